What follows belongs to an exercise in optimizing a design on an open flow for small area and a short achievable clock period; a production flow would make more cautious choices.
RTL that was checked went through simulation tests only; none was proved equivalent to the original.
The runs stand in the order in which they began. Some may have run side by side, so a run need not build on the results above it, and the first need not be the original design.
The series may have gaps, and a smaller design here may also do less where the tests do not look.
For run 1, only the layout was checked, not whether the RTL still works.
Power is estimated from default activity; no workload was simulated.

==> flow/design.v <==
`timescale 1ns / 1ps
  module priority_encoder#
	(
		N = 8  
	)
	(
		in,
		idx,
		vld
	);
input wire [N - 1 : 0] in;
output wire [$clog2(N) - 1 : 0] idx;
output wire vld;
localparam N_K = N / 2;  
generate
    if (N == 2) begin   
		assign vld = in[0] | in[1];
		assign idx = in[0] ? (1'b0) : (in[1] ? (1'b1) : (1'bX));
	end else begin  
		wire [$clog2(N_K) - 1 : 0] idx0, idx1;
		wire vld0, vld1;
		priority_encoder#
		(
			.N(N_K)
		)
		priority_encoder_0
		(
			.in(in[N_K - 1 : 0]),
			.vld(vld0),
			.idx(idx0)
		);
		priority_encoder#
		(
			.N(N_K)
		)
		priority_encoder_1
		(
			.in(in[N - 1 : N_K]),
			.vld(vld1),
			.idx(idx1)
		);
		assign vld = vld0 | vld1;
		assign idx = vld ? (vld0 ? {1'b0, idx0} : {1'b1, idx1}) : (1'bX); 
	end
endgenerate
endmodule
`timescale 1ns / 1ps
 module mem_arr#
	(
		WORD_WIDTH = 8,
		WORD_NUM = 8
	)
	(
		clk,
		rst_n,
		word,
		mask,
		addr,
		opcode,  
		req,
		clr,
		line
	);
input wire clk;
input wire rst_n;
input wire [WORD_WIDTH - 1 : 0] word;
input wire [WORD_WIDTH - 1 : 0] mask;
input wire [$clog2(WORD_NUM) - 1 : 0] addr;
input wire opcode;
input wire req;
input wire clr;
output wire [WORD_NUM - 1 : 0] line;
 reg [2 * WORD_WIDTH - 1 : 0] mem_entries[WORD_NUM - 1 : 0];
reg [WORD_NUM - 1 : 0] entry_valid;
reg [WORD_NUM - 1 : 0] line_reg;
assign line = line_reg;
integer i, j;
always @(posedge clk) begin
	if (rst_n == 1'b0) begin
		entry_valid <= {WORD_NUM{1'b0}};
		for (j = 0; j < WORD_NUM; j = j + 1) begin
			mem_entries[j] <= {2 * WORD_WIDTH{1'b0}};
		end
	end else begin
		if (req == 1'b1 && opcode == 1'b0) begin
			entry_valid[addr] <= ~clr;
			mem_entries[addr][2 * WORD_WIDTH - 1 : WORD_WIDTH] <= word;
			mem_entries[addr][WORD_WIDTH - 1 : 0] <= mask;
		end
	end
end
always @(posedge clk) begin
	if (rst_n == 1'b0) begin
        line_reg <= {WORD_WIDTH{1'b0}};
	end else begin
		if (req == 1'b1 && opcode == 1'b1) begin
			for (i = 0; i < WORD_NUM; i = i + 1) begin
				line_reg[i] <= entry_valid[i] &
				                ((word & mem_entries[i][WORD_WIDTH - 1 : 0]) ==
						mem_entries[i][2 * WORD_WIDTH - 1 : WORD_WIDTH]);
			end
		end
	end
end
endmodule
`timescale 1ns / 1ps
module ram#
	(
		DATA_WIDTH = 8, 
		ADDR_WIDTH = 8
	)
	(
		clk,
		rst_n,
		wr_addr,
		wr_en,
		wr_data,
		rd_addr,
		rd_data
	);
input wire clk;
input wire rst_n;
input wire [ADDR_WIDTH - 1 : 0] wr_addr;
input wire wr_en;
input wire [DATA_WIDTH - 1 : 0] wr_data;
input wire [ADDR_WIDTH - 1 : 0] rd_addr;
output wire [DATA_WIDTH - 1 : 0] rd_data;
(* ram_style="block" *)reg [DATA_WIDTH - 1 : 0] mem[2 ** ADDR_WIDTH - 1 : 0];
reg [DATA_WIDTH - 1 : 0] rd_data_reg;
assign rd_data = rd_data_reg;
integer i;
always @(posedge clk) begin
	if (rst_n == 1'b0) begin
		for (i = 0; i < 2 ** ADDR_WIDTH; i = i + 1) begin
			mem[i] <= {DATA_WIDTH{1'b0}};
		end
	end else begin
		if (wr_en == 1'b1) begin
			mem[wr_addr] <= wr_data; 
		end
		rd_data_reg <= mem[rd_addr];
	end
end
endmodule
`timescale 1ns / 1ps
module tcam#
	(
		WORD_WIDTH = 32,
		ADDR_WIDTH = 4,
		DATA_WIDTH = 32,
		DATA_SIZE_PER_ENTRY = 4
	)
	(
		clk,
		rst_n,
		ack,
		opcode,  
		req,
		clr,
		word,
		mask_in,
		addr_in,
		data_in,
		valid,
		data_out
	);
input wire clk;
input wire rst_n;
input wire ack;
input wire opcode;
input wire req;
input wire clr;
input wire [WORD_WIDTH - 1 : 0] word;
input wire [WORD_WIDTH - 1 : 0] mask_in;
input wire [ADDR_WIDTH - 1 : 0] addr_in;
input wire [DATA_WIDTH - 1 : 0] data_in;
output wire valid;
output wire [DATA_WIDTH - 1 : 0] data_out;
reg valid_reg;
wire valid_wire;
wire vld;
assign valid = ack ? 1'b0 : valid_reg;
wire [2 ** ADDR_WIDTH - 1 : 0] line;
wire [ADDR_WIDTH - 1 : 0] encoded_addr;
assign valid_wire = vld; 
always @(posedge clk) begin
    if (rst_n == 1'b0) begin
        valid_reg <= 1'b0;
    end else begin
        valid_reg <= valid_wire;
    end
end
mem_arr#
	(
		.WORD_WIDTH(WORD_WIDTH),
		.WORD_NUM(2 **ADDR_WIDTH)
	)
mem_arr_0	
	(
		.clk(clk),
		.rst_n(rst_n),
		.opcode(opcode),
		.req(req),
		.clr(clr),
		.word(word),
		.mask(mask_in),
		.addr(addr_in),
		.line(line)
	);
priority_encoder#
	(
		.N(2 ** ADDR_WIDTH)
	)
priority_encoder_0
	(
		.in(line),
		.vld(vld),
		.idx(encoded_addr)
	);
ram#
	(
		.DATA_WIDTH(DATA_WIDTH),
		.ADDR_WIDTH(ADDR_WIDTH)
	)
ram_0
	(
		.clk(clk),
		.rst_n(rst_n),
		.wr_addr(addr_in),
		.wr_en(req & ~opcode),
		.wr_data(data_in),
		.rd_addr(encoded_addr),
		.rd_data(data_out)
	);
endmodule
==> flow/run.sh <==
#!/bin/bash
# synth_recipe.tcl (not shown) runs the flow's synth.tcl, then flattens the netlist and writes it again
# the make line also repeats each setting of config.mk as NAME=value (left out here)
make -C /OpenROAD-flow-scripts/flow DESIGN_CONFIG=/design/flow/config.mk WORK_HOME=/design/flow/orfs CLKGATE_MAP_FILE= SYNTH_SCRIPT=/design/flow/synth_recipe.tcl finish
==> flow/config.mk <==
export PLATFORM = sky130hd
export DESIGN_NAME = tcam
export DESIGN_NICKNAME = tcam
export VERILOG_FILES = /design/flow/design.v
export SDC_FILE = /design/flow/constraint.sdc
export NUM_CORES = 4
export LEC_CHECK = 0
export CAP_MARGIN = 20
export CORE_MARGIN = 2
export CORE_UTILIZATION = 45
export PLACE_DENSITY = 0.6
export SLEW_MARGIN = 20
==> flow/constraint.sdc <==
create_clock -name core_clock -period 5.0 [get_ports {clk}]
set_input_delay 1.0000 -clock core_clock [delete_from_list [all_inputs] [get_ports {clk}]]
set_output_delay 1.0000 -clock core_clock [all_outputs]
set_load 0.01 [all_outputs]
==> results of run 1 <==
cell type report:
cell class / count / area [um2]
multi-input cells: 3379 / 22200
clock buffers: 241 / 4640
well taps: 2058 / 2570
flip-flops and latches: 1601 / 47700
diodes: 10 / 25.0
clock inverters: 69 / 484
fillers: 13300 / 75400
inverters: 6 / 22.5
repair buffers: 352 / 3470
synth_stat cells, drive strengths merged (30+ instances only):
cell,number,area share (%)
and2,1541,14
nand2,557,2.9
xor2,91,1.1
nor4,97,0.87
dfxtp,33,0.93
clkbuf,347,1.8
o22ai,98,0.86
xnor2,400,4.9
edfxtp,1568,66
o21ai,30,0.21
nor3,36,0.25
buf,40,0.33
nor2,60,0.32
mux2i,238,3.3
nand4,54,0.47
per-layer routing:
metal	wire length, um	global-route usage (%)	share of wire, %	vias up
met5	27	0	0.013	-
met4	6390	8.02	3.1	4
met3	12800	3.44	6.1	328
met2	103000	44.0	50	1444
met1	85400	33.9	41	21200
li1	-	-	-	18900
report_power, final:
part | internal [mW] | switching, mW
registers | 15.4 | 0.225
logic | 0.631 | 1.28
clock network | 6.70 | 5.21
total | 22.8 | 6.71
worst max path at each step:
stage,from,to,slack (ns)
final,mem_arr_0.line_reg[8]$_SDFFE_PN0P_,ram_0.rd_data_reg[17]$_DFFE_PP_,0.92
after global routing,mem_arr_0.line_reg[8]$_SDFFE_PN0P_,ram_0.rd_data_reg[22]$_DFFE_PP_,0.78
after CTS,mem_arr_0.line_reg[8]$_SDFFE_PN0P_,ram_0.rd_data_reg[30]$_DFFE_PP_,0.92
after detailed placement,req,ram_0.mem[14][7]$_SDFFCE_PN0P_,0.79
after global placement,word[30],mem_arr_0.line_reg[4]$_SDFFE_PN0P_,0.75
after floorplan,addr_in[0],mem_arr_0.mem_entries[12][0]$_SDFFCE_PN0P_,-1.51
per-stage QoR:
stage / total power [mW] / instance area, um2
detailed placement: 17.9 / 75900
CTS: 29.6 / 81100
global route: 30.3 / 81100
finish: 29.5 / 81100
floorplan: 16.9 / 71200
global placement: 17.8 / 75900
logic make-up after synthesis:
kind of cell / Yosys count / share of synthesized area [%]
and+or+nand+nor: 2419 / 19.1
AOI/OAI and AO/OA: 222 / 2.05
muxes: 241 / 3.44
buffers and inverters: 393 / 2.19
DFF: 1601 / 67.1
adders and majority gates: 6 / 0.105
xor gates and xnor gates: 491 / 6.04
critical path, cell delays in order, from the launching register on:
cell	delay, ns
dfxtp_1	0.38
nor4_2	0.67
a2111oi_4	0.20
nor2_4	0.91
buf_12	0.50
mux2i_1	0.29
o22ai_1	0.11
or4_1	0.61
==> flow_metrics.py, run 1 <==
metrics = {
    "run_status": {
        "status": "timing/DRC/antenna clean",
    },
    "timing": {
        "worst_pin_slew_ns": 1.16,
        "fin_ws_ns": 0.918,
        "relSlewSlack_pct": 22.2,
        "rsz0062_at_grt": "false",
        "fin_crit_ns": 4.08,
        "slew_viol_final": 0,
        "tns_ns": 0,
        "whs_ns": 0.490,
        "hold_violations": 0,
        "finClkSkew_ns": 0.0250,
        "setup-violations-final": 0,
        "fin_crit_sh_pct": 81.6,
        "max_freq_mhz": 245,
    },
    "placement": {
        "dp_cells": 7395,
        "place_hpwl_mm": 122,
        "dpl_worst_slack_ns": 0.787,
        "place_congestion": 0.842,
        "port_buffers": 138,
    },
    "clock_network": {
        "cts.sinks": 1601,
        "clkTransAtPathRegs_ns": 0.06,
        "cts.repair.resized": 0,
        "cts_made_buffers": 169,
        "cts_tree": "done",
        "htree_levels": 4,
        "post_cts_buffers": 0,
        "clk_path_buf_depth": 3,
        "root_buffer": "clkbuf_16",
        "postCtsHoldBufs": 0,
        "insertion_delay_ns": 0.79,
    },
    "pwr": {
        "ir_drop_uv": 350,
        "leakagePower_nw": 29.8,
        "powerDensity_mw_per_mm2": 363,
    },
    "route": {
        "first_pass_iters": 5,
        "initialDrtViolationCount": 4204,
        "via_count": 41900,
        "via_per_inst": 5.44,
        "drt-total-wl_mm": 208,
        "wire_per_inst_um": 26.9,
        "ant_nets": 0,
        "drc": 0,
    },
    "setup_path": {
        "reg2regPathDepth": 7,
        "worst-r2r-setup-slack_ns": 0.92,
        "required_ns": 5.50,
        "rr_startpoint": "mem_arr_0.line_reg[8]$_SDFFE_PN0P_",
        "r2r-end": "ram_0.rd_data_reg[17]$_DFFE_PP_",
        "endpoint_kind": "flip-flop",
        "startpoint_type": "flip-flop",
        "crit_arrival_ns": 4.59,
        "path_max_fanout": 76,
        "critPathKind": "reg -> reg",
    },
    "worst_hold_path": {
        "min_from": "mem_arr_0.entry_valid[12]$_SDFFE_PN0P_",
        "holdPathEnd": "mem_arr_0.entry_valid[12]$_SDFFE_PN0P_",
        "hp-class": "reg -> reg",
        "hold_depth": 2,
    },
    "yosys": {
        "synth_edf_count": 1568,
        "syn_area_per_cell_um2": 13.2,
        "seq_area_frac_synth_pct": 67.1,
        "synth-async-reset-ratio_pct": 0,
        "synthesis.area_mm2": 0.0712,
        "yosysWarnings": 3,
        "syn_nets": 5485,
        "synth-main-ff-cell": "edfxtp_1",
        "synth_seq_cells": 1601,
        "ys_types": 51,
        "synth_cells": 5373,
    },
    "cells_and_area": {
        "fin_nets": 5621,
        "drive_above_1_share_pct": 8.99,
        "finalCoreUtilization_pct": 51.8,
        "instances_no_fill": 7716,
        "final_common_cell": "edfxtp_1",
        "largest_reg_flops": 1024,
        "layout_common_cells": "edfxtp_1, and2_1, nand2_1",
        "areaGrowthSynthToFinish_pct": 14.0,
    },
    "floorplan": {
        "die_w_um": 402,
        "dieArea_mm2": 0.161,
        "rows": 145,
        "start_util_pct": 45.5,
        "die_y_um": 402,
        "core_mm2": 0.157,
        "io_pins": 139,
    },
    "global_route": {
        "grt_start_max_net_pins": 97,
        "antenna_found_initial": 34,
        "grt_pass1_vias": 40900,
        "overflow": 0,
        "grtUsageTotal_pct": 25.7,
        "grt_pass1_wl_mm": 297,
    },
    "flow_run": {
        "cap_violations": 0,
    },
}
==> run 2: changes to the inputs <==
==> flow/design.v (replaced) <==
module tcam #
	(
		parameter WORD_WIDTH = 32,
		parameter ADDR_WIDTH = 4,
		parameter DATA_WIDTH = 32,
		parameter DATA_SIZE_PER_ENTRY = 4
	)
	(
		clk,
		rst_n,
		ack,
		opcode,  
		req,
		clr,
		word,
		mask_in,
		addr_in,
		data_in,
		valid,
		data_out
	);
localparam N = 2 ** ADDR_WIDTH;
input wire clk;
input wire rst_n;
input wire ack;
input wire opcode;
input wire req;
input wire clr;
input wire [WORD_WIDTH - 1 : 0] word;
input wire [WORD_WIDTH - 1 : 0] mask_in;
input wire [ADDR_WIDTH - 1 : 0] addr_in;
input wire [DATA_WIDTH - 1 : 0] data_in;
output wire valid;
output wire [DATA_WIDTH - 1 : 0] data_out;
reg [WORD_WIDTH - 1 : 0] mz [0 : N - 1];
reg [WORD_WIDTH - 1 : 0] mo [0 : N - 1];
reg [DATA_WIDTH - 1 : 0] dat [0 : N - 1];
reg [N - 1 : 0] entry_valid;
reg [N - 1 : 0] line_reg;
reg valid_reg;
reg [DATA_WIDTH - 1 : 0] data_reg;
wire wr = req & ~opcode;
wire srch = req & opcode;
wire [WORD_WIDTH - 1 : 0] mo_in = word ^ mask_in;
assign valid = ~ack & valid_reg;
assign data_out = data_reg;
integer e;
always @(posedge clk) begin
	for (e = 0; e < N; e = e + 1) begin
		if (wr && addr_in == e) begin
			mz[e] <= word;
			mo[e] <= mo_in;
			dat[e] <= data_in;
		end
	end
end
always @(posedge clk) begin
	if (!rst_n)
		entry_valid <= {N{1'b0}};
	else if (wr)
		entry_valid[addr_in] <= ~clr;
end
reg [N - 1 : 0] match;
always @(*) begin
	for (e = 0; e < N; e = e + 1)
		match[e] = entry_valid[e] & ~|((word & mo[e]) | (~word & mz[e]));
end
always @(posedge clk) begin
	if (!rst_n)
		line_reg <= {N{1'b0}};
	else if (srch)
		line_reg <= match;
end
reg [N - 1 : 0] first;
reg [N - 1 : 0] below;
reg [DATA_WIDTH - 1 : 0] sel_data;
always @(*) begin
	below[0] = 1'b0;
	for (e = 1; e < N; e = e + 1)
		below[e] = below[e - 1] | line_reg[e - 1];
	first = line_reg & ~below;
	sel_data = {DATA_WIDTH{1'b0}};
	for (e = 0; e < N; e = e + 1)
		sel_data = sel_data | ({DATA_WIDTH{first[e]}} & dat[e]);
end
always @(posedge clk) begin
	valid_reg <= rst_n & |line_reg;
	data_reg <= sel_data;
end
endmodule
==> run 2 against run 1 <==
The layout now fails its checks (antenna rules); flip-flop and latch count did not move; total power down 5.3%; global-route usage down 1.1 points; wire length fell by 21%; utilization is 0.82 points higher; sequential power shrank 4%; final area fell by 16%; register-to-register slack better by 0.83 ns; critical path type is now in -> reg; cell count is 32% lower; highest routed layer unchanged.
==> flow_metrics.py, run 2 <==
metrics = {
    "yosys": {
        "synth_cells": 3107,
        "seq_area_frac_synth_pct": 80.9,
        "synth_top_area_share_pct": 78.6,
        "synth_seq_cells": 1601,
        "synth-main-ff-cell": "edfxtp_1",
        "yosysWarnings": 4,
        "syn_area_per_cell_um2": 18.9,
        "yosysTopAreaCell": "edfxtp_1",
        "synth_commonest_cells": "edfxtp_1, mux2i_1, a22oi_1",
        "synth_area_leaders": "edfxtp_1, mux2i_1, a22oi_1, dfxtp_1, nand4_1",
        "synth_edf_count": 1536,
        "ys_types": 41,
        "synth-async-reset-ratio_pct": 0,
        "yosysMostFrequentCell": "edfxtp_1",
        "synthesis.area_mm2": 0.0587,
        "syn_nets": 3218,
    },
    "setup_path": {
        "critical-path-max-stage-delay_ns": 0.69,
        "path_max_fanout": 64,
        "endpoint_kind": "flip-flop",
        "cp.depth": 5,
        "crit_arrival_ns": 3.65,
        "required_ns": 5.39,
        "startpoint_type": "input pin",
        "worst-r2r-setup-slack_ns": 1.75,
        "reg2regPathDepth": 6,
        "crit_chain": "clkdlybuf4s50_1 -> nor2b_1 -> nand2_1 -> nor2_4 -> buf_4",
        "critPathTopFamily": "simple AND/OR/NAND/NOR gates",
        "critPathKind": "in -> reg",
        "rr_startpoint": "line_reg[2]$_SDFFE_PN0P_",
        "r2r-end": "data_reg[18]$_DFF_P_",
        "slowest_stage": "buf_4",
        "crit_buf_inv": 2,
    },
    "timing": {
        "setup-violations-final": 0,
        "slew_viol_final": 0,
        "finClkSkew_ns": 0.0284,
        "fin_crit_sh_pct": 65.1,
        "fin_ws_ns": 1.75,
        "relSlewSlack_pct": 28.3,
        "max_freq_mhz": 307,
        "fin_crit_ns": 3.25,
        "rsz0062_at_grt": "false",
        "worst_pin_slew_ns": 1.07,
        "hold_violations": 0,
    },
    "worst_hold_path": {
        "hold_depth": 2,
        "min_from": "dat[4][13]$_DFFE_PP_",
        "holdPathEnd": "data_reg[13]$_DFF_P_",
        "hp-class": "reg -> reg",
    },
    "flow_run": {
        "cap_violations": 0,
    },
    "clock_network": {
        "cts.sinks": 1601,
        "cts_tree": "done",
        "insertion_delay_ns": 0.79,
        "htree_levels": 4,
        "postCtsHoldBufs": 0,
        "cts.repair.resized": 0,
        "post_cts_buffers": 0,
        "clk_path_buf_depth": 3,
        "root_buffer": "clkbuf_16",
        "cts_made_buffers": 160,
        "clkTransAtPathRegs_ns": 0.06,
    },
    "pwr": {
        "leakagePower_nw": 22.5,
        "ir_drop_uv": 384,
        "pwr-share-clk_pct": 42.1,
        "switchingPower_mw": 5.79,
        "seqPwrFrac_pct": 53.7,
        "p_int_mw": 22.1,
        "switching_share_pct": 20.8,
        "powerDensity_mw_per_mm2": 409,
        "pwr-share-comb_pct": 4.2,
    },
    "floorplan": {
        "die_w_um": 365,
        "start_util_pct": 45.3,
        "dieArea_mm2": 0.133,
        "io_pins": 139,
        "core_mm2": 0.129,
        "rows": 132,
        "die_y_um": 365,
    },
    "placement": {
        "dpl_worst_slack_ns": 1.05,
        "place_hpwl_mm": 99.2,
        "port_buffers": 138,
        "place_congestion": 0.838,
        "dp_cells": 4972,
    },
    "cells_and_area": {
        "areaGrowthSynthToFinish_pct": 16.2,
        "drive_above_1_share_pct": 12.4,
        "instances_no_fill": 5273,
        "n_fill_cell": 10200,
        "layout_common_cells": "edfxtp_1, mux2i_1, a22oi_1",
        "final_common_cell": "edfxtp_1",
        "fin_nets": 3503,
    },
    "global_route": {
        "grt_pass1_vias": 30000,
        "grt_start_max_net_pins": 97,
        "overflow": 0,
        "grt_pass1_wl_mm": 227,
        "antenna_found_initial": 18,
        "grtUsageTotal_pct": 24.6,
    },
    "route": {
        "drc": 0,
        "via_per_inst": 5.89,
        "drt-total-wl_mm": 164,
        "initialDrtViolationCount": 3599,
        "wire_per_inst_um": 31.1,
        "first_pass_iters": 8,
        "via_count": 31100,
        "ant_nets": 1,
    },
    "run_status": {
        "so_faults": "antenna rules",
        "status": "failed layout checks",
    },
}
## run 2: cell types whose count changed after synthesis, moves of 41 or more
cell / change
a22o_1: +48
a22oi_1: +168
and2_1: -1541
clkbuf_1: -198
mux2i_1: +276
nand2_1: -463
nand4_1: +75
nor4_1: -93
o21ai_0: +41
o22ai_1: -98
xnor2_1: -400
xor2_1: -59
## run 2: metrics by stage
step           util [%]  power [mW]  hold WS (ns)  TNS (ns)  area [um2]
6_report           52.6        27.9         0.492         0       68200
5_1_grt            52.6        28.6         0.518         0       68100
4_1_cts            52.6        28.1         0.492         0       68100
3_5_place_dp       48.6        16.4         0.480         0       63000
3_3_place_gp       48.6        16.4         0.471         0       63000
2_1_floorplan         -        15.6         0.439  -1665.86       58700
## run 2: cell families after synthesis
family,count (synthesis),synth area share [%]
flip-flops,1601,80.9
multiplexers,514,8.77
AO/OA/AOI/OAI,399,5.06
AND/OR/NAND/NOR,393,3.62
buffers and inverters,163,1.10
XOR/XNOR,32,0.478
adder cells (fa/ha/maj),5,0.107
## run 2: power by group through the flow
stage	sequential, mW	combinational, mW	clock (mW)
2_1_floorplan	15.2	0.399	0
3_3_place_gp	15.2	1.16	0
3_5_place_dp	15.2	1.18	0
4_1_cts	15.0	1.18	11.9
5_1_grt	15.0	1.21	12.4
6_report	15.0	1.17	11.8
## run 2: layer usage
layer	global-route usage (%)	vias up	routed length [um]
met1	32.4	16100	64600
li1	-	13200	-
met3	3.91	269	11700
met2	41.4	1413	81800
met4	9.05	6	5860
met5	0	-	36
## run 2: worst max-delay path by stage
| stage | to | startpoint | slack, ns |
|---|---|---|---|
| after floorplan | dat[13][0]$_DFFE_PP_ | req | -1.20 |
| after global placement | dat[9][16]$_DFFE_PP_ | req | 1.17 |
| after detailed placement | mo[15][15]$_DFFE_PP_ | req | 1.05 |
| after CTS | data_reg[25]$_DFF_P_ | line_reg[2]$_SDFFE_PN0P_ | 1.75 |
| after global routing | mz[15][31]$_DFFE_PP_ | req | 1.72 |
| final | mz[15][3]$_DFFE_PP_ | req | 1.75 |
## run 2: worst min-delay path, cell delays in order (launching register included)
cell	delay, ns
edfxtp_1	0.32
a221oi_1	0.07
nand3_1	0.08
## run 2: cell type report
class	count	area, um2	share of cell area, %
Antenna cell	10	25.0	0.0367
Inverter	6	22.5	0.0330
Timing Repair Buffer	280	2520	3.70
Multi-Input combinational cell	1343	10800	15.9
Clock inverter	74	706	1.04
Clock buffer	217	4440	6.51
Sequential cell	1601	47400	69.6
Tap cell	1742	2180	3.20
==> run 3: changes to the inputs <==
--- a/flow/config.mk
+++ b/flow/config.mk
@@ -10,3 +10,4 @@
 export CORE_UTILIZATION = 45
 export PLACE_DENSITY = 0.6
+export SETUP_SLACK_MARGIN = 2.6
 export SLEW_MARGIN = 20
==> run 3 against run 2 <==
The run now finishes clean; count of clock-buffer cells in the layout grew 1; non-clock buffer count grew 37; via count grew 1.4%; combinational power is essentially flat; register-to-register slack gained 0.76 ns; worst hold slack gained 0.012 ns; utilization grew 0.74 points; critical path depth grew 4; flip-flop and latch count is the same; wire length is essentially flat; maximum frequency grew 30%; first-iteration DRC count grew 3.1%; critical endpoint is now data_reg[30]$_DFF_P_.
==> flow_metrics.py, run 3 <==
metrics = {
    "timing": {
        "tns_ns": 0,
        "fin_ws_ns": 2.51,
        "slew_viol_final": 0,
        "fin_crit_ns": 2.49,
        "relSlewSlack_pct": 27.9,
        "whs_ns": 0.504,
        "setup-violations-final": 0,
        "hold_violations": 0,
        "max_freq_mhz": 401,
        "worst_pin_slew_ns": 1.08,
        "fin_crit_sh_pct": 49.9,
        "rsz0062_at_grt": "true",
        "finClkSkew_ns": 0.0311,
    },
    "route": {
        "via_count": 31500,
        "wire_per_inst_um": 30.8,
        "ant_nets": 0,
        "first_pass_iters": 6,
        "drt-total-wl_mm": 164,
        "via_per_inst": 5.92,
        "drc": 0,
        "initialDrtViolationCount": 3710,
    },
    "pwr": {
        "leakagePower_nw": 23.0,
        "ir_drop_uv": 311,
        "powerDensity_mw_per_mm2": 400,
    },
    "yosys": {
        "synth_seq_cells": 1601,
        "synth-main-ff-cell": "edfxtp_1",
        "synth_commonest_cells": "edfxtp_1, mux2i_1, a22oi_1",
        "yosysMostFrequentCell": "edfxtp_1",
        "ys_types": 41,
        "synth-async-reset-ratio_pct": 0,
        "synth_area_leaders": "edfxtp_1, mux2i_1, a22oi_1, dfxtp_1, nand4_1",
        "syn_area_per_cell_um2": 18.9,
        "syn_nets": 3218,
        "yosysTopAreaCell": "edfxtp_1",
        "synth_edf_count": 1536,
        "yosysWarnings": 4,
        "synthesis.area_mm2": 0.0587,
        "synth_top_area_share_pct": 78.6,
        "seq_area_frac_synth_pct": 80.9,
        "synth_cells": 3107,
    },
    "worst_hold_path": {
        "min_from": "word[3]",
        "hold_depth": 1,
        "holdPathEnd": "mz[11][3]$_DFFE_PP_",
        "hp-class": "in -> reg",
    },
    "setup_path": {
        "worst-r2r-setup-slack_ns": 2.51,
        "rr_startpoint": "line_reg[1]$_SDFFE_PN0P_",
        "critPathKind": "reg -> reg",
        "crit_arrival_ns": 3.20,
        "endpoint_kind": "flip-flop",
        "crit_start": "line_reg[1]$_SDFFE_PN0P_",
        "required_ns": 5.70,
        "reg2regPathDepth": 9,
        "startpoint_type": "flip-flop",
        "path_max_fanout": 8,
        "r2r-end": "data_reg[30]$_DFF_P_",
    },
    "floorplan": {
        "core_mm2": 0.129,
        "rows": 132,
        "die_w_um": 365,
        "io_pins": 139,
        "die_y_um": 365,
        "start_util_pct": 45.3,
        "dieArea_mm2": 0.133,
    },
    "cells_and_area": {
        "n_fill_cell": 10100,
        "drive_above_1_share_pct": 15.3,
        "fin_area_mm2": 0.0691,
        "final_common_cell": "edfxtp_1",
        "layout_common_cells": "edfxtp_1, mux2i_1, clkbuf_16",
        "fin_nets": 3547,
        "areaGrowthSynthToFinish_pct": 17.8,
        "instances_no_fill": 5317,
    },
    "clock_network": {
        "insertion_delay_ns": 0.79,
        "cts.sinks": 1601,
        "cts_made_buffers": 161,
        "clk_path_buf_depth": 3,
        "cts_tree": "done",
        "root_buffer": "clkbuf_16",
        "htree_levels": 4,
        "clkTransAtPathRegs_ns": 0.06,
    },
    "placement": {
        "dpl_worst_slack_ns": 1.19,
        "place_hpwl_mm": 92.7,
        "port_buffers": 138,
        "dpl_cell_area_mm2": 0.0628,
        "dp_cells": 4966,
        "place_congestion": 0.848,
    },
    "global_route": {
        "grt_pass1_wl_mm": 229,
        "overflow": 0,
        "grt_pass1_vias": 30600,
        "antenna_found_initial": 20,
        "grtUsageTotal_pct": 24.5,
        "grt_start_max_net_pins": 67,
    },
    "run_status": {
        "status": "timing/DRC/antenna clean",
    },
    "flow_run": {
        "cap_violations": 0,
    },
}
run 3: worst max-delay path by stage:
stage                     depth (start not counted)  slack (ns)                        to
after floorplan                                   4        0.73       dat[1][0]$_DFFE_PP_
after global placement                            7        1.28  line_reg[8]$_SDFFE_PN0P_
after detailed placement                          4        1.19      mo[14][15]$_DFFE_PP_
after CTS                                        10        2.39       data_reg[2]$_DFF_P_
after global routing                              9        2.48      data_reg[25]$_DFF_P_
final                                             9        2.51      data_reg[30]$_DFF_P_
run 3: cell families after synthesis:
kind of cell	synth area share, %
mux	8.77
xor+xnor	0.478
fa+ha+maj	0.107
simple gates	3.62
buf+inv	1.10
compound gates	5.06
flops	80.9
run 3: power breakdown:
part	total (mW)	internal, mW	switching [mW]	leakage (nW)
combinational	1.15	0.303	0.849	6.11
sequential	15.0	14.9	0.0379	14.4
clock	11.5	6.46	5.04	2.48
run 3: worst max-delay path: stages, from the launching register on:
cell	delay, ns
dfxtp_2	0.35
or4_4	0.52
or4b_4	0.59
nor4_4	0.17
buf_6	0.18
buf_6	0.12
buf_12	0.10
buf_16	0.15
a22oi_2	0.07
nand3_1	0.15
run 3: timing repair:
| action | CTS | global route |
|---|---|---|
| setup endpoints to repair | 1613 | 1231 |
| cloned | 15 | 1 |
| pin swaps | 69 | 11 |
| setup buffers | 25 | 6 |
| hold buffers | 0 | 0 |
| resized for setup | 174 | 51 |
run 3: metrics by stage:
stage               utilization (%)  total power, mW
floorplan                         -             15.7
global placement               48.5             16.4
detailed placement             48.5             16.4
CTS                            53.2             27.8
global route                   53.4             28.4
finish                         53.4             27.6
run 3: layout make-up:
type	instances	area [um2]	share of cell area, %
diodes	3	7.51	0.0109
clock buffers	218	4380	6.34
clock inverters	81	698	1.01
inverters	6	26.3	0.0380
multi-input cells	1349	11200	16.2
flip-flops and latches	1601	47400	68.7
well taps	1742	2180	3.15
repair buffers	317	3180	4.61
run 3: metal layers:
metal  GRT usage [%]  part of all wire [%]  up-vias
li1                -                     -    13300
met4            7.63                   2.9        2
met2            39.7                    48     1498
met1            33.8                    41    16400
met3            4.67                   8.4      265
met5               0                0.0067        -
==> run 4: changes to the inputs <==
--- a/flow/config.mk
+++ b/flow/config.mk
@@ -9,4 +9,7 @@
 export CORE_MARGIN = 2
 export CORE_UTILIZATION = 45
+export CTS_BUF_LIST = sky130_fd_sc_hd__clkbuf_16
+export CTS_CLUSTER_DIAMETER = 100
+export CTS_CLUSTER_SIZE = 30
 export PLACE_DENSITY = 0.6
 export SETUP_SLACK_MARGIN = 2.6
==> run 4 against run 3 <==
Still clean on timing, DRC and antenna; setup slack better by 0.088 ns; cell count is 3.6% lower; non-clock buffer count shrank 5; clock skew rose by 0.0014 ns; critical path depth decreased by 1; synthesized cell count unchanged; combinational power hardly changed; global-route usage is 0.55 points lower; final area is 4.9% lower; sequential share of layout area is 3.5 points higher; largest cell class unchanged.
==> flow_metrics.py, run 4 <==
metrics = {
    "worst_hold_path": {
        "hp-class": "reg -> reg",
    },
    "setup_path": {
        "startpoint_type": "flip-flop",
        "path_max_fanout": 8,
        "crit_arrival_ns": 3.07,
        "critPathKind": "reg -> reg",
        "endpoint_kind": "flip-flop",
        "required_ns": 5.66,
    },
    "timing": {
        "setup-violations-final": 0,
        "max_freq_mhz": 416,
        "fin_crit_ns": 2.41,
        "relSlewSlack_pct": 22.0,
        "slew_viol_final": 0,
        "worst_pin_slew_ns": 1.17,
        "whs_ns": 0.524,
        "fin_crit_sh_pct": 48.1,
        "hold_violations": 0,
        "rsz0062_at_grt": "true",
        "tns_ns": 0,
        "finClkSkew_ns": 0.0325,
    },
    "clock_network": {
        "cts_tree": "done",
        "cts.sinks": 1601,
        "root_buffer": "clkbuf_16",
        "insertion_delay_ns": 0.73,
        "clkTransAtPathRegs_ns": 0.11,
        "htree_levels": 2,
        "clk_path_buf_depth": 3,
        "cts_made_buffers": 59,
    },
    "floorplan": {
        "die_y_um": 365,
        "rows": 132,
        "die_w_um": 365,
        "io_pins": 139,
        "dieArea_mm2": 0.133,
        "start_util_pct": 45.3,
        "core_mm2": 0.129,
    },
    "yosys": {
        "synth-async-reset-ratio_pct": 0,
        "synthesis.area_mm2": 0.0587,
        "synth_edf_count": 1536,
        "synth_cells": 3107,
        "yosysTopAreaCell": "edfxtp_1",
        "syn_area_per_cell_um2": 18.9,
        "seq_area_frac_synth_pct": 80.9,
        "yosysWarnings": 4,
        "synth-main-ff-cell": "edfxtp_1",
        "ys_types": 41,
        "synth_top_area_share_pct": 78.6,
        "synth_commonest_cells": "edfxtp_1, mux2i_1, a22oi_1",
        "synth_area_leaders": "edfxtp_1, mux2i_1, a22oi_1, dfxtp_1, nand4_1",
        "syn_nets": 3218,
        "synth_seq_cells": 1601,
        "yosysMostFrequentCell": "edfxtp_1",
    },
    "route": {
        "via_per_inst": 5.99,
        "drc": 0,
        "via_count": 30700,
        "ant_nets": 0,
        "drt-total-wl_mm": 162,
        "first_pass_iters": 5,
        "wire_per_inst_um": 31.5,
        "initialDrtViolationCount": 3883,
    },
    "pwr": {
        "leakagePower_nw": 21.6,
        "powerDensity_mw_per_mm2": 337,
        "ir_drop_uv": 255,
    },
    "global_route": {
        "grt_pass1_wl_mm": 225,
        "grt_start_max_net_pins": 67,
        "grtUsageTotal_pct": 24.0,
        "overflow": 0,
        "grt_pass1_vias": 29400,
        "antenna_found_initial": 18,
    },
    "cells_and_area": {
        "finalCoreUtilization_pct": 50.8,
        "layout_common_cells": "edfxtp_1, mux2i_1, a22oi_1",
        "drive_above_1_share_pct": 11.3,
        "fin_nets": 3440,
        "final_common_cell": "edfxtp_1",
        "areaGrowthSynthToFinish_pct": 12.1,
    },
    "placement": {
        "port_buffers": 138,
        "place_congestion": 0.848,
        "place_hpwl_mm": 92.7,
    },
    "flow_run": {
        "cap_violations": 0,
    },
    "run_status": {
        "status": "timing/DRC/antenna clean",
    },
}
-- run 4: layer usage --
| metal | part of all wire, % | GRT usage, % | vias up |
|---|---|---|---|
| met5 | 0.0056 | 0 | - |
| met4 | 2.4 | 5.70 | 2 |
| met3 | 7.5 | 3.37 | 171 |
| met2 | 49 | 40.0 | 1281 |
| met1 | 41 | 33.5 | 16300 |
| li1 | - | - | 13000 |
-- run 4: layout make-up --
class	instances	area, um2
Inverter	6	26.3
Sequential cell	1601	47400
Tap cell	1742	2180
Fill cell	10400	63800
Timing Repair Buffer	312	3130
Multi-Input combinational cell	1349	11200
Clock buffer	60	1500
Antenna cell	4	10.0
Clock inverter	50	225
-- run 4: through the flow --
stage	power [mW]	std cells	cell area, um2	setup WS (ns)
after floorplan	15.7	3107	58900	0.727
after global placement	16.4	4966	62800	1.28
after detailed placement	16.4	4966	62800	1.19
after CTS	22.3	5113	65500	2.49
after global routing	22.7	5121	65700	2.53
final	22.2	5124	65700	2.59
-- run 4: logic make-up after synthesis --
logic type               Yosys count  synth area share [%]
buffers and inverters            163                  1.10
flip-flops                      1601                  80.9
XOR/XNOR                          32                 0.478
AO/OA/AOI/OAI                    399                  5.06
adder cells (fa/ha/maj)            5                 0.107
AND/OR/NAND/NOR                  393                  3.62
multiplexers                     514                  8.77
-- run 4: final timing paths --
| path | cells after the start | to | slack (ns) | startpoint |
|---|---|---|---|---|
| worst max-delay path | 8 | data_reg[20]$_DFF_P_ | 2.59 | line_reg[0]$_SDFFE_PN0P_ |
| worst min-delay path | 2 | data_reg[8]$_DFF_P_ | 0.52 | dat[4][8]$_DFFE_PP_ |
| worst max register to register | 8 | data_reg[20]$_DFF_P_ | 2.59 | line_reg[0]$_SDFFE_PN0P_ |
| worst min register to register | 2 | data_reg[8]$_DFF_P_ | 0.52 | dat[4][8]$_DFFE_PP_ |
-- run 4: report_power, final --
| part | switching [mW] | internal [mW] | total (mW) |
|---|---|---|---|
| clock network | 3.86 | 2.23 | 6.08 |
| registers | 0.0375 | 14.9 | 14.9 |
| logic | 0.848 | 0.304 | 1.15 |
| total | 4.74 | 17.4 | 22.2 |
-- run 4: what timing repair did --
action,CTS,global route
pin swaps,71,8
endpoints found under the setup margin,1624,1337
gates cloned,14,2
gates resized for setup,163,46
setup buffers,23,4
hold buffers,0,0
-- run 4: worst max-delay path, cell delays in order, from the launching register on --
cell and delay (ns):
dfxtp_2 0.36, or4_4 0.54, or4b_4 0.59, nor4_4 0.17
buf_6 0.16, buf_12 0.13, buf_16 0.16, a22oi_2 0.08
nand3_1 0.15
==> run 5: changes to the inputs <==
--- a/flow/design.v
+++ b/flow/design.v
@@ -38,10 +38,10 @@
 reg [N - 1 : 0] entry_valid;
 reg [N - 1 : 0] line_reg;
-reg valid_reg;
+reg valid_n_reg;  
 reg [DATA_WIDTH - 1 : 0] data_reg;
 wire wr = req & ~opcode;
 wire srch = req & opcode;
 wire [WORD_WIDTH - 1 : 0] mo_in = word ^ mask_in;
-assign valid = ~ack & valid_reg;
+assign valid = ~(ack | valid_n_reg);
 assign data_out = data_reg;
 integer e;
@@ -73,10 +73,20 @@
 end
 reg [N - 1 : 0] first;
+reg [N / 4 - 1 : 0] gany;
+reg [N / 4 - 1 : 0] gbelow;
 reg [N - 1 : 0] below;
 reg [DATA_WIDTH - 1 : 0] sel_data;
+integer g;
 always @(*) begin
-	below[0] = 1'b0;
-	for (e = 1; e < N; e = e + 1)
-		below[e] = below[e - 1] | line_reg[e - 1];
+	for (g = 0; g < N / 4; g = g + 1)
+		gany[g] = |line_reg[4 * g +: 4];
+	gbelow[0] = 1'b0;
+	for (g = 1; g < N / 4; g = g + 1)
+		gbelow[g] = gbelow[g - 1] | gany[g - 1];
+	for (e = 0; e < N; e = e + 1) begin
+		below[e] = gbelow[e / 4];
+		for (g = 4 * (e / 4); g < e; g = g + 1)
+			below[e] = below[e] | line_reg[g];
+	end
 	first = line_reg & ~below;
 	sel_data = {DATA_WIDTH{1'b0}};
@@ -85,5 +95,5 @@
 end
 always @(posedge clk) begin
-	valid_reg <= rst_n & |line_reg;
+	valid_n_reg <= ~(rst_n & |gany);
 	data_reg <= sel_data;
 end
--- a/flow/config.mk
+++ b/flow/config.mk
@@ -13,4 +13,4 @@
 export CTS_CLUSTER_SIZE = 30
 export PLACE_DENSITY = 0.6
-export SETUP_SLACK_MARGIN = 2.6
+export SETUP_SLACK_MARGIN = 2.8
 export SLEW_MARGIN = 20
==> run 5 against run 4 <==
Critical path type is now in -> out; clock power grew 0.8%; via count shrank 0.67%; largest cell class unchanged; register-to-register slack improved by 0.20 ns.
==> flow_metrics.py, run 5 <==
metrics = {
    "yosys": {
        "synth_edf_count": 1536,
        "yosysWarnings": 4,
        "synth-main-ff-cell": "edfxtp_1",
        "synthesis.area_mm2": 0.0588,
        "synth_commonest_cells": "edfxtp_1, mux2i_1, nand4_1",
        "synthMuxAreaShare_pct": 8.75,
        "synth_compound_area_share_pct": 5.23,
        "synth_top_family_by_area": "multiplexers",
        "syn_nets": 3229,
        "synth_area_leaders": "edfxtp_1, mux2i_1, dfxtp_1, a22o_1, nand4_1",
        "synth_seq_cells": 1601,
        "synth-async-reset-ratio_pct": 0,
        "syn_area_per_cell_um2": 18.9,
        "yosysMostFrequentCell": "edfxtp_1",
        "ys_types": 48,
        "yosys.area_share.simple_pct": 3.61,
        "synth_cells": 3118,
        "seq_area_frac_synth_pct": 80.7,
        "yosysTopAreaCell": "edfxtp_1",
        "synth_top_area_share_pct": 78.5,
        "synth_adder_area_share_pct": 0.106,
        "synthXorXnorAreaFrac_pct": 0.477,
    },
    "pwr": {
        "ir_drop_uv": 255,
        "powerDensity_mw_per_mm2": 333,
        "leakagePower_nw": 22.1,
        "power_mw": 22.1,
    },
    "route": {
        "ant_nets": 0,
        "wire_per_inst_um": 30.0,
        "drc": 0,
        "via_per_inst": 5.91,
        "first_pass_iters": 6,
        "drt-total-wl_mm": 155,
        "initialDrtViolationCount": 3347,
        "via_count": 30500,
    },
    "setup_path": {
        "worst-r2r-setup-slack_ns": 2.79,
        "path_max_fanout": 1,
        "required_ns": 4.00,
        "rr_startpoint": "line_reg[1]$_SDFFE_PN0P_",
        "r2r-end": "data_reg[6]$_DFF_P_",
        "endpoint_kind": "primary output",
        "crit_start": "ack",
        "crit_arrival_ns": 1.29,
        "reg2regPathDepth": 6,
        "startpoint_type": "input pin",
        "critPathKind": "in -> out",
    },
    "global_route": {
        "grtUsageTotal_pct": 22.8,
        "grt_start_max_net_pins": 67,
        "antenna_found_initial": 8,
        "grt_pass1_vias": 29600,
        "grt_pass1_wl_mm": 217,
        "overflow": 0,
    },
    "cells_and_area": {
        "drive_above_1_share_pct": 13.4,
        "n_fill_cell": 10200,
        "areaGrowthSynthToFinish_pct": 13.2,
        "fin_nets": 3481,
        "multi_input_area_mm2": 0.0114,
        "seq_area_mm2": 0.0475,
        "layout_common_cells": "edfxtp_1, mux2i_1, nand4_1",
        "final_common_cell": "edfxtp_1",
    },
    "clock_network": {
        "clkTransAtPathRegs_ns": 0.11,
        "cts.sinks": 1601,
        "cts_tree": "done",
        "cts_made_buffers": 60,
        "clk_path_buf_depth": 3,
        "insertion_delay_ns": 0.72,
        "root_buffer": "clkbuf_16",
        "htree_levels": 2,
    },
    "timing": {
        "relSlewSlack_pct": 28.1,
        "setup-violations-final": 0,
        "fin_crit_ns": 2.29,
        "hold_violations": 0,
        "max_freq_mhz": 437,
        "rsz0062_at_grt": "true",
        "fin_crit_sh_pct": 45.8,
        "worst_pin_slew_ns": 1.07,
        "tns_ns": 0,
        "slew_viol_final": 0,
        "finClkSkew_ns": 0.0267,
    },
    "floorplan": {
        "die_y_um": 365,
        "die_w_um": 365,
        "rows": 132,
        "io_pins": 139,
        "dieArea_mm2": 0.134,
        "start_util_pct": 45.3,
        "core_mm2": 0.130,
    },
    "worst_hold_path": {
        "hp-class": "reg -> reg",
        "holdPathEnd": "entry_valid[4]$_SDFFE_PN0P_",
        "min_from": "entry_valid[4]$_SDFFE_PN0P_",
        "hold_depth": 2,
    },
    "placement": {
        "port_buffers": 138,
        "place_hpwl_mm": 87.9,
        "place_congestion": 0.824,
    },
    "run_status": {
        "status": "timing/DRC/antenna clean",
    },
    "flow_run": {
        "cap_violations": 0,
    },
}
==> run 5: changes by cell type after synthesis, moves of 22 or more <==
| cell | previous run | this run |
|---|---|---|
| nand3_1 | 40 | 8 |
| or3_1 | 2 | 24 |
| buf_2 | 4 | 51 |
| clkbuf_1 | 149 | 89 |
| nand2b_1 | 36 | 4 |
| a22oi_1 | 190 | 107 |
| o221ai_1 | 32 | 1 |
| a22o_1 | 48 | 99 |
==> run 5: cell families (layout without fill, tap and decap cells) <==
group	after synthesis	after routing
DFF	1601	1601
muxes	514	514
AOI/OAI and AO/OA	410	410
and+or+nand+nor	398	411
buffers and inverters	158	449
xor gates and xnor gates	32	32
adders and majority gates	5	5
other	0	1
==> run 5: through the flow <==
stage | utilization (%) | cell area [um2] | hold WS [ns] | instances | setup WS (ns)
after floorplan | - | 59000 | 0.437 | 3118 | 0.727
after global placement | 48.6 | 63000 | 0.462 | 4986 | 1.30
after detailed placement | 48.6 | 63000 | 0.453 | 4986 | 1.18
after CTS | 51.0 | 66100 | 0.476 | 5153 | 2.70
after global routing | 51.3 | 66500 | 0.509 | 5164 | 2.67
final | 51.3 | 66500 | 0.482 | 5165 | 2.71
==> run 5: worst max path at each step <==
stage | endpoint
after floorplan | dat[1][0]$_DFFE_PP_
after global placement | mz[15][27]$_DFFE_PP_
after detailed placement | mz[15][28]$_DFFE_PP_
after CTS | valid
after global routing | valid
final | valid
==> run 5: critical path, stage by stage <==
cell	delay [ns]
buf_6	0.09
nor2_2	0.07
buf_2	0.13
==> run 5: report_power, final <==
group	internal, mW	switching [mW]	total, mW
logic	0.321	0.763	1.08
registers	14.9	0.0375	14.9
clock network	2.27	3.86	6.13
total	17.5	4.66	22.1
==> run 5: area by class of cell <==
| class | count | area share, % |
|---|---|---|
| diodes | 1 | 0.00376 |
| clock buffers | 61 | 2.29 |
| clock inverters | 53 | 0.363 |
| inverters | 8 | 0.0508 |
| multi-input cells | 1372 | 17.2 |
| flip-flops and latches | 1601 | 71.3 |
| well taps | 1742 | 3.28 |
| repair buffers | 327 | 5.51 |
==> run 5: what timing repair did <==
item / CTS / global route
buffers inserted: 30 / 7
gates resized for setup: 327 / 70
hold buffers: 0 / 0
pin swaps: 17 / 5
endpoints found under the setup margin: 1634 / 125
cloned: 23 / 4
==> run 5: metal layers <==
layer	part of all wire [%]	wire, um	GRT usage (%)
met5	0.022	34	0
met4	2.5	3860	5.56
met3	7.0	10900	2.69
met2	49	75500	38.2
met1	42	64600	32.0
==> run 6: changes to the inputs <==
--- a/flow/design.v
+++ b/flow/design.v
@@ -33,8 +33,9 @@
 output wire valid;
 output wire [DATA_WIDTH - 1 : 0] data_out;
-reg [WORD_WIDTH - 1 : 0] mz [0 : N - 1];
-reg [WORD_WIDTH - 1 : 0] mo [0 : N - 1];
+reg [WORD_WIDTH - 1 : 1] mz [0 : N - 1];
+reg [WORD_WIDTH - 1 : 1] mo [0 : N - 1];
+reg [N - 1 : 0] mz0;
+reg [N - 1 : 0] mo0;
 reg [DATA_WIDTH - 1 : 0] dat [0 : N - 1];
-reg [N - 1 : 0] entry_valid;
 reg [N - 1 : 0] line_reg;
 reg valid_n_reg;  
@@ -49,6 +50,6 @@
 	for (e = 0; e < N; e = e + 1) begin
 		if (wr && addr_in == e) begin
-			mz[e] <= word;
-			mo[e] <= mo_in;
+			mz[e] <= word[WORD_WIDTH - 1 : 1];
+			mo[e] <= mo_in[WORD_WIDTH - 1 : 1];
 			dat[e] <= data_in;
 		end
@@ -56,13 +57,18 @@
 end
 always @(posedge clk) begin
-	if (!rst_n)
-		entry_valid <= {N{1'b0}};
-	else if (wr)
-		entry_valid[addr_in] <= ~clr;
+	for (e = 0; e < N; e = e + 1) begin
+		if (!rst_n) begin
+			mz0[e] <= 1'b1;
+			mo0[e] <= 1'b1;
+		end else if (wr && addr_in == e) begin
+			mz0[e] <= clr | word[0];
+			mo0[e] <= clr | mo_in[0];
+		end
+	end
 end
 reg [N - 1 : 0] match;
 always @(*) begin
 	for (e = 0; e < N; e = e + 1)
-		match[e] = entry_valid[e] & ~|((word & mo[e]) | (~word & mz[e]));
+		match[e] = ~|((word & {mo[e], mo0[e]}) | (~word & {mz[e], mz0[e]}));
 end
 always @(posedge clk) begin
==> flow/flow/run.sh (new file) <==
#!/bin/bash
# The standard layout, with plain buffers (instead of the default delay
# buffers) on the input and output ports.
set -euo pipefail
export BUFFER_PORTS_ARGS="-buffer_cell sky130_fd_sc_hd__buf_2"
bash standard.sh > standard.log 2>&1
==> flow/standard.sh (new file) <==
#!/bin/bash
# synth_recipe.tcl (not shown) runs the flow's synth.tcl, then flattens the netlist and writes it again
# the make line also repeats each setting of config.mk as NAME=value (left out here)
make -C /OpenROAD-flow-scripts/flow DESIGN_CONFIG=/design/flow/config.mk WORK_HOME=/design/flow/orfs CLKGATE_MAP_FILE= SYNTH_SCRIPT=/design/flow/synth_recipe.tcl "${@:-finish}"
removed: flow/run.sh
==> run 6 against run 5 <==
Still clean on timing, DRC and antenna; non-clock buffer count fell by 22; critical path depth rose by 4; cell count fell by 0.56%; maximum frequency fell by 3.8%; critical path type is now in -> reg.
==> flow_metrics.py, run 6 <==
metrics = {
    "clock_network": {
        "clkTransAtPathRegs_ns": 0.12,
        "clk_path_buf_depth": 3,
        "cts.sinks": 1585,
        "htree_levels": 2,
        "cts_made_buffers": 60,
        "cts_tree": "done",
        "postCtsHoldBufs": 0,
        "root_buffer": "clkbuf_16",
        "insertion_delay_ns": 0.76,
    },
    "floorplan": {
        "die_y_um": 363,
        "io_pins": 139,
        "dieArea_mm2": 0.132,
        "core_mm2": 0.128,
        "rows": 131,
        "die_w_um": 363,
        "start_util_pct": 45.4,
    },
    "worst_hold_path": {
        "min_from": "dat[15][15]$_DFFE_PP_",
        "hp-class": "reg -> reg",
        "hold_depth": 2,
    },
    "cells_and_area": {
        "layout_common_cells": "edfxtp_1, mux2i_1, a22oi_1",
        "drive_above_1_share_pct": 15.7,
        "final_common_cell": "edfxtp_1",
        "n_fill_cell": 10300,
        "fin_area_mm2": 0.0656,
        "instances_no_fill": 5136,
        "fin_nets": 3529,
        "areaGrowthSynthToFinish_pct": 13.2,
        "largest_register": "dat",
        "largest_reg_flops": 512,
        "n_antenna_cell": 0,
        "finalCoreUtilization_pct": 51.4,
    },
    "setup_path": {
        "required_ns": 5.71,
        "rr_startpoint": "line_reg[9]$_SDFFE_PN0P_",
        "cp.depth": 7,
        "startpoint_type": "input pin",
        "crit_arrival_ns": 3.09,
        "critical-path-max-stage-delay_ns": 0.54,
        "path_max_fanout": 15,
        "slowest_stage": "a2111oi_2",
        "reg2regPathDepth": 7,
        "critPathTopFamily": "simple AND/OR/NAND/NOR gates",
        "crit_buf_inv": 2,
        "crit_start": "word[4]",
        "endpoint_kind": "flip-flop",
        "critPathKind": "in -> reg",
        "crit_chain": "buf_4 -> buf_6 -> nor2b_1 -> a2111oi_2 -> nand4_1 -> nor4_4 -> a22o_1",
    },
    "global_route": {
        "grt_start_max_net_pins": 97,
        "grt_pass1_wl_mm": 241,
        "overflow": 0,
        "grtUsageTotal_pct": 26.2,
        "grt_pass1_vias": 29800,
        "antenna_found_initial": 8,
    },
    "yosys": {
        "synth_edf_count": 1504,
        "syn_area_per_cell_um2": 18.1,
        "synth_seq_cells": 1585,
        "ys_types": 47,
        "synth_commonest_cells": "edfxtp_1, mux2i_1, a22oi_1",
        "synth_cells": 3208,
        "yosysMostFrequentCell": "edfxtp_1",
        "seq_area_frac_synth_pct": 80.8,
        "synth-async-reset-ratio_pct": 0,
        "synth_area_leaders": "edfxtp_1, mux2i_1, dfxtp_1, a22oi_1, a22o_1",
        "synth_top_area_share_pct": 78.0,
        "syn_nets": 3314,
        "synthesis.area_mm2": 0.0579,
        "synth-main-ff-cell": "edfxtp_1",
        "yosysWarnings": 4,
        "yosysTopAreaCell": "edfxtp_1",
    },
    "route": {
        "via_count": 31800,
        "initialDrtViolationCount": 4156,
        "drt-total-wl_mm": 175,
        "wire_per_inst_um": 34.1,
        "ant_nets": 0,
        "via_per_inst": 6.19,
        "first_pass_iters": 6,
        "drc": 0,
    },
    "timing": {
        "fin_crit_ns": 2.38,
        "relSlewSlack_pct": 20.0,
        "worst_pin_slew_ns": 1.20,
        "tns_ns": 0,
        "slew_viol_final": 0,
        "fin_crit_sh_pct": 47.6,
        "rsz0062_at_grt": "true",
        "max_freq_mhz": 420,
        "hold_violations": 0,
        "finClkSkew_ns": 0.0703,
        "setup-violations-final": 0,
    },
    "pwr": {
        "ir_drop_uv": 302,
        "switching_share_pct": 22.1,
        "pwr-share-clk_pct": 28.0,
        "p_int_mw": 17.3,
        "pwr-share-comb_pct": 5.5,
        "switchingPower_mw": 4.92,
        "leakagePower_nw": 21.4,
        "powerDensity_mw_per_mm2": 339,
        "seqPwrFrac_pct": 66.5,
    },
    "placement": {
        "dp_cells": 4978,
        "dpl_cell_area_mm2": 0.0620,
        "place_hpwl_mm": 101,
        "port_buffers": 138,
        "place_congestion": 0.892,
    },
    "flow_run": {
        "cap_violations": 0,
    },
    "run_status": {
        "status": "timing/DRC/antenna clean",
    },
}
## run 6: cell types whose count changed after synthesis, sizes merged, moves of 31 or more
cell | previous run | this run
inv | 8 | 42
edfxtp | 1536 | 1504
o21ai | 83 | 50
a22oi | 107 | 196
nor2b | 17 | 58
mux2i | 514 | 311
o221ai | 1 | 32
nand2 | 115 | 191
## run 6: power by group through the flow
stage	combinational, mW	clock (mW)	sequential (mW)
after floorplan	0.399	0	15.1
after global placement	1.11	0	15.1
after detailed placement	1.12	0	15.1
after CTS	1.18	6.30	14.8
after global routing	1.25	6.66	14.8
final	1.22	6.23	14.8
## run 6: cell type report
cell class                      instances  area [um2]  share of cell area (%)
Tap cell                             1662        2080                    3.17
Clock buffer                           60        1500                    2.29
Inverter                               42         264                   0.403
Sequential cell                      1585       46800                    71.4
Timing Repair Buffer                  305        3140                    4.79
Timing Repair inverter                  1        8.76                  0.0134
Multi-Input combinational cell       1428       11500                    17.5
Clock inverter                         53         279                   0.426
## run 6: timing repair
item / CTS / global route
resized for setup: 217 / 95
pin swaps: 21 / 15
gates cloned: 11 / 2
setup endpoints to repair: 873 / 194
setup buffers: 22 / 10
## run 6: worst register-to-register path: cells and delay by family (launching register included)
family	cells	cell delay (ns)
flip-flops	1	0.64
AND/OR/NAND/NOR	4	0.67
buffers and inverters	2	0.47
AO/OA/AOI/OAI	1	0.20
## run 6: worst paths after layout
check	end	slack, ns
worst min register to register	data_reg[15]$_DFF_P_	0.45
worst max register to register	data_reg[19]$_DFF_P_	2.79
worst min-delay path	data_reg[15]$_DFF_P_	0.45
worst max-delay path	line_reg[9]$_SDFFE_PN0P_	2.62
## run 6: logic make-up (layout without fill, tap and decap cells)
family,after synthesis,in the layout,share of synthesized area (%)
multiplexers,332,332,5.78
AO/OA/AOI/OAI,524,524,6.89
XOR/XNOR,32,32,0.484
flip-flops,1585,1585,80.8
AND/OR/NAND/NOR,535,540,4.73
buffers and inverters,200,461,1.36
## run 6: per-stage QoR
stage | setup WS (ns) | hold slack (ns) | power (mW)
global placement | 0.823 | 0.445 | 16.2
detailed placement | 0.917 | 0.444 | 16.2
finish | 2.62 | 0.454 | 22.2
CTS | 2.39 | 0.461 | 22.2
global route | 2.60 | 0.489 | 22.7
floorplan | 0.531 | 0.428 | 15.5
## run 6: metal layers
layer / up-vias / wire, um / track usage [%]
li1: 13300 / - / -
met1: 16700 / 69800 / 36.3
met2: 1587 / 84900 / 43.2
met3: 270 / 13900 / 3.25
met4: 0 / 6540 / 8.67
met5: - / 0 / 0
==> run 7: changes to the inputs <==
--- a/flow/config.mk
+++ b/flow/config.mk
@@ -8,9 +8,9 @@
 export CAP_MARGIN = 20
 export CORE_MARGIN = 2
-export CORE_UTILIZATION = 45
+export CORE_UTILIZATION = 60
 export CTS_BUF_LIST = sky130_fd_sc_hd__clkbuf_16
 export CTS_CLUSTER_DIAMETER = 100
 export CTS_CLUSTER_SIZE = 30
-export PLACE_DENSITY = 0.6
+export PLACE_DENSITY = 0.75
 export SETUP_SLACK_MARGIN = 2.8
 export SLEW_MARGIN = 20
==> run 7 against run 6 <==
Sequential power about the same; flip-flop and latch count did not move; still clean on timing, DRC and antenna; total power shrank 1.5%.
==> flow_metrics.py, run 7 <==
metrics = {
    "route": {
        "via_count": 32700,
        "via_per_inst": 6.90,
        "drc": 0,
        "wire_per_inst_um": 34.8,
        "ant_nets": 0,
        "first_pass_iters": 6,
        "initialDrtViolationCount": 5257,
        "drt-total-wl_mm": 165,
    },
    "placement": {
        "place_congestion": 0.949,
        "port_buffers": 138,
        "place_hpwl_mm": 94.3,
    },
    "setup_path": {
        "worst-r2r-setup-slack_ns": 2.66,
        "reg2regPathDepth": 5,
        "rr_startpoint": "mz[14][9]$_DFFE_PP_",
        "path_max_fanout": 3,
        "crit_start": "word[9]",
        "startpoint_type": "input pin",
        "required_ns": 5.65,
        "crit_chain": "buf_16 -> mux2i_4 -> nand4_1 -> or3_1 -> or4_1 -> o21ai_1",
        "critPathKind": "in -> reg",
        "critical-path-max-stage-delay_ns": 0.51,
        "crit_buf_inv": 1,
        "endpoint": "line_reg[14]$_SDFFE_PN0P_",
        "r2r-end": "line_reg[14]$_SDFFE_PN0P_",
        "cp.depth": 6,
        "critPathTopFamily": "simple AND/OR/NAND/NOR gates",
        "slowest_stage": "or4_1",
        "crit_arrival_ns": 3.00,
        "endpoint_kind": "flip-flop",
    },
    "clock_network": {
        "root_buffer": "clkbuf_16",
        "cts_made_buffers": 58,
        "postCtsHoldBufs": 0,
        "insertion_delay_ns": 0.71,
        "clk_path_buf_depth": 3,
        "htree_levels": 2,
        "clkTransAtPathRegs_ns": 0.11,
        "cts_tree": "done",
        "cts.sinks": 1585,
    },
    "timing": {
        "tns_ns": 0,
        "fin_crit_ns": 2.36,
        "max_freq_mhz": 424,
        "rsz0062_at_grt": "true",
        "fin_crit_sh_pct": 47.1,
        "relSlewSlack_pct": 23.2,
        "setup-violations-final": 0,
        "worst_pin_slew_ns": 1.15,
        "finClkSkew_ns": 0.0420,
        "hold_violations": 0,
        "slew_viol_final": 0,
    },
    "yosys": {
        "syn_nets": 3314,
        "ys_types": 47,
        "synthesis.area_mm2": 0.0579,
        "synth_seq_cells": 1585,
        "synth_edf_count": 1504,
        "yosysWarnings": 4,
        "synth_commonest_cells": "edfxtp_1, mux2i_1, a22oi_1",
        "synth_cells": 3208,
        "synth-main-ff-cell": "edfxtp_1",
        "yosysMostFrequentCell": "edfxtp_1",
        "synth-async-reset-ratio_pct": 0,
        "synth_area_leaders": "edfxtp_1, mux2i_1, dfxtp_1, a22oi_1, a22o_1",
        "seq_area_frac_synth_pct": 80.8,
        "syn_area_per_cell_um2": 18.1,
        "yosysTopAreaCell": "edfxtp_1",
        "synth_top_area_share_pct": 78.0,
    },
    "pwr": {
        "powerDensity_mw_per_mm2": 337,
        "leakagePower_nw": 21.5,
        "ir_drop_uv": 353,
    },
    "cells_and_area": {
        "layout_common_cells": "edfxtp_1, mux2i_1, a22oi_1",
        "largest_register": "dat",
        "drive_above_1_share_pct": 15.6,
        "final_common_cell": "edfxtp_1",
        "fin_nets": 3524,
        "n_fill_cell": 5979,
        "areaGrowthSynthToFinish_pct": 12.1,
        "finalCoreUtilization_pct": 68.1,
        "largest_reg_flops": 512,
    },
    "global_route": {
        "antenna_found_initial": 14,
        "grt_pass1_vias": 31200,
        "grtUsageMet1_pct": 44.8,
        "grtUsageTotal_pct": 32.6,
        "grt_use_met3_pct": 5.16,
        "grt_pass1_wl_mm": 227,
        "met2_usage_pct": 52.2,
        "busiest_layer": "met2",
        "grt_start_max_net_pins": 97,
        "overflow": 0,
    },
    "flow_run": {
        "cap_violations": 0,
    },
    "floorplan": {
        "dieArea_mm2": 0.0991,
        "core_mm2": 0.0953,
        "rows": 113,
        "die_w_um": 315,
        "start_util_pct": 60.8,
        "die_y_um": 315,
        "io_pins": 139,
    },
    "worst_hold_path": {
        "hp-class": "reg -> reg",
    },
    "run_status": {
        "status": "timing/DRC/antenna clean",
    },
}
run 7: cell types whose count changed in the layout (fill, tap and decap cells not counted), moves of 10 or more:
cell,before,now
nand2_2,2,17
nand2_1,185,159
buf_2,90,102
dfxtp_1,56,67
buf_6,44,34
nand2_4,4,15
run 7: worst min-delay path, stage by stage (launching register included):
cell and delay (ns):
dfxtp_1 0.33, nand2_1 0.05, nand3_1 0.06
run 7: worst min-delay path by stage:
stage,startpoint,end,slack (ns),cells past startpoint
after global routing,dat[10][21]$_DFFE_PP_,data_reg[21]$_DFF_P_,0.51,2
final,mz0[5]$_SDFFE_PN1P_,mz0[5]$_SDFFE_PN1P_,0.49,2
after CTS,dat[15][7]$_DFFE_PP_,data_reg[7]$_DFF_P_,0.48,2
after global placement,dat[15][20]$_DFFE_PP_,data_reg[20]$_DFF_P_,0.44,2
after detailed placement,dat[15][7]$_DFFE_PP_,data_reg[7]$_DFF_P_,0.46,2
after floorplan,line_reg[7]$_SDFFE_PN0P_,line_reg[7]$_SDFFE_PN0P_,0.43,2
run 7: timing repair:
action | 4_1_cts | 5_1_grt
endpoints found under the setup margin | 839 | 244
pin swaps | 24 | 64
setup buffers | 29 | 12
resized for setup | 185 | 154
cloned | 7 | 10
run 7: power by group:
group / switching (mW) / total (mW) / leakage (nW) / internal, mW
clock network: 3.73 / 5.90 / 0.981 / 2.18
registers: 0.0420 / 14.8 / 14.2 / 14.7
logic: 0.881 / 1.21 / 6.27 / 0.325
run 7: metal layers:
| layer | wire [um] | part of all wire (%) |
|---|---|---|
| met1 | 58500 | 35 |
| met2 | 78300 | 47 |
| met4 | 9300 | 5.6 |
| met3 | 18900 | 11 |
| met5 | 34 | 0.021 |
run 7: final cells by class:
| type | instances | area (um2) | area share [%] |
|---|---|---|---|
| sequential | 1585 | 46800 | 72.1 |
| multi-input combinational | 1424 | 11400 | 17.5 |
| timing repair buffer | 306 | 3240 | 4.99 |
| tap | 1265 | 1580 | 2.44 |
| clock buffer | 59 | 1480 | 2.27 |
| inverter | 42 | 267 | 0.410 |
| clock inverter | 48 | 186 | 0.287 |
| antenna | 7 | 17.5 | 0.0270 |
| timing repair inverter | 1 | 8.76 | 0.0135 |
run 7: cells by family after synthesis:
kind of cell           count (synthesis)  share of synthesized area (%)
AND/OR/NAND/NOR                      535                           4.73
XOR/XNOR                              32                          0.484
multiplexers                         332                           5.78
flip-flops                          1585                           80.8
AO/OA/AOI/OAI                        524                           6.89
buffers and inverters                200                           1.36
run 7: metrics by stage:
stage          setup slack, ns  total power [mW]  hold slack (ns)  cell area, um2  std cells
2_1_floorplan            0.531              15.5            0.428           58200       3208
3_3_place_gp             0.317              16.1            0.443           61100       4563
3_5_place_dp             0.909              16.1            0.458           61100       4565
4_1_cts                   2.56              21.8            0.482           64000       4708
5_1_grt                   2.68              22.3            0.514           64900       4730
6_report                  2.64              21.9            0.486           64900       4737
==> run 8: changes to the inputs <==
--- a/flow/design.v
+++ b/flow/design.v
@@ -33,8 +33,8 @@
 output wire valid;
 output wire [DATA_WIDTH - 1 : 0] data_out;
-reg [WORD_WIDTH - 1 : 1] mz [0 : N - 1];
-reg [WORD_WIDTH - 1 : 1] mo [0 : N - 1];
-reg [N - 1 : 0] mz0;
-reg [N - 1 : 0] mo0;
+reg [WORD_WIDTH - 1 : 1] mzn [0 : N - 1];
+reg [WORD_WIDTH - 1 : 1] mon [0 : N - 1];
+reg [N - 1 : 0] mzn0;
+reg [N - 1 : 0] mon0;
 reg [DATA_WIDTH - 1 : 0] dat [0 : N - 1];
 reg [N - 1 : 0] line_reg;
@@ -43,5 +43,6 @@
 wire wr = req & ~opcode;
 wire srch = req & opcode;
-wire [WORD_WIDTH - 1 : 0] mo_in = word ^ mask_in;
+wire [WORD_WIDTH - 1 : 0] mzn_in = ~word;
+wire [WORD_WIDTH - 1 : 0] mon_in = ~(word ^ mask_in);
 assign valid = ~(ack | valid_n_reg);
 assign data_out = data_reg;
@@ -50,6 +51,6 @@
 	for (e = 0; e < N; e = e + 1) begin
 		if (wr && addr_in == e) begin
-			mz[e] <= word[WORD_WIDTH - 1 : 1];
-			mo[e] <= mo_in[WORD_WIDTH - 1 : 1];
+			mzn[e] <= mzn_in[WORD_WIDTH - 1 : 1];
+			mon[e] <= mon_in[WORD_WIDTH - 1 : 1];
 			dat[e] <= data_in;
 		end
@@ -59,16 +60,32 @@
 	for (e = 0; e < N; e = e + 1) begin
 		if (!rst_n) begin
-			mz0[e] <= 1'b1;
-			mo0[e] <= 1'b1;
+			mzn0[e] <= 1'b0;
+			mon0[e] <= 1'b0;
 		end else if (wr && addr_in == e) begin
-			mz0[e] <= clr | word[0];
-			mo0[e] <= clr | mo_in[0];
+			mzn0[e] <= ~clr & mzn_in[0];
+			mon0[e] <= ~clr & mon_in[0];
 		end
 	end
 end
+wire [WORD_WIDTH - 1 : 0] word_n = ~word;
+wire [WORD_WIDTH - 1 : 0] mis [0 : N - 1];
 reg [N - 1 : 0] match;
+genvar ge, gb;
+generate
+	for (ge = 0; ge < N; ge = ge + 1) begin : g_entry
+		for (gb = 0; gb < WORD_WIDTH; gb = gb + 1) begin : g_bit
+			tcam_mismatch u_mis (
+				.w(word[gb]),
+				.wn(word_n[gb]),
+				.on(gb == 0 ? mon0[ge] : mon[ge][gb]),
+				.zn(gb == 0 ? mzn0[ge] : mzn[ge][gb]),
+				.mis(mis[ge][gb])
+			);
+		end
+	end
+endgenerate
 always @(*) begin
 	for (e = 0; e < N; e = e + 1)
-		match[e] = ~|((word & {mo[e], mo0[e]}) | (~word & {mz[e], mz0[e]}));
+		match[e] = ~|mis[e];
 end
 always @(posedge clk) begin
@@ -105,2 +122,11 @@
 end
 endmodule
+module tcam_mismatch (
+	input wire w,
+	input wire wn,
+	input wire on,
+	input wire zn,
+	output wire mis
+);
+assign mis = ~((wn | on) & (w | zn));
+endmodule
--- a/flow/config.mk
+++ b/flow/config.mk
@@ -15,2 +15,4 @@
 export SETUP_SLACK_MARGIN = 2.8
 export SLEW_MARGIN = 20
+export SYNTH_HIERARCHICAL = 1
+export SYNTH_MINIMUM_KEEP_SIZE = 0
==> run 8 against run 7 <==
Still clean; sequential share of layout area is 0.72 points higher; total power hardly changed; cell count up 0.68%; maximum frequency increased by 1.7%; synthesized area down 3.0%; largest cell class unchanged; largest power group unchanged.
==> flow_metrics.py, run 8 <==
metrics = {
    "setup_path": {
        "crit_arrival_ns": 2.94,
        "rr_startpoint": "line_reg[1]$_SDFFE_PN0P_",
        "r2r-end": "data_reg[16]$_DFF_P_",
        "crit_chain": "clkbuf_4 -> clkinvlp_4 -> buf_6 -> o22ai_1 -> nor4_4 -> nand4_1 -> nor3_2 -> a21oi_1 -> nor2b_1",
        "critPathKind": "in -> reg",
        "startpoint_type": "input pin",
        "critical-path-max-stage-delay_ns": 0.50,
        "worst-r2r-setup-slack_ns": 2.79,
        "slowest_stage": "nor4_4",
        "crit_buf_inv": 3,
        "required_ns": 5.63,
        "reg2regPathDepth": 7,
        "critPathTopFamily": "simple AND/OR/NAND/NOR gates",
        "endpoint_kind": "flip-flop",
        "path_max_fanout": 19,
    },
    "timing": {
        "finClkSkew_ns": 0.0321,
        "rsz0062_at_grt": "true",
        "worst_pin_slew_ns": 1.13,
        "fin_crit_ns": 2.32,
        "fin_crit_sh_pct": 46.3,
        "setup-violations-final": 0,
        "fin_ws_ns": 2.68,
        "hold_violations": 0,
        "tns_ns": 0,
        "whs_ns": 0.482,
        "slew_viol_final": 0,
        "max_freq_mhz": 432,
        "relSlewSlack_pct": 24.0,
    },
    "clock_network": {
        "cts_made_buffers": 59,
        "cts.sinks": 1585,
        "cts_tree": "done",
        "insertion_delay_ns": 0.69,
        "htree_levels": 2,
        "clk_path_buf_depth": 3,
        "postCtsHoldBufs": 0,
        "clkTransAtPathRegs_ns": 0.11,
        "root_buffer": "clkbuf_16",
    },
    "global_route": {
        "grtUsageTotal_pct": 29.8,
        "grt_start_max_net_pins": 74,
        "grt_pass1_vias": 31400,
        "grt_pass1_wl_mm": 208,
        "overflow": 0,
        "antenna_found_initial": 7,
    },
    "pwr": {
        "switchingPower_mw": 4.56,
        "power_mw": 21.9,
        "p_int_mw": 17.3,
        "seqPwrFrac_pct": 67.4,
        "leakagePower_nw": 19.6,
        "pwr-share-comb_pct": 5.0,
        "ir_drop_uv": 292,
        "switching_share_pct": 20.8,
        "pwr-share-clk_pct": 27.6,
        "powerDensity_mw_per_mm2": 340,
    },
    "cells_and_area": {
        "final_common_cell": "edfxtp_1",
        "largest_reg_flops": 512,
        "areaGrowthSynthToFinish_pct": 14.4,
        "drive_above_1_share_pct": 18.7,
        "n_fill_cell": 5695,
        "layout_common_cells": "edfxtp_1, o22ai_1, buf_4",
        "largest_register": "dat",
        "fin_nets": 3564,
        "multi_input_area_mm2": 0.0104,
        "fin_area_mm2": 0.0643,
        "seq_area_mm2": 0.0468,
    },
    "worst_hold_path": {
        "holdPathEnd": "mon0[1]$_SDFFE_PN0P_",
        "hold_depth": 2,
        "hp-class": "reg -> reg",
        "min_from": "mon0[1]$_SDFFE_PN0P_",
    },
    "yosys": {
        "synth_edf_count": 1504,
        "synth_cells": 3108,
        "syn_area_per_cell_um2": 18.1,
        "seq_area_frac_synth_pct": 83.2,
        "yosysWarnings": 13,
        "yosysMostFrequentCell": "edfxtp_1",
        "synth_commonest_cells": "edfxtp_1, o22ai_1, nor4_1",
        "syn_nets": 3214,
        "synth_adder_area_share_pct": 0,
        "synth-main-ff-cell": "edfxtp_1",
        "synth_area_leaders": "edfxtp_1, o22ai_1, dfxtp_1, nor4_1, a22oi_1",
        "yosys.area_share.simple_pct": 4.62,
        "ys_types": 46,
        "synth_compound_area_share_pct": 10.6,
        "synthesis.area_mm2": 0.0562,
        "yosysTopAreaCell": "edfxtp_1",
        "synth-async-reset-ratio_pct": 0,
        "synth_top_area_share_pct": 80.4,
        "synthXorXnorAreaFrac_pct": 0.499,
        "synthMuxAreaShare_pct": 0.142,
        "synth_top_family_by_area": "compound AO/OA/AOI/OAI gates",
        "synth_seq_cells": 1585,
    },
    "floorplan": {
        "rows": 112,
        "core_mm2": 0.0930,
        "die_w_um": 310,
        "dieArea_mm2": 0.0961,
        "die_y_um": 310,
        "start_util_pct": 60.4,
        "io_pins": 139,
    },
    "route": {
        "via_count": 33300,
        "via_per_inst": 6.99,
        "drt-total-wl_mm": 148,
        "drc": 0,
        "wire_per_inst_um": 31.0,
        "ant_nets": 0,
        "initialDrtViolationCount": 5453,
        "first_pass_iters": 9,
    },
    "placement": {
        "place_hpwl_mm": 79.7,
        "port_buffers": 138,
        "place_congestion": 0.837,
        "dpl_cell_area_mm2": 0.0594,
        "dpl_worst_slack_ns": 0.878,
    },
    "run_status": {
        "status": "timing/DRC/antenna clean",
    },
    "flow_run": {
        "cap_violations": 0,
    },
}
## run 8: layer usage
| metal | track usage, % | vias to the layer above | wire [um] |
|---|---|---|---|
| met5 | 0 | - | 39 |
| met4 | 9.65 | 6 | 5610 |
| met3 | 5.22 | 329 | 17800 |
| met2 | 48.2 | 2452 | 71200 |
| met1 | 41.9 | 16800 | 53300 |
| li1 | - | 13800 | - |
## run 8: modules after synthesis (local to each module, per instance)
module	cells	area (um2)
tcam	2596	53000
tcam_mismatch	1	6.26
## run 8: area by class of cell
| class | instances | share of cell area (%) |
|---|---|---|
| inverters | 39 | 0.586 |
| repair buffers | 354 | 5.07 |
| multi-input cells | 1400 | 16.1 |
| flip-flops and latches | 1585 | 72.8 |
| diodes | 7 | 0.0272 |
| clock buffers | 61 | 2.37 |
| repair inverters | 19 | 0.183 |
| well taps | 1254 | 2.44 |
| clock inverters | 50 | 0.381 |
## run 8: worst min-delay path, cell delays in order, from the launching register on
cell      delay [ns]
dfxtp_1         0.33
nand2_1         0.05
a21boi_0        0.06
## run 8: worst max path at each step
stage / start / endpoint / slack, ns / cells after the start
2_1_floorplan: req / mon0[0]$_SDFFE_PN0P_ / 0.50 / 6
3_3_place_gp: word[20] / line_reg[13]$_SDFFE_PN0P_ / 0.84 / 8
3_5_place_dp: word[20] / line_reg[13]$_SDFFE_PN0P_ / 0.88 / 8
4_1_cts: ack / valid / 2.69 / 3
5_1_grt: word[23] / line_reg[0]$_SDFFE_PN0P_ / 2.68 / 9
6_report: word[23] / line_reg[0]$_SDFFE_PN0P_ / 2.68 / 9
## run 8: repair_timing
item | 4_1_cts | 5_1_grt
setup buffers | 67 | 26
gates resized for setup | 251 | 142
gates cloned | 21 | 11
pin swaps | 31 | 46
setup endpoints to repair | 1331 | 512
## run 8: power by group through the flow
stage	Clock, mW	Sequential (mW)	Combinational [mW]
5_1_grt	6.51	14.8	1.13
2_1_floorplan	0	15.1	0.355
4_1_cts	6.07	14.8	1.00
3_5_place_dp	0	15.1	0.857
3_3_place_gp	0	15.1	0.817
6_report	6.05	14.8	1.08
## run 8: cell families after synthesis
| family | count (synthesis) |
|---|---|
| simple gates | 471 |
| buf+inv | 125 |
| flops | 1585 |
| compound gates | 887 |
| mux | 8 |
| xor+xnor | 32 |
## run 8: metrics by stage
| step | util [%] | instances |
|---|---|---|
| 6_report | 69.1 | 4769 |
| 5_1_grt | 69.1 | 4767 |
| 4_1_cts | 68.1 | 4725 |
| 3_5_place_dp | 63.8 | 4526 |
| 3_3_place_gp | 63.7 | 4523 |
| 2_1_floorplan | - | 3108 |
==> run 9: changes to the inputs <==
--- a/flow/design.v
+++ b/flow/design.v
@@ -38,5 +38,5 @@
 reg [N - 1 : 0] mon0;
 reg [DATA_WIDTH - 1 : 0] dat [0 : N - 1];
-reg [N - 1 : 0] line_reg;
+reg [N - 1 : 0] line_n_reg;  
 reg valid_n_reg;  
 reg [DATA_WIDTH - 1 : 0] data_reg;
@@ -70,5 +70,4 @@
 wire [WORD_WIDTH - 1 : 0] word_n = ~word;
 wire [WORD_WIDTH - 1 : 0] mis [0 : N - 1];
-reg [N - 1 : 0] match;
 genvar ge, gb;
 generate
@@ -85,14 +84,32 @@
 	end
 endgenerate
-always @(*) begin
-	for (e = 0; e < N; e = e + 1)
-		match[e] = ~|mis[e];
-end
-always @(posedge clk) begin
-	if (!rst_n)
-		line_reg <= {N{1'b0}};
-	else if (srch)
-		line_reg <= match;
-end
+wire srch_n = ~srch;
+wire [N - 1 : 0] line_reg = ~line_n_reg;
+wire [N - 1 : 0] keep_n = {N{rst_n}} & ({N{srch}} | line_reg);
+wire [N - 1 : 0] line_n_next;
+generate
+	for (ge = 0; ge < N; ge = ge + 1) begin : g_red
+		wire [15 : 0] ok2;
+		wire [3 : 0] bad8;
+		wire [1 : 0] ok16;
+		for (gb = 0; gb < 16; gb = gb + 1) begin : g_ok2
+			tcam_nor2 u_ok2 (.a(mis[ge][2 * gb]), .b(mis[ge][2 * gb + 1]), .y(ok2[gb]));
+		end
+		for (gb = 0; gb < 4; gb = gb + 1) begin : g_bad8
+			tcam_nand4 u_bad8 (.a(ok2[4 * gb +: 4]), .y(bad8[gb]));
+		end
+		tcam_nor2 u_ok16_0 (.a(bad8[0]), .b(bad8[1]), .y(ok16[0]));
+		tcam_nor2 u_ok16_1 (.a(bad8[2]), .b(bad8[3]), .y(ok16[1]));
+		tcam_line_next u_next (
+			.sn(srch_n),
+			.ok0(ok16[0]),
+			.ok1(ok16[1]),
+			.cn(keep_n[ge]),
+			.y(line_n_next[ge])
+		);
+	end
+endgenerate
+always @(posedge clk)
+	line_n_reg <= line_n_next;
 reg [N - 1 : 0] first;
 reg [N / 4 - 1 : 0] gany;
@@ -131,2 +148,17 @@
 assign mis = ~((wn | on) & (w | zn));
 endmodule
+module tcam_nor2 (input wire a, input wire b, output wire y);
+assign y = ~(a | b);
+endmodule
+module tcam_nand4 (input wire [3 : 0] a, output wire y);
+assign y = ~&a;
+endmodule
+module tcam_line_next (
+	input wire sn,
+	input wire ok0,
+	input wire ok1,
+	input wire cn,
+	output wire y
+);
+assign y = ~((sn | ok0) & (sn | ok1) & cn);
+endmodule
==> run 9 against run 8 <==
Critical endpoint is now valid; still clean; largest power group unchanged; critical path type is now reg -> out; non-clock buffer count shrank 39; clock skew shrank 0.0093 ns; count of clock-buffer cells in the layout shrank 1; combinational power up 54%; sequential share of layout area rose by 1.1 points.
==> flow_metrics.py, run 9 <==
metrics = {
    "yosys": {
        "synth_compound_area_share_pct": 10.0,
        "synth-main-ff-cell": "edfxtp_1",
        "yosysTopAreaCell": "edfxtp_1",
        "seq_area_frac_synth_pct": 82.2,
        "synth_top_family_by_area": "compound AO/OA/AOI/OAI gates",
        "syn_area_per_cell_um2": 17.1,
        "synthMuxAreaShare_pct": 0.317,
        "synth_area_leaders": "edfxtp_1, o22ai_1, dfxtp_1, nor2_1, nor2b_1",
        "synth_commonest_cells": "edfxtp_1, o22ai_1, nor2_1",
        "synth_top_area_share_pct": 79.4,
        "synthXorXnorAreaFrac_pct": 0.492,
        "yosys.area_share.simple_pct": 6.11,
        "synth_edf_count": 1504,
        "synth_cells": 3337,
        "synth_seq_cells": 1585,
        "yosysMostFrequentCell": "edfxtp_1",
        "yosysWarnings": 13,
        "synthesis.area_mm2": 0.0569,
        "syn_nets": 3443,
        "synth_adder_area_share_pct": 0,
        "synth-async-reset-ratio_pct": 0,
        "ys_types": 42,
    },
    "timing": {
        "setup-violations-final": 0,
        "fin_crit_ns": 2.31,
        "fin_ws_ns": 2.69,
        "whs_ns": 0.461,
        "rsz0062_at_grt": "true",
        "slew_viol_final": 0,
        "finClkSkew_ns": 0.0228,
        "max_freq_mhz": 433,
        "fin_crit_sh_pct": 46.2,
        "relSlewSlack_pct": 21.4,
        "hold_violations": 0,
        "worst_pin_slew_ns": 1.17,
        "tns_ns": 0,
    },
    "floorplan": {
        "core_mm2": 0.0936,
        "die_w_um": 312,
        "rows": 112,
        "start_util_pct": 60.8,
        "die_y_um": 312,
        "io_pins": 139,
        "dieArea_mm2": 0.0973,
    },
    "route": {
        "initialDrtViolationCount": 4715,
        "via_count": 32900,
        "drt-total-wl_mm": 142,
        "wire_per_inst_um": 28.7,
        "ant_nets": 0,
        "first_pass_iters": 6,
        "via_per_inst": 6.63,
        "drc": 0,
    },
    "placement": {
        "dp_cells": 4709,
        "dpl_worst_slack_ns": 1.38,
        "dpl_cell_area_mm2": 0.0599,
        "place_hpwl_mm": 74.7,
        "place_congestion": 0.786,
        "port_buffers": 138,
    },
    "setup_path": {
        "crit_arrival_ns": 1.31,
        "startpoint_type": "flip-flop",
        "required_ns": 4.00,
        "critPathKind": "reg -> out",
        "path_max_fanout": 1,
        "endpoint_kind": "primary output",
    },
    "clock_network": {
        "clkTransAtPathRegs_ns": 0.11,
        "insertion_delay_ns": 0.71,
        "htree_levels": 2,
        "cts_tree": "done",
        "cts_made_buffers": 59,
        "clk_path_buf_depth": 3,
        "postCtsHoldBufs": 0,
        "cts.sinks": 1585,
        "root_buffer": "clkbuf_16",
    },
    "global_route": {
        "overflow": 0,
        "grtUsageTotal_pct": 28.8,
        "antenna_found_initial": 8,
        "grt_pass1_vias": 31300,
        "grt_start_max_net_pins": 97,
        "grt_pass1_wl_mm": 206,
    },
    "pwr": {
        "seqPwrFrac_pct": 66.0,
        "pwr-share-comb_pct": 7.4,
        "switching_share_pct": 22.2,
        "switchingPower_mw": 5.00,
        "p_int_mw": 17.5,
        "powerDensity_mw_per_mm2": 356,
        "ir_drop_uv": 329,
        "pwr-share-clk_pct": 26.6,
        "leakagePower_nw": 19.7,
        "power_mw": 22.5,
    },
    "flow_run": {
        "cap_violations": 0,
    },
    "cells_and_area": {
        "final_common_cell": "edfxtp_1",
        "largest_register": "dat",
        "finalCoreUtilization_pct": 67.7,
        "areaGrowthSynthToFinish_pct": 11.4,
        "layout_common_cells": "edfxtp_1, o22ai_1, nor2_1",
        "largest_reg_flops": 512,
        "n_fill_cell": 6046,
        "fin_area_mm2": 0.0634,
        "drive_above_1_share_pct": 14.6,
        "instances_no_fill": 4964,
        "fin_nets": 3762,
    },
    "worst_hold_path": {
        "hp-class": "reg -> reg",
    },
    "run_status": {
        "status": "timing/DRC/antenna clean",
    },
}
==> run 9: cell types whose count changed in the layout (fill, tap and decap cells not counted), moves of 22 or more <==
cell / previous run / this run
nor2_1: 40 / 349
o2bb2ai_1: 25 / 52
a211oi_1: 8 / 32
nor4_1: 34 / 0
nor4_2: 49 / 0
and3_1: 1 / 28
nand2b_1: 2 / 28
a22oi_1: 96 / 62
nand2_1: 97 / 45
a222oi_1: 47 / 0
o21ai_0: 44 / 22
o22ai_1: 512 / 544
nand4_1: 33 / 73
nor4_4: 47 / 1
==> run 9: path summary, 6_finish.rpt <==
path                          from              endpoint  slack (ns)  cells past startpoint
max            valid_n_reg$_DFF_P_                 valid        2.69                      2
max reg2reg  line_n_reg[2]$_DFF_P_  data_reg[16]$_DFF_P_        2.87                      6
min          dat[15][12]$_DFFE_PP_  data_reg[12]$_DFF_P_        0.46                      2
min reg2reg  dat[15][12]$_DFFE_PP_  data_reg[12]$_DFF_P_        0.46                      2
==> run 9: worst max-delay path, stage by stage, from the launching register on <==
cell and delay (ns):
dfxtp_4 0.39, nor2_1 0.08, buf_2 0.13
==> run 9: layout make-up <==
class / instances / area, um2 / area share (%)
flip-flops and latches: 1585 / 46800 / 73.9
multi-input cells: 1640 / 10300 / 16.3
repair buffers: 315 / 2540 / 4.00
well taps: 1254 / 1570 / 2.48
clock buffers: 60 / 1500 / 2.37
inverters: 38 / 263 / 0.415
clock inverters: 52 / 243 / 0.383
repair inverters: 17 / 97.6 / 0.154
diodes: 3 / 7.51 / 0.0118
==> run 9: power groups by stage <==
stage | clock, mW | sequential [mW] | combinational [mW]
floorplan | 0 | 15.2 | 0.679
global placement | 0 | 15.2 | 1.42
detailed placement | 0 | 15.2 | 1.45
CTS | 6.02 | 14.9 | 1.60
global route | 6.46 | 14.9 | 1.76
finish | 6.00 | 14.9 | 1.66
==> run 9: layer usage <==
metal	vias to the layer above	wire (um)	global-route usage (%)	part of all wire, %
li1	14100	-	-	-
met1	16500	53400	41.4	37
met2	2059	67700	45.5	48
met3	253	16500	5.40	12
met4	4	4810	9.05	3.4
met5	-	26	0	0.018
==> run 9: per-module statistics from Yosys (local to each module, per instance) <==
| module | area (um2) | flip-flops and latches |
|---|---|---|
| tcam | 52000 | 1585 |
| tcam_line_next | 11.3 | 0 |
| tcam_nor2 | 3.75 | 0 |
| tcam_nand4 | 6.26 | 0 |
| tcam_mismatch | 6.26 | 0 |
==> run 9: repair_timing <==
item	CTS	global route
cloned	23	4
resized for setup	102	72
endpoints found under the hold margin	0	0
pin swaps	19	16
setup endpoints to repair	1159	566
setup buffers	101	12
==> run 9: cell families after synthesis <==
logic type / count (synthesis)
AO/OA/AOI/OAI: 869
XOR/XNOR: 32
buffers and inverters: 120
flip-flops: 1585
multiplexers: 18
AND/OR/NAND/NOR: 713
==> run 10: changes to the inputs <==
==> flow/flow/run.sh (replaced) <==
#!/bin/bash
# The standard layout, with plain buffers (instead of the default delay
# buffers) on the input and output ports.
set -euo pipefail
export BUFFER_PORTS_ARGS="-buffer_cell sky130_fd_sc_hd__buf_1"
bash standard.sh > standard.log 2>&1
--- a/flow/config.mk
+++ b/flow/config.mk
@@ -8,9 +8,9 @@
 export CAP_MARGIN = 20
 export CORE_MARGIN = 2
-export CORE_UTILIZATION = 60
+export CORE_UTILIZATION = 65
 export CTS_BUF_LIST = sky130_fd_sc_hd__clkbuf_16
 export CTS_CLUSTER_DIAMETER = 100
 export CTS_CLUSTER_SIZE = 30
-export PLACE_DENSITY = 0.75
+export PLACE_DENSITY = 0.8
 export SETUP_SLACK_MARGIN = 2.8
 export SLEW_MARGIN = 20
==> run 10 against run 9 <==
Clock skew grew 0.0091 ns; largest cell class unchanged; worst hold slack gained 0.018 ns; utilization grew 4.8 points; synthesized area is the same; total power shrank 1.1%; clock power shrank 3%; setup slack gained 0.038 ns; sequential power is essentially flat.
==> flow_metrics.py, run 10 <==
metrics = {
    "yosys": {
        "syn_nets": 3443,
        "synth-async-reset-ratio_pct": 0,
        "synth_commonest_cells": "edfxtp_1, o22ai_1, nor2_1",
        "synth_seq_cells": 1585,
        "synth_area_leaders": "edfxtp_1, o22ai_1, dfxtp_1, nor2_1, nor2b_1",
        "seq_area_frac_synth_pct": 82.2,
        "synthesis.area_mm2": 0.0569,
        "yosysTopAreaCell": "edfxtp_1",
        "yosysMostFrequentCell": "edfxtp_1",
        "synth-main-ff-cell": "edfxtp_1",
        "yosysWarnings": 13,
        "synth_top_area_share_pct": 79.4,
        "ys_types": 42,
        "synth_edf_count": 1504,
        "syn_area_per_cell_um2": 17.1,
        "synth_cells": 3337,
    },
    "clock_network": {
        "clk_path_buf_depth": 3,
        "clkTransAtPathRegs_ns": 0.11,
        "cts_tree": "done",
        "htree_levels": 2,
        "root_buffer": "clkbuf_16",
        "cts.sinks": 1585,
        "cts_made_buffers": 58,
        "insertion_delay_ns": 0.69,
    },
    "timing": {
        "fin_crit_ns": 2.27,
        "relSlewSlack_pct": 21.0,
        "slew_viol_final": 0,
        "max_freq_mhz": 440,
        "worst_pin_slew_ns": 1.18,
        "fin_crit_sh_pct": 45.4,
        "finClkSkew_ns": 0.0319,
        "fin_ws_ns": 2.73,
        "tns_ns": 0,
        "hold_violations": 0,
        "whs_ns": 0.479,
        "rsz0062_at_grt": "true",
        "setup-violations-final": 0,
    },
    "cells_and_area": {
        "largest_register": "dat",
        "drive_above_1_share_pct": 10.2,
        "final_common_cell": "edfxtp_1",
        "areaGrowthSynthToFinish_pct": 10.5,
        "fin_area_mm2": 0.0629,
        "largest_reg_flops": 512,
        "layout_common_cells": "edfxtp_1, o22ai_1, nor2_1",
        "fin_nets": 3741,
    },
    "pwr": {
        "powerDensity_mw_per_mm2": 354,
        "switching_share_pct": 21.7,
        "power_mw": 22.3,
        "ir_drop_uv": 301,
        "leakagePower_nw": 19.4,
        "pwr-share-clk_pct": 26.1,
        "p_int_mw": 17.4,
        "pwr-share-comb_pct": 7.1,
        "switchingPower_mw": 4.84,
        "seqPwrFrac_pct": 66.8,
    },
    "setup_path": {
        "slowest_stage": "buf_2",
        "crit_buf_inv": 2,
        "critPathKind": "in -> out",
        "crit_arrival_ns": 1.27,
        "critPathTopFamily": "buffers and inverters",
        "critical-path-max-stage-delay_ns": 0.13,
        "required_ns": 4.00,
        "path_max_fanout": 1,
        "crit_chain": "buf_1 -> nor2_1 -> buf_2",
        "startpoint_type": "input pin",
        "endpoint_kind": "primary output",
    },
    "floorplan": {
        "die_w_um": 300,
        "start_util_pct": 65.6,
        "die_y_um": 300,
        "io_pins": 139,
        "core_mm2": 0.0868,
        "dieArea_mm2": 0.0899,
        "rows": 108,
    },
    "global_route": {
        "grt_start_max_net_pins": 97,
        "antenna_found_initial": 5,
        "grtUsageTotal_pct": 30.2,
        "grt_pass1_wl_mm": 200,
        "overflow": 0,
        "grt_pass1_vias": 31700,
    },
    "placement": {
        "place_hpwl_mm": 75.9,
        "dpl_worst_slack_ns": 1.43,
        "port_buffers": 138,
        "dpl_cell_area_mm2": 0.0601,
        "place_congestion": 0.808,
    },
    "route": {
        "via_per_inst": 6.87,
        "wire_per_inst_um": 28.7,
        "initialDrtViolationCount": 4691,
        "drc": 0,
        "first_pass_iters": 8,
        "drt-total-wl_mm": 139,
        "ant_nets": 0,
        "via_count": 33300,
    },
    "flow_run": {
        "cap_violations": 0,
    },
    "run_status": {
        "status": "timing/DRC/antenna clean",
    },
    "worst_hold_path": {
        "hp-class": "reg -> reg",
    },
}
run 10: cell counts after synthesis:
Identical to the previous run, type by type.
run 10: kinds of logic after synthesis:
| group | count (synthesis) | synth area share (%) |
|---|---|---|
| xor+xnor | 32 | 0.492 |
| compound gates | 869 | 10.0 |
| simple gates | 713 | 6.11 |
| flops | 1585 | 82.2 |
| mux | 18 | 0.317 |
| buf+inv | 120 | 0.860 |
run 10: path summary, 6_finish.rpt:
| kind | start | endpoint | slack [ns] | cells after the start |
|---|---|---|---|---|
| max | ack | valid | 2.73 | 3 |
| min | dat[15][21]$_DFFE_PP_ | data_reg[21]$_DFF_P_ | 0.48 | 2 |
| max reg2reg | line_n_reg[7]$_DFF_P_ | data_reg[0]$_DFF_P_ | 2.76 | 5 |
| min reg2reg | dat[15][21]$_DFFE_PP_ | data_reg[21]$_DFF_P_ | 0.48 | 2 |
run 10: per-stage QoR:
stage / utilization, % / std cells
after detailed placement: 69.3 / 4677
after global routing: 72.5 / 4838
after global placement: 69.3 / 4677
after floorplan: - / 3337
after CTS: 71.9 / 4817
final: 72.5 / 4840
run 10: what timing repair did:
item / CTS / global route
cloned: 9 / 4
endpoints found under the setup margin: 1141 / 523
endpoints found under the hold margin: 0 / 0
resized for setup: 80 / 80
setup buffers: 23 / 14
pin swaps: 14 / 9
hold buffers: 0 / 0
run 10: routing by layer:
metal	track usage, %	share of wire [%]	vias up
met4	11.2	3.6	6
met2	48.8	49	2458
met3	4.90	12	314
met5	0	0.033	-
met1	42.5	36	16400
li1	-	-	14000
run 10: worst register-to-register path: stages (launching register included):
cell	delay, ns
dfxtp_4	0.44
nand3_1	0.19
nor2_4	0.93
and2_1	0.26
o21ai_0	0.11
nand4_1	0.23
run 10: final cells by class:
type | count | area [um2]
repair buffers | 313 | 2500
clock inverters | 49 | 189
flip-flops and latches | 1585 | 46800
fillers | 4943 | 23800
clock buffers | 59 | 1480
diodes | 2 | 5.00
well taps | 1155 | 1450
multi-input cells | 1639 | 10300
inverters | 38 | 191
run 10: Yosys stat by module (local to each module, per instance):
module / copies in the design / cell area, um2 / flip-flops and latches / cells inside
tcam: 1 / 52000 / 1585 / 2441
tcam_line_next: 16 / 11.3 / 0 / 2
tcam_mismatch: 512 / 6.26 / 0 / 1
tcam_nand4: 64 / 6.26 / 0 / 1
tcam_nor2: 288 / 3.75 / 0 / 1
run 10: power by group through the flow:
stage	registers (mW)	clock network, mW	logic [mW]
after CTS	14.9	5.83	1.50
final	14.9	5.82	1.58
after floorplan	15.2	0	0.679
after global placement	15.2	0	1.38
after global routing	14.9	6.25	1.67
after detailed placement	15.2	0	1.44
==> run 11: changes to the inputs <==
--- a/flow/config.mk
+++ b/flow/config.mk
@@ -10,5 +10,5 @@
 export CORE_UTILIZATION = 65
 export CTS_BUF_LIST = sky130_fd_sc_hd__clkbuf_16
-export CTS_CLUSTER_DIAMETER = 100
+export CTS_CLUSTER_DIAMETER = 80
 export CTS_CLUSTER_SIZE = 30
 export PLACE_DENSITY = 0.8
==> run 11 against run 10 <==
Flip-flop and latch count did not move; highest routed layer unchanged; register-to-register slack improved by 0.06 ns; clock skew up 0.0064 ns; cell count is 0.10% lower; maximum frequency about the same; via count decreased by 0.36%.
==> flow_metrics.py, run 11 <==
metrics = {
    "run_status": {
        "status": "timing/DRC/antenna clean",
    },
    "cells_and_area": {
        "drive_above_1_share_pct": 10.3,
        "fin_nets": 3730,
        "largest_reg_flops": 512,
        "instances_no_fill": 4835,
        "final_common_cell": "edfxtp_1",
        "layout_common_cells": "edfxtp_1, o22ai_1, nor2_1",
        "areaGrowthSynthToFinish_pct": 10.5,
        "largest_register": "dat",
    },
    "setup_path": {
        "endpoint_kind": "primary output",
        "critical-path-max-stage-delay_ns": 0.13,
        "path_max_fanout": 1,
        "critPathKind": "in -> out",
        "crit_buf_inv": 2,
        "slowest_stage": "buf_2",
        "rr_startpoint": "line_n_reg[7]$_DFF_P_",
        "crit_chain": "buf_1 -> nor2_1 -> buf_2",
        "required_ns": 4.00,
        "critPathTopFamily": "buffers and inverters",
        "crit_start": "ack",
        "crit_arrival_ns": 1.27,
        "startpoint_type": "input pin",
    },
    "clock_network": {
        "root_buffer": "clkbuf_16",
        "cts_made_buffers": 60,
        "clk_path_buf_depth": 3,
        "cts_tree": "done",
        "postCtsHoldBufs": 0,
        "htree_levels": 2,
        "clkTransAtPathRegs_ns": 0.11,
        "cts.sinks": 1585,
        "insertion_delay_ns": 0.70,
    },
    "yosys": {
        "yosysWarnings": 13,
        "synth_seq_cells": 1585,
        "synth_top_area_share_pct": 79.4,
        "synth_cells": 3337,
        "syn_area_per_cell_um2": 17.1,
        "yosysTopAreaCell": "edfxtp_1",
        "ys_types": 42,
        "synth_area_leaders": "edfxtp_1, o22ai_1, dfxtp_1, nor2_1, nor2b_1",
        "seq_area_frac_synth_pct": 82.2,
        "yosysMostFrequentCell": "edfxtp_1",
        "synth_edf_count": 1504,
        "syn_nets": 3443,
        "synth-main-ff-cell": "edfxtp_1",
        "synthesis.area_mm2": 0.0569,
        "synth_commonest_cells": "edfxtp_1, o22ai_1, nor2_1",
        "synth-async-reset-ratio_pct": 0,
    },
    "global_route": {
        "antenna_found_initial": 6,
        "overflow": 0,
        "grt_pass1_wl_mm": 201,
        "grt_pass1_vias": 31700,
        "grtUsageTotal_pct": 30.2,
        "grt_start_max_net_pins": 97,
    },
    "route": {
        "first_pass_iters": 6,
        "via_count": 33100,
        "wire_per_inst_um": 28.4,
        "drc": 0,
        "initialDrtViolationCount": 4592,
        "ant_nets": 0,
        "via_per_inst": 6.85,
        "drt-total-wl_mm": 137,
    },
    "placement": {
        "place_congestion": 0.808,
        "dp_cells": 4677,
        "port_buffers": 138,
        "place_hpwl_mm": 75.9,
    },
    "floorplan": {
        "start_util_pct": 65.6,
        "rows": 108,
        "dieArea_mm2": 0.0899,
        "io_pins": 139,
        "die_w_um": 300,
        "die_y_um": 300,
        "core_mm2": 0.0868,
    },
    "flow_run": {
        "cap_violations": 0,
    },
    "pwr": {
        "power_mw": 22.5,
        "leakagePower_nw": 19.4,
        "ir_drop_uv": 363,
        "powerDensity_mw_per_mm2": 359,
    },
    "timing": {
        "fin_crit_ns": 2.27,
        "slew_viol_final": 0,
        "max_freq_mhz": 441,
        "hold_violations": 0,
        "finClkSkew_ns": 0.0383,
        "rsz0062_at_grt": "true",
        "worst_pin_slew_ns": 1.14,
        "setup-violations-final": 0,
        "whs_ns": 0.477,
        "tns_ns": 0,
        "fin_crit_sh_pct": 45.4,
        "relSlewSlack_pct": 23.8,
    },
    "worst_hold_path": {
        "hp-class": "reg -> reg",
        "min_from": "dat[14][14]$_DFFE_PP_",
    },
}
==> run 11: cell counts after synthesis <==
No cell type changed its count.
==> run 11: layout make-up <==
cell class              count  area, um2
diodes                      4       10.0
clock buffers              62       1550
clock inverters            52        284
fillers                  4954      23900
inverters                  38        176
multi-input cells        1639      10200
flip-flops and latches   1585      46800
well taps                1155       1450
repair buffers            300       2340
==> run 11: worst min-delay path: stages, from the launching register on <==
cell and delay (ns):
edfxtp_1 0.34, a22oi_1 0.06, nand3_1 0.06
==> run 11: cells by family after synthesis <==
| logic type | synth area share (%) |
|---|---|
| compound gates | 10.0 |
| xor+xnor | 0.492 |
| buf+inv | 0.860 |
| flops | 82.2 |
| mux | 0.317 |
| simple gates | 6.11 |
==> run 11: where the power goes <==
group	switching [mW]	internal, mW	leakage [nW]	total [mW]
Combinational	1.09	0.468	4.16	1.56
Sequential	0.0825	14.8	14.2	14.9
Clock	3.78	2.32	1.06	6.11
Total	4.96	17.6	19.4	22.5
==> run 11: modules after synthesis (local to each module, per instance) <==
module          copies in the design  flops+latches
tcam_mismatch                    512              0
tcam_line_next                    16              0
tcam                               1           1585
tcam_nand4                        64              0
tcam_nor2                        288              0
==> run 11: path summary, 6_finish.rpt <==
path | endpoint | slack [ns] | depth (start not counted)
setup / recovery | valid | 2.73 | 3
hold / removal | data_reg[14]$_DFF_P_ | 0.48 | 2
setup reg to reg | data_reg[0]$_DFF_P_ | 2.82 | 5
hold reg to reg | data_reg[14]$_DFF_P_ | 0.48 | 2
==> run 11: per-layer routing <==
| layer | wire length (um) | part of all wire (%) | global-route usage (%) |
|---|---|---|---|
| met4 | 5540 | 4.0 | 12.3 |
| met2 | 66200 | 48 | 48.4 |
| met3 | 15200 | 11 | 4.60 |
| met1 | 50400 | 37 | 42.5 |
| met5 | 25 | 0.018 | 0 |
==> run 11: what timing repair did <==
action / in CTS / in global routing
cloned: 9 / 1
buffers inserted: 22 / 6
gates resized for setup: 98 / 65
endpoints found under the setup margin: 1149 / 878
pin swaps: 11 / 8
==> run 11: through the flow <==
stage	setup slack (ns)	util [%]	instance area (um2)
after CTS	2.73	72.1	62500
after floorplan	0.552	-	57100
after global routing	2.67	72.5	62900
after detailed placement	1.43	69.3	60100
final	2.73	72.5	62900
after global placement	1.52	69.3	60100

-- re-timing with driven ports --
Ports are ideal in the flow. The routed layouts listed here were re-timed in OpenROAD. Step 1 assumes that a clkbuf_16 drives the clock port and a buf_2 every other input. Step 2 adds t to the input delays and takes it off the output delays; t is the mean of the earliest and latest rising clock arrival at the registers after step 1. Input paths then give back, and output paths get back, about the clock's delay inside the block. Three values: ideal, step 1, step 2; two values: the first two.
| run | t, ns | setup WS [ns] | slew at the worst register clock pin (ns) | worst data-port slew with drivers (ns) | pins driven straight from the clock port |
|---|---|---|---|---|---|
| run 1 | 0.865 | 0.918 / 0.918 / 0.703 | 0.06 / 0.06 | 0.22 | 1 |
| run 2 | 0.847 | 1.747 / 1.688 / 0.841 | 0.06 / 0.06 | 0.13 | 1 |
| run 3 | 0.849 | 2.506 / 2.506 / 1.746 | 0.07 / 0.07 | 0.12 | 1 |
| run 4 | 0.788 | 2.594 / 2.578 / 1.817 | 0.12 / 0.12 | 0.11 | 1 |
| run 5 | 0.788 | 2.710 / 2.650 / 2.013 | 0.12 / 0.12 | 0.12 | 1 |
| run 6 | 0.802 | 2.619 / 2.616 / 1.870 | 0.12 / 0.12 | 0.17 | 1 |
| run 7 | 0.764 | 2.644 / 2.632 / 1.868 | 0.12 / 0.12 | 0.13 | 1 |
| run 8 | 0.753 | 2.684 / 2.662 / 1.970 | 0.12 / 0.12 | 0.10 | 1 |
| run 9 | 0.766 | 2.690 / 2.623 / 1.972 | 0.12 / 0.12 | 0.14 | 1 |
| run 10 | 0.746 | 2.729 / 2.702 / 1.987 | 0.12 / 0.12 | 0.15 | 1 |
| run 11 | 0.754 | 2.731 / 2.700 / 2.084 | 0.12 / 0.12 | 0.17 | 1 |
For run 2, which loses most, drivers alone change the setup slack by -0.059 ns; drivers and shift together by -0.906 ns.
